This design comes from an exercise in tuning for small area on the open sky130 flow, not from production work.
RTL that was checked went through simulation tests only; none was proved equivalent to the original.
The runs stand in the order in which they began. Some may have run side by side, so a run need not build on the results above it, and the first need not be the original design.
Some runs may be left out. An edit can pass the tests and still lose a function that they never use.
Function not checked in run 6: the RTL went through the layout flow alone.
In runs 4 to 12 the design's own scripts or RTL, not TritonCTS, make the clock network.
The clock input has no modelled driver; a real chip could not lean on it and would need a root buffer or a full tree.
Power and IR drop assume default switching activity.

`config.mk`:
```
export PLATFORM = sky130hd
export DESIGN_NAME = top
export DESIGN_NICKNAME = top
export VERILOG_FILES = /design/flow/design.v
export SDC_FILE = /design/flow/constraint.sdc
export NUM_CORES = 4
export LEC_CHECK = 0
export CAP_MARGIN = 20
export CORE_MARGIN = 2
export CORE_UTILIZATION = 40
export SLEW_MARGIN = 20
```
`constraint.sdc`:
```
create_clock -name core_clock -period 10.0 [get_ports {clk}]
set_input_delay 2.0000 -clock core_clock [delete_from_list [all_inputs] [get_ports {clk}]]
set_output_delay 2.0000 -clock core_clock [all_outputs]
set_load 0.01 [all_outputs]
```
`design.v`:
```
module key(
	input		wire			clk,
	input		wire			rst_n,
	input		wire 			key,
	output		reg				po_key_flag			
	);
parameter	CNT_5ms = 249999;
reg 		key_reg;
reg 		cnt_flag;
reg [31:0]  key_cnt;
always @(posedge clk or negedge rst_n) begin
	if (rst_n==1'b0) begin
		key_reg<='d0;
	end
	else begin 
		key_reg<=key;
	end
end
always @(posedge clk or negedge rst_n) begin
	if (rst_n==1'b0) begin
		key_cnt<='d0;
	end
	else if (key == 1'b1 && key_reg == 1'b0) begin
		key_cnt <= 'd0;
	end
	else if (key == 1'b0 && key_reg == 1'b1) begin
		key_cnt <= 'd0;
	end
	else if(cnt_flag == 'd1)begin
		key_cnt<= key_cnt;
	end
	else if(key==0)begin
		key_cnt<= key_cnt+1'b1;
	end
end
always @(posedge clk or negedge rst_n) begin
	if (rst_n==1'b0) begin
		cnt_flag <= 'd0;
	end
	else if (key == 1'b1 && key_reg == 1'b0) begin
		cnt_flag <= 'd0;
	end
	else if (key_cnt >= CNT_5ms) begin
		cnt_flag <= 'd1;
	end
end
always @(posedge clk or negedge rst_n) begin
	if (rst_n==1'b0) begin
		po_key_flag<='d0;
	end
	else if (key_cnt == CNT_5ms && cnt_flag == 'd0) begin
		po_key_flag<='d1;
	end
	else begin
		po_key_flag<='d0;
	end
end
endmodule
module fsm(
	input		wire		clk,
	input		wire		rst_n,
	input		wire        key1,
	input		wire        key2,
	output		reg [1:0]	po_money					
	);
parameter	ZERO =5'b00001;
parameter	ONE  =5'b00010;
parameter	TWO  =5'b00100;
parameter	THREE=5'b01000;
parameter	FOUR =5'b10000;
reg [4:0]state;
reg 	po_thing;
always @(posedge clk or negedge rst_n) begin
	if (rst_n== 1'b0) begin
		state <= ZERO;
	end
	else  case(state)
		ZERO:
		if(key1 == 1'b1 )begin
			state <= ONE;
		end 
		else  if(key2 == 1'b1)begin
			state <= TWO;
		end
		else begin
			state <= ZERO;
		end
		ONE  :if(key1 == 1'b1)begin
			state<=TWO;
		end 
		else  if(key2 == 1'b1)begin
			state<=THREE;
		end
		else begin
			state<=ONE;
		end 
		TWO  :if(key1 == 1'b1)begin
			state<=THREE;
		end 
		else  if(key2 == 1'b1)begin
			state<=FOUR;
		end
		else begin
			state<=TWO;
		end  
		THREE:if(key1 == 1'b1)begin
			state<=FOUR;
		end 
		else  if(key2 == 1'b1)begin
			state<=ZERO;
		end
		else begin
			state<=THREE;
		end  
		FOUR :if(key1 == 1'b1)begin
			state<=ZERO;
		end 
		else  if(key2 == 1'b1)begin
			state<=ZERO;
		end
		else begin
			state<=FOUR;
		end  
		default state<=ZERO;
	endcase
	end
always @(posedge clk or negedge rst_n) begin
	if (rst_n== 1'b0) begin
		po_money<=2'b00;
	end
	else if(state==THREE&&key2 == 1'b1)begin
		  po_money<=2'b01;
	end
	else if (state==FOUR&&key1 == 1'b1) begin
		  po_money<=2'b01;
	end
	else if(state==FOUR&&key2 == 1'b1)begin
		  po_money<=2'b10;
	end
	else po_money<=2'b00;
end
always @(posedge clk or negedge rst_n) begin
	if (rst_n== 1'b0) begin
		po_thing<='d0;
	end
	else if(state==THREE&&key2 == 1'b1)begin
		  po_thing<=1'd1;
	end
	else if (state==FOUR&&key1 == 1'b1) begin
		  po_thing<=1'd1;
	end
	else if(state==FOUR&&key2 == 1'b1)begin
		  po_thing<=1'd1;
	end
	else begin
		  po_thing<=1'd0;
	end
end
endmodule
module led(
input		wire		    clk,
input		wire		    rst_n,
input		wire[1:0]		flag_sd,	
output		reg [3:0]		led	
	);
parameter	cnt_max=119; 
parameter	cnt_max_1=124; 
reg flag_s;
reg flag_d;
reg [25:0]cnt_25;
reg [5:0]cnt_40;
reg flag_state;
always @(posedge clk or negedge rst_n) begin
	if (rst_n==1'b0) begin
		flag_d<='d0;	
	end
	else if (cnt_40==41 && cnt_25==cnt_max) begin
		flag_d <= 'd0;
	end
	else if (flag_sd == 2'b10) begin
		flag_d <= 1'b1;
	end
	else begin
		flag_d <= flag_d;
	end
end
always @(posedge clk or negedge rst_n) begin
	if (rst_n==1'b0) begin
		flag_s<='d0;	
	end
	else if (cnt_40==39 && cnt_25==cnt_max_1) begin
		flag_s <= 'd0;
		end
	else if (flag_sd ==2'b01) begin
		flag_s <= 1'b1;
	end
	else begin
		flag_s <= flag_s;
	end
end
always @(posedge clk or negedge rst_n) begin
	if (rst_n==1'b0) begin
		cnt_40 <='d0;
	end
	else if(flag_s==1'b1)
	begin 
	if (cnt_40==39 && cnt_25==cnt_max_1) begin
		        cnt_40 <='d0;
		end
	else if(cnt_25==cnt_max_1)begin
		        cnt_40 <=cnt_40 +1'b1;
		end
	end
	else if(flag_d==1'b1)
	begin if (cnt_40==41 && cnt_25==cnt_max) begin
		     cnt_40 <='d0;
		end
	else if(cnt_25==cnt_max)begin
		     cnt_40 <=cnt_40 +1'b1;
		end
	end
end
always @(posedge clk or negedge rst_n) begin
	if (rst_n==1'b0) begin
		cnt_25<='d0;
	end
	else if (flag_s==1'b1) begin
		if(cnt_25==cnt_max_1)
			cnt_25<='d0;
		else 
			cnt_25<=cnt_25+1'b1;
	end
	else if (flag_d==1'b1) begin
		if(cnt_25==cnt_max)
			cnt_25<='d0;
		else 
			cnt_25<=cnt_25+1'b1;
	end
end
always @(posedge clk or negedge rst_n) begin
	if (rst_n==1'b0) begin
		led<=4'b0001;
	end
	else if (flag_s==1'b1 && cnt_25==cnt_max_1) begin
		led<={led[2:0],led[3]};
	end
	else if(flag_d==1'b1&& cnt_25==cnt_max )begin
		 if(flag_state =='d1)begin
			led	<= {led[0],led[3:1]};
		end
		else if(flag_state =='d0)
			led	<= {led[2:0],led[3]};
	end
	else begin
	 	led<=led;
	end
end
always @(posedge clk or negedge rst_n) begin
	if (rst_n==1'b0) begin
		flag_state<='d0;
	end
	else if (led==4'b1000) begin
		flag_state<='d1;
	end
	else if (led==4'b0001) begin
		flag_state<='d0;
	end
	else begin
		flag_state <= flag_state;
	end
end
endmodule
module top(
input		wire		clk,
input		wire		rst_n,
input		wire		key1,
input		wire		key2,	
output		wire [3:0]	led	
	);
wire   [1:0]po_money;
wire   po_key_flag1;
wire   po_key_flag2;
key  inst_key (
			.clk         (clk),
			.rst_n       (rst_n),
			.key         (key1),
			.po_key_flag (po_key_flag1)
		);
key inst_key1 (
			.clk         (clk),
			.rst_n       (rst_n),
			.key         (key2),
			.po_key_flag (po_key_flag2)
		);
fsm inst_fsm (
			.clk      (clk),
			.rst_n    (rst_n),
			.key1     (po_key_flag1),
			.key2     (po_key_flag2),
			.po_money (po_money)
		);
led  inst_led (
			.clk     (clk),
			.rst_n   (rst_n),
			.flag_sd (po_money),
			.led     (led)
		);
endmodule
```
`run.sh`:
```
#!/bin/bash
# synth_recipe.tcl (not shown) runs the flow's synth.tcl, then flattens the netlist and writes it again
# the make line also repeats each setting of config.mk as NAME=value (left out here)
make -C /OpenROAD-flow-scripts/flow DESIGN_CONFIG=/design/flow/config.mk WORK_HOME=/design/flow/orfs CLKGATE_MAP_FILE= SYNTH_SCRIPT=/design/flow/synth_recipe.tcl finish
```
==> results of run 1 <==
==> power by group <==
group	internal, mW	switching (mW)
Sequential	0.476	0.00674
Clock	0.350	0.212
Combinational	0.00947	0.0267
Total	0.835	0.245
==> worst register-to-register path, stage by stage, from the launching register on <==
cell	delay [ps]
sky130_fd_sc_hd__dfrtp_1	400
sky130_fd_sc_hd__ha_1	300
sky130_fd_sc_hd__a21oi_1	560
sky130_fd_sc_hd__nand4_1	930
sky130_fd_sc_hd__nor4_1	650
sky130_fd_sc_hd__xnor2_1	170
sky130_fd_sc_hd__nor2_1	50
==> stage by stage <==
stage / total power, mW / setup WS [ps] / cell area (um^2) / util, %
after CTS: 1.10 / 5100 / 6930 / 45.7
after detailed placement: 0.528 / 4670 / 6380 / 42.1
final: 1.08 / 5040 / 6930 / 45.7
after global placement: 0.526 / 4810 / 6380 / 42.1
after floorplan: 0.509 / 6400 / 6160 / -
after global routing: 1.12 / 4660 / 6930 / 45.7
==> worst max-delay path by stage <==
stage / startpoint / end / slack [ps] / cells after the start
final: key2 / inst_key1.key_cnt[29]$_DFFE_PN0P_ / 5040 / 8
after global routing: key2 / inst_key1.key_cnt[23]$_DFFE_PN0P_ / 4660 / 8
after CTS: key2 / inst_key1.key_cnt[29]$_DFFE_PN0P_ / 5100 / 8
after detailed placement: key2 / inst_key1.key_cnt[29]$_DFFE_PN0P_ / 4670 / 8
after global placement: key2 / inst_key1.key_cnt[27]$_DFFE_PN0P_ / 4810 / 8
after floorplan: key1 / inst_key.key_cnt[26]$_DFFE_PN0P_ / 6400 / 8
==> routing by layer <==
| layer | wire (um) | up-vias | track usage [%] |
|---|---|---|---|
| met5 | 0 | - | 0 |
| met4 | 207 | 0 | 6.79 |
| met3 | 409 | 24 | 4.88 |
| met2 | 5970 | 65 | 27.2 |
| met1 | 5920 | 2285 | 21.2 |
| li1 | - | 2320 | - |
==> area by class of cell <==
class | instances | area [um^2]
clock buffer | 21 | 460
tap | 188 | 235
multi-input combinational | 489 | 3060
fill | 1431 | 8220
timing repair buffer | 12 | 105
inverter | 22 | 82.6
sequential | 116 | 2910
clock inverter | 11 | 85.1
==> cells by family (layout without fill, tap and decap cells) <==
kind of cell    count (synthesis)  after routing  share of synthesized area [%]
simple gates                  320            320                           27.9
xor+xnor                       72             72                           10.2
compound gates                 74             74                           7.13
mux                            11             11                           1.95
flops                         116            116                           47.2
buf+inv                        45             66                           3.21
fa+ha+maj                      12             12                           2.44
==> cells in the final DEF (no fill, tap or decap), types with 9 or more instances in the layout <==
cell and count:
sky130_fd_sc_hd__dfrtp_1 114, sky130_fd_sc_hd__nor2_1 84, sky130_fd_sc_hd__nand2_1 50, sky130_fd_sc_hd__nand3_1 42, sky130_fd_sc_hd__xnor2_1 37, sky130_fd_sc_hd__xor2_1 35
sky130_fd_sc_hd__o21ai_0 30, sky130_fd_sc_hd__nor4_1 26, sky130_fd_sc_hd__nand4_1 26, sky130_fd_sc_hd__inv_1 22, sky130_fd_sc_hd__nor3_1 20, sky130_fd_sc_hd__a21oi_1 19
sky130_fd_sc_hd__and3_1 18, sky130_fd_sc_hd__clkbuf_16 17, sky130_fd_sc_hd__ha_1 12, sky130_fd_sc_hd__and4_1 9
==> Yosys cell counts (all sizes together), types with 3 or more instances <==
cell type and count:
a21oi 19, a22o 3, and2 4, and3 18, and4 9, buf 9
clkbuf 14, dfrtp 114, ha 12, inv 22, mux2 8, mux2i 3
nand2 50, nand3 42, nand3b 5, nand4 28, nor2 86, nor3 21
nor3b 5, nor4 31, o211ai 3, o21ai 31, o41ai 3, or2 5
or3 6, or4 4, xnor2 37, xor2 35
==> impl_metrics.py, run 1 <==
metrics = {
    "outcome": {
        "status": "no timing/DRC/antenna violations",
    },
    "critical_path": {
        "end_kind": "flop",
        "critPathRequiredTime_ps": 10300,
        "worst_setup_path_start_kind": "input pin",
        "critical_path.cell_chain": "clkdlybuf4s50_1, inv_1, ha_1, a21oi_1, nand4_1, nor4_1, xnor2_1, nor2_1",
        "reg2reg_setup_slack_ps": 6830,
        "crit-reg2reg-capture": "inst_key1.key_cnt[29]$_DFFE_PN0P_",
        "cp.buffers_inverters": 2,
        "crit_path_top_delay_cell": "sky130_fd_sc_hd__nand4_1",
        "timing_worst_setup_path_type": "in2reg",
        "critical_path.max_stage_delay_ps": 930,
        "arrival_ps": 5260,
        "worst-r2r-cell-count": 6,
        "worstPathMaxFanout": 20,
        "cpLargestDelayFamily": "simple AND/OR/NAND/NOR gates",
        "timing.rr.start": "inst_key1.key_reg$_DFF_PN0_",
    },
    "clocking": {
        "cts_setup_buffers": 0,
        "cts.hold.buffers_added": 0,
        "max-clock-path-buffers": 2,
        "h-tree-depth": 4,
        "cts.root.buffer_cell": "sky130_fd_sc_hd__clkbuf_16",
        "cts_resized": 0,
        "cts.sink_count": 116,
        "insertion_delay_ps": 420,
        "cts_tree": "yes",
        "cts-buffers-inserted": 17,
        "clock_pin_slew_on_the_worst_setup_and_hold_paths_ps": 50,
    },
    "yosys": {
        "synth.avg_cell_area_um2": 9.47,
        "synth_top_cell_area_share_pct": 46.3,
        "synth_area_leader_cell": "sky130_fd_sc_hd__dfrtp_1",
        "yosysUniqueCellTypes": 57,
        "syn_area_mm2": 0.00616,
        "post_synth_inst_count": 650,
        "ys_dominant_reg_cell": "sky130_fd_sc_hd__dfrtp_1",
        "portion_of_the_post_synthesis_area_used_by_sequential_elements_pct": 47.2,
        "ys_ff_latch": 116,
        "synth_area_leaders": "sky130_fd_sc_hd__dfrtp_1 46%, sky130_fd_sc_hd__xnor2_1 5.3%, sky130_fd_sc_hd__nor2_1 5.1%, sky130_fd_sc_hd__xor2_1 5.0%, sky130_fd_sc_hd__nand3_1 3.4%",
        "syn_nets": 666,
        "yosys_warnings": 3,
        "synth_edf_count": 0,
        "async_flop_share_pct": 100,
    },
    "sta": {
        "number_of_failing_setup_endpoints_in_the_final_timing_report": 0,
        "max_freq_mhz": 202,
        "finalHoldWorstSlack_ps": 472,
        "slew_headroom_pct": 35.5,
        "setup_tns_ps": 0,
        "grt_setup_unrepaired": "no",
        "finalCritPeriodShare_pct": 49.6,
        "min_period_ps": 4960,
        "final_max_slew_viol_count": 0,
        "tightest_slew_ps": 964,
        "timing_hold_violations_final": 0,
        "clock_skew_ps": 8.57,
    },
    "power": {
        "power-per-cell-area_mw_per_mm2": 156,
        "irDropWorstVdd_uv": 146,
        "reported_leakage_power_nw": 3.00,
    },
    "route": {
        "route.detailed.wl_per_inst_um": 14.6,
        "drt_first_pass_iters": 4,
        "drc": 0,
        "wl_mm": 12.5,
        "vias_per_cell": 5.46,
        "drt-initial-drc-count": 302,
        "routed-via-count": 4694,
        "route.antenna.remaining_nets": 0,
    },
    "die": {
        "core_mm2": 0.0151,
        "horiz_die_dim_um": 128,
        "initial_utilization_pct": 40.7,
        "design.portCount": 8,
        "rows": 45,
        "die_area_mm2": 0.0164,
        "die_height_um": 128,
    },
    "global_route": {
        "grtUsageTotal_pct": 16.8,
        "grt_max_degree": 65,
        "global_route_wire_length_before_repair_mm": 22.1,
        "first_global_vias": 4701,
        "grt_overflow": 0,
        "antenna_found_initial": 0,
    },
    "placed_design": {
        "gp_routability_congestion": 0.810,
        "place_inst": 827,
        "place.port_buffers": 7,
        "dp.final_hpwl_mm": 8.25,
    },
    "min_path": {
        "worstHoldEndpoint": "inst_led.cnt_25[25]$_DFFE_PN0P_",
        "cell_count_of_the_worst_hold_path": 1,
        "hold_start": "inst_led.cnt_25[25]$_DFFE_PN0P_",
        "hold_class": "reg2reg",
    },
    "final_layout": {
        "biggestRegsByFlops": "inst_key.key_cnt: 32 flops, inst_key1.key_cnt: 32 flops, inst_led.cnt_25: 26 flops",
        "stdcell_count": 859,
        "nNetsFinal": 674,
        "synthToLayoutAreaGrowth_pct": 12.5,
        "count_of_inserted_antenna_diode_cells": 0,
        "drive_gt1_share_pct": 9.39,
    },
    "flow_run": {
        "cap_viol_max_count": 0,
    },
}
==> inputs of run 2 (changes only) <==
==> design.v (replaced) <==
module top(
	input  wire       clk,
	input  wire       rst_n,
	input  wire       key1,
	input  wire       key2,
	output wire [3:0] led
);
reg r;
always @(posedge clk or negedge rst_n)
	if (!rst_n) r <= 1'b1;
	else        r <= 1'b0;
localparam [17:0] KPOL  = 18'h2AAAA;
localparam [17:0] KHIGH = 18'h2AAAA;
localparam [17:0] KS1   = 18'h2AAAB;
localparam [17:0] KTHR  = 18'h15E74;
localparam [17:0] KMSK  = 18'h3F7FF;
reg  [17:0] q1, q2;           
wire [17:0] l1 = q1 ^ KPOL;
wire [17:0] l2 = q2 ^ KPOL;
wire        m1 = ((l1 ^ KTHR) & KMSK) == 18'd0;
wire        m2 = ((l2 ^ KTHR) & KMSK) == 18'd0;
wire        k1 = m1 & !r;     
wire        k2 = m2 & !r;
always @(posedge clk) begin
	q1 <= (key1 ? KHIGH : r ? KS1 : m1 ? 18'd0 : {l1[16:0], l1[17] ^ l1[6]}) ^ KPOL;
	q2 <= (key2 ? KHIGH : r ? KS1 : m2 ? 18'd0 : {l2[16:0], l2[17] ^ l2[6]}) ^ KPOL;
end
reg  [2:0] c;                 
wire vend_s = ((c == 3'd3) & k2) | ((c == 3'd4) & k1);
wire vend_d = (c == 3'd4) & k2 & !k1;
always @(posedge clk) begin
	if (r)       c <= 3'd0;
	else if (k1) c <= (c == 3'd4) ? 3'd0 : c + 3'd1;
	else if (k2) c <= (c >= 3'd3) ? 3'd0 : c + 3'd2;
end
reg        rs, rd;            
reg  [6:0] tm;                
reg  [5:0] ns;                
reg  [2:0] j;                 
wire idle   = !rs & !rd;
wire tick_s = rs & (tm == 7'h50);        
wire tick_d = rd & (tm[5:0] == 6'h2a);   
wire tick   = tick_s | tick_d;
wire end_s  = tick_s & ({ns[5:4], ns[2:0]} == 5'b10101);  
wire end_d  = tick_d & (ns[3:0] == 4'b0100);              
always @(posedge clk) begin
	if (idle)      tm <= 7'h20;
	else if (tick) tm <= 7'h00;
	else           tm <= {tm[5:0], ~(tm[6] ^ tm[5])};
	if (idle | tick) ns <= {ns[4:0], ~idle & ~(ns[5] ^ ns[4])};
end
always @(posedge clk or negedge rst_n) begin
	if (!rst_n) begin
		rs <= 1'b0;
		rd <= 1'b0;
		j  <= 3'b000;
	end else begin
		rs <= (rs & !end_s) | vend_s;
		rd <= (rd & !end_d) | vend_d;
		if (tick_s)
			case (j)
				3'b000: j <= 3'b001;
				3'b001: j <= 3'b011;
				3'b011: j <= 3'b111;
				3'b111: j <= 3'b000;
				3'b100: j <= 3'b110;
				default: j <= 3'b111;
			endcase
		else if (tick_d)
			j <= {j[1:0], !j[2]};
	end
end
assign led = {j[2] & j[0], j[1] & !(j[2] & j[0]), !j[1] & (j[0] | j[2]), !j[2] & !j[0]};
endmodule
--- a/config.mk
+++ b/config.mk
@@ -5,6 +5,7 @@
 export SDC_FILE = /design/flow/constraint.sdc
 export NUM_CORES = 4
 export LEC_CHECK = 0
+export ABC_AREA = 1
 export CAP_MARGIN = 20
 export CORE_MARGIN = 2
 export CORE_UTILIZATION = 40
==> run 2 against run 1 <==
  * Die area shrank 63%
  * Final cell count shrank 58%
  * Via count shrank 65%
  * Count of clock-buffer cells in the layout shrank 10
  * Non-clock buffer count shrank 5
  * Synthesized cell count shrank 59%
  * Flip-flop and latch count shrank 58
  * Synthesized area shrank 64%
  * Critical endpoint is now led[2]
  * Largest cell class is now registers
  * Largest power group is now registers
==> impl_metrics.py, run 2 <==
metrics = {
    "final_layout": {
        "biggestRegsByFlops": "q1: 18 flops, q2: 18 flops, tm: 7 flops",
        "nNetsFinal": 291,
        "layout_commonest_cell": "sky130_fd_sc_hd__nor2_1",
        "stdcell_count": 359,
        "final_core_utilization_pct": 47.8,
        "count_of_inserted_antenna_diode_cells": 0,
        "drive_gt1_share_pct": 10.1,
        "synthToLayoutAreaGrowth_pct": 17.2,
        "final_cell_area_mm2": 0.00258,
        "commonest_cells_after_routing_fill_and_taps_aside": "50 x sky130_fd_sc_hd__nor2_1, 47 x sky130_fd_sc_hd__nand2_1, 46 x sky130_fd_sc_hd__dfxtp_1",
    },
    "route": {
        "route.antenna.remaining_nets": 0,
        "vias_per_cell": 4.52,
        "wl_mm": 3.70,
        "drt-initial-drc-count": 58,
        "drc": 0,
        "routed-via-count": 1624,
        "drt_first_pass_iters": 4,
        "route.detailed.wl_per_inst_um": 10.3,
    },
    "critical_path": {
        "worst_setup_path_start_kind": "flop",
        "crit-reg2reg-capture": "ns[1]$_DFFE_PP_",
        "timing_worst_setup_path_type": "reg2out",
        "arrival_ps": 1570,
        "worst-r2r-cell-count": 4,
        "timing.rr.start": "tm[5]$_SDFF_PP1_",
        "end_kind": "primary output",
        "worstPathMaxFanout": 4,
        "reg2reg_setup_slack_ps": 8440,
        "critPathRequiredTime_ps": 8000,
    },
    "clocking": {
        "max-clock-path-buffers": 2,
        "cts.root.buffer_cell": "sky130_fd_sc_hd__clkbuf_8",
        "insertion_delay_ps": 330,
        "cts_tree": "yes",
        "cts_setup_buffers": 0,
        "cts_resized": 0,
        "clock_pin_slew_on_the_worst_setup_and_hold_paths_ps": 70,
        "cts-buffers-inserted": 9,
        "cts.hold.buffers_added": 0,
        "h-tree-depth": 3,
        "cts.sink_count": 58,
    },
    "placed_design": {
        "place.port_buffers": 7,
        "placement.setup.worst_slack_ps": 6780,
        "gp_routability_congestion": 0.746,
        "postPlaceCellArea_mm2": 0.00236,
        "place_inst": 343,
        "dp.final_hpwl_mm": 2.59,
    },
    "sta": {
        "max_freq_mhz": 280,
        "clock_skew_ps": 7.51,
        "finalCritPeriodShare_pct": 35.7,
        "tightest_slew_ps": 503,
        "finalHoldWorstSlack_ps": 386,
        "grt_setup_unrepaired": "no",
        "timing.final.ws_setup_ps": 6430,
        "number_of_failing_setup_endpoints_in_the_final_timing_report": 0,
        "min_period_ps": 3570,
        "timing_hold_violations_final": 0,
        "setup_tns_ps": 0,
        "slew_headroom_pct": 66.4,
        "final_max_slew_viol_count": 0,
    },
    "die": {
        "die_area_mm2": 0.00612,
        "design.portCount": 8,
        "die_height_um": 78.2,
        "rows": 27,
        "horiz_die_dim_um": 78.2,
        "core_mm2": 0.00541,
        "initial_utilization_pct": 40.8,
    },
    "yosys": {
        "ys_ff_latch": 58,
        "portion_of_the_post_synthesis_area_used_by_sequential_elements_pct": 56.8,
        "async_flop_share_pct": 10.3,
        "syn_area_mm2": 0.00220,
        "synth_top_cells_by_count": "50 x sky130_fd_sc_hd__nor2_1, 47 x sky130_fd_sc_hd__nand2_1, 46 x sky130_fd_sc_hd__dfxtp_1, 38 x sky130_fd_sc_hd__inv_1, 17 x sky130_fd_sc_hd__a21oi_1",
        "syn_nets": 273,
        "synth.avg_cell_area_um2": 8.35,
        "post_synth_inst_count": 264,
        "synth_area_leader_cell": "sky130_fd_sc_hd__dfxtp_1",
        "synth_edf_count": 6,
        "yosys_warnings": 1,
        "synth_area_leaders": "sky130_fd_sc_hd__dfxtp_1 42%, sky130_fd_sc_hd__nor2_1 8.5%, sky130_fd_sc_hd__edfxtp_1 8.2%, sky130_fd_sc_hd__nand2_1 8.0%, sky130_fd_sc_hd__inv_1 6.5%",
        "post-synth-top-count-cell": "sky130_fd_sc_hd__nor2_1",
        "yosysUniqueCellTypes": 25,
        "ys_dominant_reg_cell": "sky130_fd_sc_hd__dfxtp_1",
        "synth_top_cell_area_share_pct": 41.8,
    },
    "global_route": {
        "first_global_vias": 1586,
        "antenna_found_initial": 0,
        "grt_overflow": 0,
        "global_route_wire_length_before_repair_mm": 6.76,
        "grtUsageTotal_pct": 14.7,
        "grt_max_degree": 13,
    },
    "min_path": {
        "cell_count_of_the_worst_hold_path": 1,
        "hold_start": "q2[11]$_DFF_P_",
        "hold_class": "reg2reg",
        "worstHoldEndpoint": "q2[12]$_SDFF_PP0_",
    },
    "power": {
        "p_sw_mw": 0.0999,
        "power_frac_comb_pct": 2.4,
        "reported_leakage_power_nw": 1.17,
        "seq_power_share_pct": 50.3,
        "internal-power_mw": 0.395,
        "power.share.switching_pct": 20.2,
        "irDropWorstVdd_uv": 95.1,
        "power.share.clock_pct": 47.3,
        "fin_total_pwr_mw": 0.494,
        "power-per-cell-area_mw_per_mm2": 191,
    },
    "flow_run": {
        "cap_viol_max_count": 0,
    },
    "outcome": {
        "status": "no timing/DRC/antenna violations",
    },
}
[run 2: changes by cell type after synthesis, moves of 16 or more]
cell and change:
sky130_fd_sc_hd__nand3_1 -30, sky130_fd_sc_hd__and3_1 -18, sky130_fd_sc_hd__xnor2_1 -37, sky130_fd_sc_hd__dfxtp_1 +46
sky130_fd_sc_hd__o21ai_0 -22, sky130_fd_sc_hd__inv_1 +16, sky130_fd_sc_hd__nand4_1 -19, sky130_fd_sc_hd__nor3_1 -19
sky130_fd_sc_hd__dfrtp_1 -109, sky130_fd_sc_hd__nor4_1 -26, sky130_fd_sc_hd__nor2_1 -34, sky130_fd_sc_hd__xor2_1 -35
[run 2: power groups by stage]
| stage | Sequential [mW] | Combinational, mW | Clock, mW |
|---|---|---|---|
| after floorplan | 0.252 | 0.00839 | 0 |
| after detailed placement | 0.253 | 0.0122 | 0 |
| after global routing | 0.249 | 0.0142 | 0.256 |
| final | 0.249 | 0.0120 | 0.234 |
| after global placement | 0.254 | 0.0120 | 0 |
| after CTS | 0.248 | 0.0123 | 0.243 |
[run 2: kinds of logic after synthesis]
kind of cell	count (synthesis)	share of synthesized area, %
compound gates	30	7.38
flops	58	56.8
simple gates	129	25.8
fa+ha+maj	5	2.84
other cells	1	0.170
buf+inv	41	6.98
[run 2: layout make-up]
cell class / count / area [um^2]
clock buffers: 11 / 141
clock inverters: 5 / 77.6
fillers: 540 / 2820
inverters: 41 / 154
multi-input cells: 165 / 798
flip-flops and latches: 58 / 1250
well taps: 72 / 90.1
repair buffers: 7 / 70.1
[run 2: worst max path at each step]
stage,from,endpoint,slack (ps)
3_5_place_dp,j[0]$_DFFE_PN0P_,led[2],6780
3_3_place_gp,j[0]$_DFFE_PN0P_,led[2],6820
5_1_grt,j[0]$_DFFE_PN0P_,led[2],6320
2_1_floorplan,j[0]$_DFFE_PN0P_,led[2],7250
4_1_cts,j[0]$_DFFE_PN0P_,led[2],6400
6_report,j[0]$_DFFE_PN0P_,led[2],6430
[run 2: layer usage]
metal | global-route usage, % | routed length (um)
met4 | 6.84 | 58
met5 | 0 | 0
met2 | 22.8 | 1700
met3 | 8.05 | 168
met1 | 16.5 | 1780
[run 2: worst max-delay path: stages, from the launching register on]
cell and delay [ps]:
sky130_fd_sc_hd__dfrtp_1 400, sky130_fd_sc_hd__nand2_1 120, sky130_fd_sc_hd__inv_1 60, sky130_fd_sc_hd__nor2_1 120
sky130_fd_sc_hd__clkdlybuf4s50_1 550
==> inputs of run 3 (changes only) <==
--- a/design.v
+++ b/design.v
@@ -28,11 +28,18 @@
 reg  [2:0] c;                 
 wire vend_s = ((c == 3'd3) & k2) | ((c == 3'd4) & k1);
 wire vend_d = (c == 3'd4) & k2 & !k1;
-always @(posedge clk) begin
-	if (r)       c <= 3'd0;
-	else if (k1) c <= (c == 3'd4) ? 3'd0 : c + 3'd1;
-	else if (k2) c <= (c >= 3'd3) ? 3'd0 : c + 3'd2;
+reg [2:0] cn;
+always @* begin
+	case (c)
+		3'd0:    cn = k1 ? 3'd1 : k2 ? 3'd2 : 3'd0;
+		3'd1:    cn = k1 ? 3'd2 : k2 ? 3'd3 : 3'd1;
+		3'd2:    cn = k1 ? 3'd3 : k2 ? 3'd4 : 3'd2;
+		3'd3:    cn = k1 ? 3'd4 : k2 ? 3'd0 : 3'd3;
+		default: cn = (k1 | k2) ? 3'd0 : 3'd4;
+	endcase
+	if (r) cn = 3'd0;
 end
+always @(posedge clk) c <= cn;
 reg        rs, rd;            
 reg  [6:0] tm;                
 reg  [5:0] ns;                
--- a/config.mk
+++ b/config.mk
@@ -5,8 +5,8 @@
 export SDC_FILE = /design/flow/constraint.sdc
 export NUM_CORES = 4
 export LEC_CHECK = 0
-export ABC_AREA = 1
 export CAP_MARGIN = 20
 export CORE_MARGIN = 2
-export CORE_UTILIZATION = 40
+export CORE_UTILIZATION = 60
+export CTS_BUF_LIST = sky130_fd_sc_hd__clkbuf_8
 export SLEW_MARGIN = 20
==> run 3 against run 2 <==
  * Via count decreased by 18%
  * Total power decreased by 13%
  * Critical path type unchanged
  * Fmax increased by 1.3%
  * Still clean
  * Sequential share of layout area increased by 7.7 points
  * Core utilization increased by 25 points
==> impl_metrics.py, run 3 <==
metrics = {
    "outcome": {
        "status": "no timing/DRC/antenna violations",
    },
    "placed_design": {
        "gp_routability_congestion": 0.811,
        "place.port_buffers": 7,
        "dp.final_hpwl_mm": 2.29,
    },
    "die": {
        "rows": 20,
        "initial_utilization_pct": 63.9,
        "core_mm2": 0.00308,
        "die_area_mm2": 0.00375,
        "design.portCount": 8,
        "horiz_die_dim_um": 61.3,
        "die_height_um": 61.3,
    },
    "yosys": {
        "post_synth_inst_count": 185,
        "ys_ff_latch": 58,
        "yosysUniqueCellTypes": 41,
        "ys_dominant_reg_cell": "sky130_fd_sc_hd__dfxtp_1",
        "post-synth-top-count-cell": "sky130_fd_sc_hd__dfxtp_1",
        "syn_area_mm2": 0.00197,
        "synth_top_cell_area_share_pct": 46.8,
        "syn_nets": 189,
        "async_flop_share_pct": 10.3,
        "synth_edf_count": 6,
        "portion_of_the_post_synthesis_area_used_by_sequential_elements_pct": 63.7,
        "synth_top_cells_by_count": "46 x sky130_fd_sc_hd__dfxtp_1, 33 x sky130_fd_sc_hd__nor2_1, 18 x sky130_fd_sc_hd__a21oi_1, 8 x sky130_fd_sc_hd__nand2_1",
        "synth.avg_cell_area_um2": 10.6,
        "yosys_warnings": 1,
        "synth_area_leader_cell": "sky130_fd_sc_hd__dfxtp_1",
        "synth_area_leaders": "sky130_fd_sc_hd__dfxtp_1 47%, sky130_fd_sc_hd__edfxtp_1 9.2%, sky130_fd_sc_hd__dfrtp_1 6.4%, sky130_fd_sc_hd__nor2_1 6.3%, sky130_fd_sc_hd__a21oi_1 4.6%",
    },
    "sta": {
        "slew_headroom_pct": 62.7,
        "timing_hold_violations_final": 0,
        "max_freq_mhz": 284,
        "grt_setup_unrepaired": "no",
        "clock_skew_ps": 6.20,
        "final_max_slew_viol_count": 0,
        "tightest_slew_ps": 554,
        "finalCritPeriodShare_pct": 35.3,
        "setup_tns_ps": 0,
        "number_of_failing_setup_endpoints_in_the_final_timing_report": 0,
        "min_period_ps": 3530,
    },
    "clocking": {
        "cts.root.buffer_cell": "sky130_fd_sc_hd__clkbuf_8",
        "insertion_delay_ps": 320,
        "h-tree-depth": 3,
        "cts.hold.buffers_added": 0,
        "clock_pin_slew_on_the_worst_setup_and_hold_paths_ps": 60,
        "cts_resized": 0,
        "cts.sink_count": 58,
        "cts_setup_buffers": 0,
        "cts-buffers-inserted": 9,
        "cts_tree": "yes",
        "max-clock-path-buffers": 2,
    },
    "power": {
        "power-per-cell-area_mw_per_mm2": 194,
        "irDropWorstVdd_uv": 128,
        "reported_leakage_power_nw": 0.912,
        "fin_total_pwr_mw": 0.431,
    },
    "final_layout": {
        "layout_commonest_cell": "sky130_fd_sc_hd__dfxtp_1",
        "synthToLayoutAreaGrowth_pct": 13.3,
        "count_of_inserted_antenna_diode_cells": 0,
        "nNetsFinal": 203,
        "biggestRegsByFlops": "q1: 18 flops, q2: 18 flops, tm: 7 flops",
        "commonest_cells_after_routing_fill_and_taps_aside": "46 x sky130_fd_sc_hd__dfxtp_1, 33 x sky130_fd_sc_hd__nor2_1, 18 x sky130_fd_sc_hd__a21oi_1",
        "drive_gt1_share_pct": 9.45,
    },
    "critical_path": {
        "arrival_ps": 1530,
        "worstPathMaxFanout": 5,
        "critPathRequiredTime_ps": 8000,
        "crit-reg2reg-capture": "q2[2]$_SDFF_PP0_",
        "timing.critical_path.from": "j[2]$_DFFE_PN0P_",
        "timing_worst_setup_path_type": "reg2out",
        "worstSetupEndpoint": "led[2]",
        "worst_setup_path_start_kind": "flop",
        "worst-r2r-cell-count": 5,
        "reg2reg_setup_slack_ps": 8170,
        "timing.rr.start": "q2[13]$_DFF_P_",
        "end_kind": "primary output",
    },
    "min_path": {
        "hold_class": "reg2reg",
    },
    "route": {
        "route.antenna.remaining_nets": 0,
        "route.layer.met1.wl_mm": 1.48,
        "drt-initial-drc-count": 81,
        "routed-via-count": 1331,
        "route.detailed.wl_per_inst_um": 13.3,
        "vias_per_cell": 5.43,
        "routed.top_layer": "met4",
        "drc": 0,
        "wl_met3_um": 159,
        "wl_met2_mm": 1.56,
        "wl_mm": 3.26,
        "drt_first_pass_iters": 4,
    },
    "global_route": {
        "global_route_wire_length_before_repair_mm": 5.53,
        "antenna_found_initial": 0,
        "grt_max_degree": 14,
        "grtUsageTotal_pct": 21.6,
        "grt_overflow": 0,
        "first_global_vias": 1234,
    },
    "flow_run": {
        "cap_viol_max_count": 0,
    },
}
-- run 3: changes by cell type in the layout (fill, tap and decap cells not counted), moves of 4 or more --
cell                      change
sky130_fd_sc_hd__nand2_1     -39
sky130_fd_sc_hd__inv_1       -32
sky130_fd_sc_hd__nor2_1      -17
sky130_fd_sc_hd__and2_1       +6
sky130_fd_sc_hd__o21ai_0      -6
sky130_fd_sc_hd__ha_1         -5
sky130_fd_sc_hd__nand3_1      -5
sky130_fd_sc_hd__nand2_2      -4
sky130_fd_sc_hd__nand4_1      -4
-- run 3: layout make-up --
type	instances	area [um^2]
clock buffers	11	151
clock inverters	2	7.51
fillers	225	850
inverters	4	15.0
multi-input cells	119	677
flip-flops and latches	58	1250
well taps	44	55.1
repair buffers	7	70.1
-- run 3: report_power, final --
group	switching, mW	internal (mW)
combinational	0.00514	0.00475
sequential	0.00526	0.244
clock	0.0750	0.0972
total	0.0854	0.346
-- run 3: worst max-delay path: stages (launching register included) --
cell and delay (ps):
sky130_fd_sc_hd__dfrtp_1 420, sky130_fd_sc_hd__nand2_1 100, sky130_fd_sc_hd__inv_1 50, sky130_fd_sc_hd__nor2_1 80, sky130_fd_sc_hd__clkdlybuf4s50_1 540
-- run 3: logic make-up (layout without fill, tap and decap cells) --
group | Yosys count | count (layout) | share of synthesized area, %
muxes | 3 | 3 | 1.59
DFF | 58 | 58 | 63.7
xor gates and xnor gates | 4 | 4 | 1.78
AOI/OAI and AO/OA | 28 | 28 | 8.46
buffers and inverters | 8 | 24 | 1.91
other | 1 | 1 | 0.191
and+or+nand+nor | 83 | 83 | 22.4
-- run 3: per-stage QoR --
stage / cell area [um^2] / hold slack (ps) / util (%) / worst slack (ps) / instances
floorplan: 1970 / 368 / - / 7280 / 185
global placement: 2070 / 372 / 67.2 / 6740 / 232
detailed placement: 2070 / 380 / 67.2 / 6720 / 232
CTS: 2230 / 387 / 72.4 / 6450 / 245
global route: 2230 / 389 / 72.4 / 6390 / 245
finish: 2230 / 384 / 72.4 / 6470 / 245
-- run 3: layer usage --
metal | track usage [%] | vias to the layer above
met4 | 12.1 | 0
met2 | 31.8 | 34
met5 | 0 | -
met1 | 26.1 | 625
li1 | - | 667
met3 | 10.1 | 5
-- run 3: worst min-delay path by stage --
stage                   endpoint  slack [ps]           start  depth (start not counted)
5_1_grt        q1[12]$_SDFF_PP0_         390  q1[11]$_DFF_P_                          1
6_report       q1[12]$_SDFF_PP0_         380  q1[11]$_DFF_P_                          1
2_1_floorplan  q1[12]$_SDFF_PP0_         370  q1[11]$_DFF_P_                          1
3_3_place_gp   q1[12]$_SDFF_PP0_         370  q1[11]$_DFF_P_                          1
4_1_cts        q1[12]$_SDFF_PP0_         390  q1[11]$_DFF_P_                          1
3_5_place_dp   q1[12]$_SDFF_PP0_         380  q1[11]$_DFF_P_                          1
==> inputs of run 4 (changes only) <==
==> flow/run.sh (new file) <==
#!/bin/bash
# Own layout flow: the standard flow, except that
#  - ports get the smallest buffer (buf_1) instead of clkdlybuf4s50_1, and
#  - the clock tree is two clkbuf_16, each driving one placement cluster of
#    registers (flow/clock.tcl), instead of TritonCTS's H-tree with dummy loads.
# Each tool's output goes to a log file in the work folder.
set -euo pipefail
here=$(pwd)
res=$here/orfs/results/$FLOW_PLATFORM/top/base
bash standard.sh BUFFER_PORTS_ARGS="-buffer_cell sky130_fd_sc_hd__buf_1" synth floorplan place > $here/flow_place.log 2>&1
RES=$res CLKBUF=sky130_fd_sc_hd__clkbuf_16 NBUF=2 OUTDIR=$res \
  openroad -no_init -exit $here/flow/clock.tcl > $here/flow_clock.log 2>&1
cp $res/4_1_cts.odb $res/4_cts.odb
bash standard.sh BUFFER_PORTS_ARGS="-buffer_cell sky130_fd_sc_hd__buf_1" finish > $here/flow_finish.log 2>&1
==> flow/clock.tcl (new file) <==
# Replace CTS: the clock port drives NBUF clock buffers, each feeding the
# registers of one placement cluster (k-means on register locations).
set res $::env(RES)
set platform /OpenROAD-flow-scripts/flow/platforms/sky130hd
read_liberty $platform/lib/sky130_fd_sc_hd__tt_025C_1v80.lib
read_db $res/3_place.odb
read_sdc $res/3_place.sdc
source $platform/setRC.tcl
set block [ord::get_db_block]
set clknet [$block findNet clk]
set master [[ord::get_db] findMaster $::env(CLKBUF)]
set k $::env(NBUF)
set pins {}
foreach it [$clknet getITerms] {
  set bb [[$it getInst] getBBox]
  lappend pins [list $it [expr {([$bb xMin] + [$bb xMax]) / 2.0}] [expr {([$bb yMin] + [$bb yMax]) / 2.0}]]
}
set pins [lsort -real -index 1 $pins]
set n [llength $pins]
# initial centres: spread along x
set cx {}; set cy {}
for {set i 0} {$i < $k} {incr i} {
  set p [lindex $pins [expr {int(($i + 0.5) * $n / $k)}]]
  lappend cx [lindex $p 1]; lappend cy [lindex $p 2]
}
for {set iter 0} {$iter < 50} {incr iter} {
  set sx [lrepeat $k 0.0]; set sy [lrepeat $k 0.0]; set cnt [lrepeat $k 0]
  set asg {}
  foreach p $pins {
    set best 0; set bd 1e30
    for {set i 0} {$i < $k} {incr i} {
      set d [expr {abs([lindex $p 1] - [lindex $cx $i]) + abs([lindex $p 2] - [lindex $cy $i])}]
      if {$d < $bd} { set bd $d; set best $i }
    }
    lappend asg $best
    lset sx $best [expr {[lindex $sx $best] + [lindex $p 1]}]
    lset sy $best [expr {[lindex $sy $best] + [lindex $p 2]}]
    lset cnt $best [expr {[lindex $cnt $best] + 1}]
  }
  for {set i 0} {$i < $k} {incr i} {
    if {[lindex $cnt $i] > 0} {
      lset cx $i [expr {[lindex $sx $i] / [lindex $cnt $i]}]
      lset cy $i [expr {[lindex $sy $i] / [lindex $cnt $i]}]
    }
  }
}
for {set i 0} {$i < $k} {incr i} {
  set buf [odb::dbInst_create $block $master clkbuf_$i]
  set out [odb::dbNet_create $block clknet_$i]
  $out setSigType CLOCK
  [$buf findITerm A] connect $clknet
  [$buf findITerm X] connect $out
  $buf setLocation [expr {int([lindex $cx $i])}] [expr {int([lindex $cy $i])}]
  $buf setPlacementStatus PLACED
  lappend outs $out
}
foreach p $pins a $asg {
  set it [lindex $p 0]
  $it disconnect
  $it connect [lindex $outs $a]
}
puts "clock buffers: $k, sinks per buffer: $cnt"
detailed_placement
check_placement -verbose
set_propagated_clock [all_clocks]
estimate_parasitics -placement
report_clock_skew
foreach out $outs {
  set worst 0
  foreach it [$out getITerms] {
    if {[$it isInputSignal]} {
      set pin [get_pins [[$it getInst] getName]/[[$it getMTerm] getName]]
      set s [get_property $pin slew_max]
    }
  }
}
report_check_types -max_slew -max_capacitance -violators
report_worst_slack -min
report_worst_slack -max
foreach it [get_pins -hierarchical */CLK] { foreach e {rise fall} { lappend sl [sta::time_sta_ui [get_property $it slew_max_$e]] } }
puts "max clk pin slew: [lindex [lsort -real $sl] end]"
if {[info exists ::env(OUTDIR)]} {
  write_db $::env(OUTDIR)/4_1_cts.odb
  write_sdc -no_timestamp $::env(OUTDIR)/4_cts.sdc
}
==> standard.sh (new file) <==
#!/bin/bash
# synth_recipe.tcl (not shown) runs the flow's synth.tcl, then flattens the netlist and writes it again
# the make line also repeats each setting of config.mk as NAME=value (left out here)
make -C /OpenROAD-flow-scripts/flow DESIGN_CONFIG=/design/flow/config.mk WORK_HOME=/design/flow/orfs CLKGATE_MAP_FILE= SYNTH_SCRIPT=/design/flow/synth_recipe.tcl "${@:-finish}"
--- a/config.mk
+++ b/config.mk
@@ -8,5 +8,4 @@
 export CAP_MARGIN = 20
 export CORE_MARGIN = 2
 export CORE_UTILIZATION = 60
-export CTS_BUF_LIST = sky130_fd_sc_hd__clkbuf_8
 export SLEW_MARGIN = 20
removed: run.sh
==> run 4 against run 3 <==
  * Still clean
  * Setup slack improved by 570 ps
  * Core utilization fell by 5.0 points
  * Register-to-register slack got worse by 40 ps
  * Synthesized cell count did not move
  * Clock power fell by 48%
  * Fmax rose by 19%
  * Synthesized area did not move
  * Final cell count fell by 4.5%
  * Sequential share of layout area rose by 4.1 points
  * Routed wire length fell by 6.7%
  * Via count fell by 3.5%
  * Combinational power fell by 7.6%
  * Critical path type unchanged
  * Highest routed layer unchanged
==> impl_metrics.py, run 4 <==
metrics = {
    "outcome": {
        "status": "no timing/DRC/antenna violations",
    },
    "route": {
        "route.antenna.remaining_nets": 0,
        "route.detailed.wl_per_inst_um": 13.0,
        "drt_first_pass_iters": 6,
        "drt-initial-drc-count": 75,
        "wl_mm": 3.04,
        "vias_per_cell": 5.49,
        "drc": 0,
        "routed-via-count": 1285,
    },
    "sta": {
        "timing_hold_violations_final": 0,
        "min_period_ps": 2960,
        "max_freq_mhz": 338,
        "grt_setup_unrepaired": "no",
        "finalHoldWorstSlack_ps": 397,
        "clock_skew_ps": 16.0,
        "timing.final.ws_setup_ps": 7040,
        "final_max_slew_viol_count": 0,
        "finalCritPeriodShare_pct": 29.6,
        "number_of_failing_setup_endpoints_in_the_final_timing_report": 0,
        "slew_headroom_pct": 57.1,
        "setup_tns_ps": 0,
        "tightest_slew_ps": 638,
    },
    "die": {
        "die_height_um": 61.3,
        "initial_utilization_pct": 63.9,
        "die_area_mm2": 0.00375,
        "design.portCount": 8,
        "horiz_die_dim_um": 61.3,
        "rows": 20,
        "core_mm2": 0.00308,
    },
    "yosys": {
        "syn_area_mm2": 0.00197,
        "ys_dominant_reg_cell": "sky130_fd_sc_hd__dfxtp_1",
        "synth-simple-area-share_pct": 22.4,
        "synth_edf_count": 6,
        "synth_area_leader_cell": "sky130_fd_sc_hd__dfxtp_1",
        "post_synth_inst_count": 185,
        "dominant_combinational_cell_family_by_area_after_synthesis": "simple AND/OR/NAND/NOR gates",
        "synth_area_leaders": "sky130_fd_sc_hd__dfxtp_1 47%, sky130_fd_sc_hd__edfxtp_1 9.2%, sky130_fd_sc_hd__dfrtp_1 6.4%, sky130_fd_sc_hd__nor2_1 6.3%, sky130_fd_sc_hd__a21oi_1 4.6%",
        "yosys_warnings": 1,
        "ys_ff_latch": 58,
        "proportion_of_synthesized_area_in_mux_cells_pct": 1.59,
        "syn_nets": 189,
        "post-synth-top-count-cell": "sky130_fd_sc_hd__dfxtp_1",
        "yosysUniqueCellTypes": 41,
        "synth_compound_gate_area_share_pct": 8.46,
        "post_synth_fa_ha_maj_area_fraction_pct": 0,
        "synth.avg_cell_area_um2": 10.6,
        "portion_of_the_post_synthesis_area_used_by_sequential_elements_pct": 63.7,
        "synth_top_cell_area_share_pct": 46.8,
        "synth_top_cells_by_count": "46 x sky130_fd_sc_hd__dfxtp_1, 33 x sky130_fd_sc_hd__nor2_1, 18 x sky130_fd_sc_hd__a21oi_1, 8 x sky130_fd_sc_hd__nand2_1",
        "xor_xnor_cell_area_share_of_the_yosys_netlist_pct": 1.78,
        "async_flop_share_pct": 10.3,
    },
    "final_layout": {
        "final_core_utilization_pct": 67.4,
        "biggestRegsByFlops": "q1: 18 flops, q2: 18 flops, tm: 7 flops",
        "commonest_cells_after_routing_fill_and_taps_aside": "46 x sky130_fd_sc_hd__dfxtp_1, 33 x sky130_fd_sc_hd__nor2_1, 18 x sky130_fd_sc_hd__a21oi_1",
        "nNetsFinal": 196,
        "layout_commonest_cell": "sky130_fd_sc_hd__dfxtp_1",
        "count_of_inserted_antenna_diode_cells": 0,
        "fillCellCount": 237,
        "drive_gt1_share_pct": 5.26,
        "final_cell_area_mm2": 0.00208,
        "synthToLayoutAreaGrowth_pct": 5.53,
        "stdcell_count": 234,
    },
    "min_path": {
        "cell_count_of_the_worst_hold_path": 1,
        "worstHoldEndpoint": "q1[12]$_SDFF_PP0_",
        "hold_class": "reg2reg",
        "hold_start": "q1[11]$_DFF_P_",
    },
    "critical_path": {
        "critPathRequiredTime_ps": 8000,
        "worst-r2r-cell-count": 5,
        "worstPathMaxFanout": 5,
        "critical_path.cell_chain": "nand2_1, inv_1, nor2_1, buf_1",
        "arrival_ps": 960,
        "reg2reg_setup_slack_ps": 8130,
        "worst_setup_path_start_kind": "flop",
        "timing_worst_setup_path_type": "reg2out",
        "critical_path.max_stage_delay_ps": 430,
        "crit_path_top_delay_cell": "sky130_fd_sc_hd__dfrtp_1",
        "timing.rr.start": "q2[16]$_SDFF_PP0_",
        "end_kind": "primary output",
        "crit-reg2reg-capture": "q2[16]$_SDFF_PP0_",
    },
    "power": {
        "irDropWorstVdd_uv": 174,
        "power.share.switching_pct": 18.1,
        "power-per-cell-area_mw_per_mm2": 167,
        "seq_power_share_pct": 71.7,
        "reported_leakage_power_nw": 0.829,
        "p_sw_mw": 0.0626,
        "power_frac_comb_pct": 2.6,
        "internal-power_mw": 0.284,
        "fin_total_pwr_mw": 0.347,
        "power.share.clock_pct": 25.7,
    },
    "global_route": {
        "antenna_found_initial": 0,
        "grtUsageTotal_pct": 17.0,
        "global_route_wire_length_before_repair_mm": 4.97,
        "grt_overflow": 0,
        "first_global_vias": 1134,
        "grt_max_degree": 34,
    },
    "placed_design": {
        "dp.final_hpwl_mm": 2.20,
        "place.port_buffers": 7,
        "postPlaceCellArea_mm2": 0.00203,
        "placement.setup.worst_slack_ps": 7040,
        "place_inst": 232,
        "gp_routability_congestion": 0.826,
    },
    "flow_run": {
        "cap_viol_max_count": 0,
    },
    "clocking": {
        "insertion_delay_ps": 170,
        "clock_pin_slew_on_the_worst_setup_and_hold_paths_ps": 110,
    },
}
## run 4: changes by cell type in the layout (fill, tap and decap cells not counted)
cell                              previous run  this run
sky130_fd_sc_hd__clkdlybuf4s50_1             7         0
sky130_fd_sc_hd__clkbuf_8                   11         0
sky130_fd_sc_hd__clkbuf_16                   0         2
sky130_fd_sc_hd__buf_1                       0         7
sky130_fd_sc_hd__inv_1                       6         4
## run 4: area by class of cell
type                       instances  area [um^2]  area share [%]
sequential                        58         1250            60.3
multi-input combinational        119          677            32.6
tap                               44         55.1            2.65
buffer                             2         50.0            2.41
timing repair buffer               7         26.3            1.27
inverter                           4         15.0           0.723
## run 4: worst max-delay path by stage
stage	startpoint	to	slack [ps]	depth (start not counted)
finish	j[2]$_DFFE_PN0P_	led[2]	7040	4
floorplan	j[0]$_DFFE_PN0P_	led[1]	7280	2
detailed placement	key1	q1[12]$_SDFF_PP0_	7040	4
global route	j[2]$_DFFE_PN0P_	led[2]	6960	4
global placement	key1	q1[2]$_SDFF_PP0_	7060	4
## run 4: worst max-delay path, delay by kind of cell (launching register included)
kind                   cells  cell delay [ps]
AND/OR/NAND/NOR            2              180
flip-flops                 1              430
buffers and inverters      2              200
## run 4: power groups by stage
stage / Combinational [mW] / Sequential [mW] / Clock (mW)
after floorplan: 0.00711 / 0.252 / 0
after global placement: 0.00886 / 0.254 / 0
after detailed placement: 0.00938 / 0.254 / 0
after global routing: 0.0107 / 0.250 / 0.0991
final: 0.00914 / 0.249 / 0.0892
## run 4: cell families after synthesis
group / after synthesis
other: 1
DFF: 58
AOI/OAI and AO/OA: 28
buffers and inverters: 8
xor gates and xnor gates: 4
and+or+nand+nor: 83
muxes: 3
## run 4: metal layers
metal | track usage [%] | share of wire (%) | vias to the layer above
met3 | 1.26 | 2.6 | 2
met1 | 22.2 | 48 | 613
met5 | 0 | 0 | -
li1 | - | - | 653
met2 | 32.4 | 49 | 17
met4 | 0.932 | 0.69 | 0
==> inputs of run 5 (changes only) <==
==> flow/run.sh (replaced) <==
#!/bin/bash
# Own layout flow: the standard flow, except that
#  - after the standard synthesis, Yosys/ABC re-maps the combinational logic
#    for area (flow/reopt.ys, flow/reopt.abc); registers are left untouched,
#  - ports get the smallest buffer (buf_1) instead of clkdlybuf4s50_1, and
#  - the clock tree is two clkbuf_16, each driving one placement cluster of
#    registers (flow/clock.tcl), instead of TritonCTS's H-tree with dummy loads.
# Each tool's output goes to a log file in the work folder.
set -euo pipefail
here=$(pwd)
res=$here/orfs/results/$FLOW_PLATFORM/top/base
lib=$FLOW_HOME/platforms/$FLOW_PLATFORM/lib/sky130_fd_sc_hd__tt_025C_1v80.lib
yosys=$(command -v yosys || echo $FLOW_HOME/../tools/install/yosys/bin/yosys)
ports="BUFFER_PORTS_ARGS=-buffer_cell sky130_fd_sc_hd__buf_1"

bash standard.sh "$ports" synth > $here/flow_synth.log 2>&1

cp $res/1_2_yosys.v $here/synth_standard.v
dontuse=$(sed -n '/DONT_USE_CELLS/,/^$/p' $FLOW_HOME/platforms/$FLOW_PLATFORM/config.mk | grep -o 'sky130_fd_sc_hd__[A-Za-z0-9_]*' | sed 's/^/-dont_use /' | tr '\n' ' ')
sed -e "s#@LIB@#$lib#g" -e "s#@IN@#$here/synth_standard.v#" -e "s#@OUT@#$here/synth_reopt.v#g" \
    -e "s#@SCRIPT@#$here/flow/reopt.abc#" -e "s#@DONTUSE@#$dontuse#" $here/flow/reopt.ys > $here/reopt.ys
$yosys -s $here/reopt.ys > $here/flow_reopt.log 2>&1
cp $here/synth_reopt.v $res/1_2_yosys.v

bash standard.sh "$ports" floorplan place > $here/flow_place.log 2>&1
RES=$res CLKBUF=sky130_fd_sc_hd__clkbuf_16 NBUF=2 OUTDIR=$res \
  openroad -no_init -exit $here/flow/clock.tcl > $here/flow_clock.log 2>&1
cp $res/4_1_cts.odb $res/4_cts.odb
bash standard.sh "$ports" finish > $here/flow_finish.log 2>&1
==> flow/reopt.abc (new file) <==
strash
&get -n
&st
&deepsyn -T 30
&put
dch -f
amap
==> flow/reopt.ys (new file) <==
# Re-map the combinational logic of the standard synthesis for area. The
# registers stay as they are (same instances, names and cells).
read_liberty -ignore_miss_func @LIB@
read_verilog @IN@
hierarchy -top top
setattr -mod -set keep_hierarchy 1 sky130_fd_sc_hd__df* sky130_fd_sc_hd__edf* sky130_fd_sc_hd__conb*
flatten
blackbox =sky130_fd_sc_hd__df* =sky130_fd_sc_hd__edf* =sky130_fd_sc_hd__conb*
select -module top
opt_clean top
cd top
abc -liberty @LIB@ @DONTUSE@ -script @SCRIPT@
opt_clean -purge
splitnets
opt_clean -purge
hilomap -singleton -hicell sky130_fd_sc_hd__conb_1 HI -locell sky130_fd_sc_hd__conb_1 LO
insbuf -buf sky130_fd_sc_hd__buf_1 A X
cd
tee -o @OUT@.stat stat -liberty @LIB@
write_verilog -noattr -noexpr -nohex -nodec -selected @OUT@
==> run 5 against run 4 <==
  * Clock power increased by 0.7%
  * Flip-flop and latch count unchanged
  * Die area decreased by 5.2%
  * Synthesized cell count up 0.54%
  * Final cell count decreased by 2.1%
  * Global-route usage up 0.21 points
  * Register-to-register slack got worse by 480 ps
  * Critical path depth is the same
  * Routed wire length fell by 5.0%
  * Core utilization down 1.4 points
  * Sequential share of layout area up 2.9 points
  * Largest power group unchanged
==> impl_metrics.py, run 5 <==
metrics = {
    "outcome": {
        "status": "no timing/DRC/antenna violations",
    },
    "global_route": {
        "grt_util_met2_pct": 30.6,
        "grt_max_degree": 34,
        "grt_overflow": 0,
        "globalRoute.busiestLayer": "met2",
        "first_global_vias": 1167,
        "global_route_wire_length_before_repair_mm": 4.84,
        "met1_layer_usage_reported_by_global_route_pct": 23.5,
        "antenna_found_initial": 0,
        "grtUsageTotal_pct": 17.3,
        "global_route.usage.met3_pct": 1.53,
    },
    "final_layout": {
        "synthToLayoutAreaGrowth_pct": 6.74,
        "drive_gt1_share_pct": 2.04,
        "nNetsFinal": 202,
        "sequential_cell_area_mm2": 0.00125,
        "final_cell_area_mm2": 0.00198,
        "count_of_inserted_antenna_diode_cells": 0,
        "final_core_utilization_pct": 66.0,
        "multi_input_comb_area_um2": 548,
        "biggestRegsByFlops": "q1: 18 flops, q2: 18 flops, tm: 7 flops",
        "fillCellCount": 232,
        "commonest_cells_after_routing_fill_and_taps_aside": "48 x sky130_fd_sc_hd__nor2_1, 46 x sky130_fd_sc_hd__dfxtp_1, 18 x sky130_fd_sc_hd__a21oi_1",
        "layout_commonest_cell": "sky130_fd_sc_hd__nor2_1",
    },
    "sta": {
        "timing_hold_violations_final": 0,
        "max_freq_mhz": 332,
        "tightest_slew_ps": 670,
        "min_period_ps": 3010,
        "final_max_slew_viol_count": 0,
        "finalCritPeriodShare_pct": 30.1,
        "finalHoldWorstSlack_ps": 392,
        "slew_headroom_pct": 54.9,
        "setup_tns_ps": 0,
        "clock_skew_ps": 13.6,
        "number_of_failing_setup_endpoints_in_the_final_timing_report": 0,
        "grt_setup_unrepaired": "no",
    },
    "route": {
        "wl_mm": 2.89,
        "drt_first_pass_iters": 4,
        "route.antenna.remaining_nets": 0,
        "route.detailed.wl_per_inst_um": 12.6,
        "drt-initial-drc-count": 48,
        "vias_per_cell": 5.46,
        "drc": 0,
        "routed-via-count": 1250,
    },
    "critical_path": {
        "critical_path.cell_chain": "nand2_1, clkinv_1, nor2b_1, buf_1",
        "critical_path.max_stage_delay_ps": 430,
        "arrival_ps": 1010,
        "timing_worst_setup_path_type": "reg2out",
        "crit_path_top_delay_cell": "sky130_fd_sc_hd__dfrtp_1",
        "end_kind": "primary output",
        "worst_setup_path_start_kind": "flop",
        "cp.buffers_inverters": 2,
        "cpLargestDelayFamily": "flip-flops",
        "worstPathMaxFanout": 5,
        "critPathRequiredTime_ps": 8000,
    },
    "yosys": {
        "post_synth_inst_count": 186,
        "syn_nets": 190,
        "syn_area_mm2": 0.00186,
        "synth.avg_cell_area_um2": 9.98,
        "yosys_warnings": 1,
    },
    "die": {
        "horiz_die_dim_um": 59.6,
        "design.portCount": 8,
        "core_mm2": 0.00300,
        "die_height_um": 59.6,
        "die_area_mm2": 0.00356,
        "rows": 20,
        "initial_utilization_pct": 61.8,
    },
    "flow_run": {
        "cap_viol_max_count": 0,
    },
    "placed_design": {
        "gp_routability_congestion": 0.764,
        "place.port_buffers": 7,
        "dp.final_hpwl_mm": 2.17,
        "postPlaceCellArea_mm2": 0.00193,
    },
    "min_path": {
        "hold_class": "reg2reg",
    },
    "power": {
        "reported_leakage_power_nw": 0.771,
        "irDropWorstVdd_uv": 175,
        "power-per-cell-area_mw_per_mm2": 175,
    },
    "clocking": {
        "clock_pin_slew_on_the_worst_setup_and_hold_paths_ps": 110,
        "insertion_delay_ps": 170,
    },
}
## run 5: routing by layer
metal / part of all wire [%] / routed length [um] / up-vias
li1: - / - / 648
met1: 48 / 1380 / 587
met2: 49 / 1420 / 13
met3: 2.5 / 73 / 2
met4: 0.69 / 20 / 0
met5: 0 / 0 / -
## run 5: stage by stage
| step | instances | total power [mW] | worst slack, ps |
|---|---|---|---|
| 2_1_floorplan | 186 | 0.258 | 7190 |
| 3_3_place_gp | 227 | 0.262 | 7190 |
| 3_5_place_dp | 227 | 0.262 | 7120 |
| 5_1_grt | 229 | 0.361 | 6870 |
| 6_report | 229 | 0.347 | 6990 |
## run 5: worst register-to-register path, delay by kind of cell (launching register included)
| family | cells | cell delay, ps |
|---|---|---|
| buffers and inverters | 1 | 390 |
| and+or+nand+nor | 5 | 1120 |
| DFF | 1 | 320 |
| AOI/OAI and AO/OA | 2 | 400 |
## run 5: power breakdown
group | switching (mW) | internal, mW | total (mW)
sequential | 0.00464 | 0.243 | 0.248
clock | 0.0529 | 0.0369 | 0.0898
combinational | 0.00551 | 0.00342 | 0.00892
total | 0.0630 | 0.284 | 0.347
## run 5: final timing paths
path | startpoint | to | slack (ps) | cells past startpoint
max | j[0]$_DFFE_PN0P_ | led[2] | 6990 | 4
min reg2reg | q1[11]$_DFF_P_ | q1[12]$_SDFF_PP0_ | 390 | 1
max reg2reg | q2[8]$_SDFF_PP0_ | c[0]$_SDFF_PP0_ | 7650 | 8
min | q1[11]$_DFF_P_ | q1[12]$_SDFF_PP0_ | 390 | 1
min in group asynchronous | rst_n | rs$_DFF_PN0_ | 1710 | 1
max in group asynchronous | rst_n | r$_DFF_PN1_ | 7990 | 1
## run 5: layout make-up
cell class,instances,area share [%]
multi-input combinational,113,27.7
sequential,58,63.2
timing repair buffer,8,1.70
buffer,2,2.53
inverter,15,2.84
tap,33,2.08
==> inputs of run 6 (changes only) <==
--- a/design.v
+++ b/design.v
@@ -5,10 +5,11 @@
 	input  wire       key2,
 	output wire [3:0] led
 );
-reg r;
+reg  rn;
+wire r = !rn;
 always @(posedge clk or negedge rst_n)
-	if (!rst_n) r <= 1'b1;
-	else        r <= 1'b0;
+	if (!rst_n) rn <= 1'b0;
+	else        rn <= rst_n;
 localparam [17:0] KPOL  = 18'h2AAAA;
 localparam [17:0] KHIGH = 18'h2AAAA;
 localparam [17:0] KS1   = 18'h2AAAB;
==> flow/run.sh (replaced) <==
#!/bin/bash
# Own layout flow: the standard flow, except that
#  - after the standard synthesis, Yosys/ABC re-maps the combinational logic
#    for area (flow/reopt.ys; several ABC seeds, the smallest result is kept);
#    the registers are left untouched,
#  - ports get the smallest buffer (buf_1) instead of clkdlybuf4s50_1, and
set -euo pipefail
here=$(pwd)
res=$here/orfs/results/$FLOW_PLATFORM/top/base
lib=$FLOW_HOME/platforms/$FLOW_PLATFORM/lib/sky130_fd_sc_hd__tt_025C_1v80.lib
yosys=$(command -v yosys || echo $FLOW_HOME/../tools/install/yosys/bin/yosys)
ports="BUFFER_PORTS_ARGS=-buffer_cell sky130_fd_sc_hd__buf_1"

bash standard.sh "$ports" synth > $here/flow_synth.log 2>&1

# ---- re-map the combinational logic
cp $res/1_2_yosys.v $here/synth_standard.v
dontuse=$(sed -n '/DONT_USE_CELLS/,/^$/p' $FLOW_HOME/platforms/$FLOW_PLATFORM/config.mk | grep -o 'sky130_fd_sc_hd__[A-Za-z0-9_]*' | sed 's/^/-dont_use /' | tr '\n' ' ')
mkdir -p $here/reopt
for s in 1 2 3 4 5 6 7 8; do
  printf 'strash\n&get -n\n&st\n&deepsyn -T 15 -S %s\n&put\ndch -f\namap\n' $s > $here/reopt/s$s.abc
  sed -e "s#@LIB@#$lib#g" -e "s#@IN@#$here/synth_standard.v#" -e "s#@OUT@#$here/reopt/s$s.v#g" \
      -e "s#@SCRIPT@#$here/reopt/s$s.abc#" -e "s#@DONTUSE@#$dontuse#" $here/flow/reopt.ys > $here/reopt/s$s.ys
done
for s in 1 2 3 4 5 6 7 8; do echo $s; done | xargs -P 4 -I{} sh -c "$yosys -s $here/reopt/s{}.ys > $here/flow_reopt_s{}.log 2>&1"
best=""; bestarea=1e30
for s in 1 2 3 4 5 6 7 8; do
  a=$(awk '/Chip area for module/ {print $NF}' $here/reopt/s$s.v.stat | tail -1)
  echo "seed $s: area $a" >> $here/flow_reopt_pick.log
  if [[ -n "$a" ]] && awk -v a=$a -v b=$bestarea 'BEGIN{exit !(a<b)}'; then best=$s; bestarea=$a; fi
done
echo "picked seed $best: area $bestarea" >> $here/flow_reopt_pick.log
cp $here/reopt/s$best.v $res/1_2_yosys.v

# ---- floorplan and placement
bash standard.sh "$ports" floorplan place > $here/flow_place.log 2>&1

# ---- clock buffers
pick=""
for cfg in "buf_12 2" "clkbuf_16 2" "buf_12 3" "clkbuf_16 3" "clkbuf_16 4"; do
  set -- $cfg
  s=$(RES=$res CLKBUF=sky130_fd_sc_hd__$1 NBUF=$2 openroad -no_init -exit $here/flow/clock.tcl 2>&1 \
      | tee -a $here/flow_clock_try.log | awk '/max clk pin slew:/ {print $NF}')
  echo "$cfg: $s" >> $here/flow_clock_pick.log
  if [[ -n "$s" ]] && awk -v s=$s 'BEGIN{exit !(s < 112)}'; then pick=$cfg; break; fi
done
[[ -n "$pick" ]] || pick="clkbuf_16 4"
set -- $pick
echo "picked $pick" >> $here/flow_clock_pick.log
RES=$res CLKBUF=sky130_fd_sc_hd__$1 NBUF=$2 OUTDIR=$res \
  openroad -no_init -exit $here/flow/clock.tcl > $here/flow_clock.log 2>&1
cp $res/4_1_cts.odb $res/4_cts.odb

# ---- routing and final layout
bash standard.sh "$ports" finish > $here/flow_finish.log 2>&1
--- a/flow/clock.tcl
+++ b/flow/clock.tcl
@@ -78,7 +78,7 @@
 report_worst_slack -min
 report_worst_slack -max
 foreach it [get_pins -hierarchical */CLK] { foreach e {rise fall} { lappend sl [sta::time_sta_ui [get_property $it slew_max_$e]] } }
-puts "max clk pin slew: [lindex [lsort -real $sl] end]"
+puts "max clk pin slew: [format %.2f [expr {[lindex [lsort -real $sl] end] / 1e6}]]"
 if {[info exists ::env(OUTDIR)]} {
   write_db $::env(OUTDIR)/4_1_cts.odb
   write_sdc -no_timestamp $::env(OUTDIR)/4_cts.sdc
==> config.mk (replaced) <==
export PLATFORM = sky130hd
export DESIGN_NAME = top
export DESIGN_NICKNAME = top
export VERILOG_FILES = /design/flow/design.v
export SDC_FILE = /design/flow/constraint.sdc
export NUM_CORES = 4
export LEC_CHECK = 0
export CAP_MARGIN = 0
export CORE_MARGIN = 2
export CORE_UTILIZATION = 70
export SLEW_MARGIN = 0
removed: flow/reopt.abc
==> run 6 against run 5 <==
  * Clock power shrank 2%
  * Combinational power rose by 2.9%
  * Sequential power hardly changed
  * Die area is 13% lower
==> impl_metrics.py, run 6 <==
metrics = {
    "sta": {
        "clock_skew_ps": 25.2,
        "min_period_ps": 2960,
        "slew_headroom_pct": 41.0,
        "tightest_slew_ps": 876,
        "max_freq_mhz": 338,
        "final_max_slew_viol_count": 0,
        "finalCritPeriodShare_pct": 29.6,
        "setup_tns_ps": 0,
        "grt_setup_unrepaired": "no",
        "timing_hold_violations_final": 0,
        "number_of_failing_setup_endpoints_in_the_final_timing_report": 0,
    },
    "yosys": {
        "yosys_warnings": 1,
        "post_synth_inst_count": 185,
        "syn_area_mm2": 0.00186,
        "synth.avg_cell_area_um2": 10.1,
        "syn_nets": 189,
    },
    "die": {
        "initial_utilization_pct": 74.4,
        "core_mm2": 0.00250,
        "rows": 18,
        "horiz_die_dim_um": 55.5,
        "die_area_mm2": 0.00308,
        "design.portCount": 8,
        "die_height_um": 55.5,
    },
    "global_route": {
        "global_route_wire_length_before_repair_mm": 5.31,
        "first_global_vias": 1231,
        "grtUsageTotal_pct": 20.6,
        "grt_max_degree": 36,
        "antenna_found_initial": 0,
        "grt_overflow": 0,
    },
    "final_layout": {
        "sequential_cell_area_mm2": 0.00125,
        "multi_input_comb_area_um2": 544,
        "stdcell_count": 225,
        "count_of_inserted_antenna_diode_cells": 0,
        "final_core_utilization_pct": 79.2,
        "fillCellCount": 166,
        "layout_commonest_cell": "sky130_fd_sc_hd__nor2_1",
        "drive_gt1_share_pct": 1.54,
        "nNetsFinal": 201,
        "biggestRegsByFlops": "q1: 18 flops, q2: 18 flops, tm: 7 flops",
        "commonest_cells_after_routing_fill_and_taps_aside": "52 x sky130_fd_sc_hd__nor2_1, 46 x sky130_fd_sc_hd__dfxtp_1, 18 x sky130_fd_sc_hd__a21oi_1",
        "synthToLayoutAreaGrowth_pct": 6.53,
    },
    "outcome": {
        "status": "no timing/DRC/antenna violations",
    },
    "route": {
        "route.antenna.remaining_nets": 0,
        "drc": 0,
        "routed-via-count": 1273,
        "vias_per_cell": 5.66,
        "drt_first_pass_iters": 4,
        "drt-initial-drc-count": 63,
        "wl_mm": 3.10,
        "route.detailed.wl_per_inst_um": 13.8,
    },
    "critical_path": {
        "critPathRequiredTime_ps": 8000,
        "arrival_ps": 960,
        "worstPathMaxFanout": 3,
        "end_kind": "primary output",
        "crit_path_top_delay_cell": "sky130_fd_sc_hd__dfrtp_1",
        "path_common_cell": "sky130_fd_sc_hd__nor2_1",
        "timing_worst_setup_path_type": "reg2out",
        "worst_setup_path_start_kind": "flop",
        "critical_path.cell_chain": "nor2_1, nor2_1, buf_1",
        "critical_path.max_stage_delay_ps": 410,
    },
    "min_path": {
        "hold_class": "reg2reg",
    },
    "placed_design": {
        "gp_routability_congestion": 0.901,
        "dp.final_hpwl_mm": 2.32,
        "place.port_buffers": 7,
        "place_inst": 223,
    },
    "clocking": {
        "clock_pin_slew_on_the_worst_setup_and_hold_paths_ps": 110,
        "insertion_delay_ps": 170,
    },
    "power": {
        "irDropWorstVdd_uv": 212,
        "power-per-cell-area_mw_per_mm2": 175,
        "fin_total_pwr_mw": 0.346,
        "reported_leakage_power_nw": 0.771,
    },
    "flow_run": {
        "cap_viol_max_count": 0,
    },
}
## run 6: per-stage QoR
| stage | worst slack [ps] | area [um^2] | hold slack (ps) |
|---|---|---|---|
| global route | 6980 | 1980 | 400 |
| detailed placement | 7110 | 1930 | 373 |
| finish | 7040 | 1980 | 391 |
| floorplan | 7240 | 1860 | 368 |
| global placement | 7210 | 1930 | 369 |
## run 6: final timing paths
path / slack (ps) / depth (start not counted) / from / endpoint
max in group asynchronous: 8070 / 1 / rst_n / rn$_DFF_PN0_
hold / removal: 390 / 1 / q1[11]$_DFF_P_ / q1[12]$_SDFF_PP0_
min in group asynchronous: 1700 / 1 / rst_n / j[0]$_DFFE_PN0P_
setup reg to reg: 7450 / 8 / q2[8]$_SDFF_PP0_ / c[0]$_SDFF_PN0_
hold reg to reg: 390 / 1 / q1[11]$_DFF_P_ / q1[12]$_SDFF_PP0_
setup / recovery: 7040 / 3 / j[2]$_DFFE_PN0P_ / led[1]
## run 6: worst max-delay path: cells and delay by family (launching register included)
| kind | cells | cell delay [ps] |
|---|---|---|
| flops | 1 | 410 |
| simple gates | 2 | 270 |
| buf+inv | 1 | 130 |
## run 6: layout make-up
| cell class | count | area share, % |
|---|---|---|
| Buffer | 2 | 2.53 |
| Inverter | 17 | 3.22 |
| Timing Repair Buffer | 8 | 1.71 |
| Sequential cell | 58 | 63.2 |
| Tap cell | 30 | 1.90 |
| Multi-Input combinational cell | 110 | 27.5 |
## run 6: power breakdown
part | internal [mW] | leakage (nW) | switching [mW]
Sequential | 0.243 | 0.535 | 0.00499
Combinational | 0.00346 | 0.211 | 0.00572
Clock | 0.0369 | 0.0246 | 0.0515
Total | 0.284 | 0.771 | 0.0622
## run 6: per-layer routing
metal  global-route usage, %  vias to the layer above  wire [um]
met2                    36.6                       23       1540
met5                       0                        -          0
li1                        -                      650          -
met3                    1.64                        5         87
met1                    27.7                      595       1430
met4                    4.18                        0         41
==> inputs of run 7 (changes only) <==
--- a/design.v
+++ b/design.v
@@ -43,19 +43,19 @@
 always @(posedge clk) c <= cn;
 reg        rs, rd;            
 reg  [6:0] tm;                
-reg  [5:0] ns;                
+reg  [6:0] nc;                
 reg  [2:0] j;                 
 wire idle   = !rs & !rd;
 wire tick_s = rs & (tm == 7'h50);        
 wire tick_d = rd & (tm[5:0] == 6'h2a);   
 wire tick   = tick_s | tick_d;
-wire end_s  = tick_s & ({ns[5:4], ns[2:0]} == 5'b10101);  
-wire end_d  = tick_d & (ns[3:0] == 4'b0100);              
+wire end_s  = tick_s & ({nc[5:3], nc[0]} == 4'b1000);     
+wire end_d  = tick_d & ({nc[6], nc[4], nc[1:0]} == 4'b1011);  
 always @(posedge clk) begin
 	if (idle)      tm <= 7'h20;
 	else if (tick) tm <= 7'h00;
 	else           tm <= {tm[5:0], ~(tm[6] ^ tm[5])};
-	if (idle | tick) ns <= {ns[4:0], ~idle & ~(ns[5] ^ ns[4])};
+	nc <= {nc[5:0], ~idle & ~(nc[6] ^ nc[0])};
 end
 always @(posedge clk or negedge rst_n) begin
 	if (!rst_n) begin
==> flow/run.sh (replaced) <==
#!/bin/bash
# Own layout flow: the standard flow, except that
#  - after the standard synthesis, Yosys/ABC re-maps the combinational logic
#    for area (flow/reopt.ys; two ABC scripts with eight seeds each, the
#    smallest result is kept);
#    the registers are left untouched,
#  - ports get the smallest buffer (buf_1) instead of clkdlybuf4s50_1, and
set -euo pipefail
here=$(pwd)
res=$here/orfs/results/$FLOW_PLATFORM/top/base
lib=$FLOW_HOME/platforms/$FLOW_PLATFORM/lib/sky130_fd_sc_hd__tt_025C_1v80.lib
yosys=$(command -v yosys || echo $FLOW_HOME/../tools/install/yosys/bin/yosys)
ports="BUFFER_PORTS_ARGS=-buffer_cell sky130_fd_sc_hd__buf_1"

bash standard.sh "$ports" synth > $here/flow_synth.log 2>&1

# ---- re-map the combinational logic
cp $res/1_2_yosys.v $here/synth_standard.v
dontuse=$(sed -n '/DONT_USE_CELLS/,/^$/p' $FLOW_HOME/platforms/$FLOW_PLATFORM/config.mk | grep -o 'sky130_fd_sc_hd__[A-Za-z0-9_]*' | sed 's/^/-dont_use /' | tr '\n' ' ')
mkdir -p $here/reopt
runs=""
for s in 1 2 3 4 5 6 7 8; do
  printf 'strash\n&get -n\n&st\n&deepsyn -T 15 -S %s\n&put\ndch -f\namap\n' $s > $here/reopt/a$s.abc
  printf 'strash\n&get -n\n&st\n&deepsyn -T 15 -S %s\n&dch -f\n&nf -R 1000\n&put\n' $s > $here/reopt/n$s.abc
  runs="$runs a$s n$s"
done
for v in $runs; do
  sed -e "s#@LIB@#$lib#g" -e "s#@IN@#$here/synth_standard.v#" -e "s#@OUT@#$here/reopt/$v.v#g" \
      -e "s#@SCRIPT@#$here/reopt/$v.abc#" -e "s#@DONTUSE@#$dontuse#" $here/flow/reopt.ys > $here/reopt/$v.ys
done
for v in $runs; do echo $v; done | xargs -P 4 -I{} sh -c "$yosys -s $here/reopt/{}.ys > $here/flow_reopt_{}.log 2>&1"
best=""; bestarea=1e30
for v in $runs; do
  a=$(awk '/Chip area for module/ {print $NF}' $here/reopt/$v.v.stat 2>/dev/null | tail -1)
  echo "run $v: area $a" >> $here/flow_reopt_pick.log
  if [[ -n "$a" ]] && awk -v a=$a -v b=$bestarea 'BEGIN{exit !(a<b)}'; then best=$v; bestarea=$a; fi
done
echo "picked $best: area $bestarea" >> $here/flow_reopt_pick.log
cp $here/reopt/$best.v $res/1_2_yosys.v

# ---- floorplan and placement
bash standard.sh "$ports" floorplan place > $here/flow_place.log 2>&1

# ---- clock buffers
pick=""
for cfg in "buf_12 2 x" "buf_12 2 y" "clkbuf_8 3 x" "buf_8 3 x" "clkbuf_16 2 x" "clkbuf_16 2 y" "clkbuf_16 3 x" "clkbuf_16 4 x"; do
  set -- $cfg
  s=$(RES=$res CLKBUF=sky130_fd_sc_hd__$1 NBUF=$2 SPLIT=$3 openroad -no_init -exit $here/flow/clock.tcl 2>&1 \
      | tee -a $here/flow_clock_try.log | awk '/max clk pin slew:/ {print $NF}')
  echo "$cfg: $s" >> $here/flow_clock_pick.log
  if [[ -n "$s" ]] && awk -v s=$s 'BEGIN{exit !(s < 112)}'; then pick=$cfg; break; fi
done
[[ -n "$pick" ]] || pick="clkbuf_16 4 x"
set -- $pick
echo "picked $pick" >> $here/flow_clock_pick.log
RES=$res CLKBUF=sky130_fd_sc_hd__$1 NBUF=$2 SPLIT=$3 OUTDIR=$res \
  openroad -no_init -exit $here/flow/clock.tcl > $here/flow_clock.log 2>&1
cp $res/4_1_cts.odb $res/4_cts.odb

# ---- routing and final layout
bash standard.sh "$ports" finish > $here/flow_finish.log 2>&1
--- a/flow/clock.tcl
+++ b/flow/clock.tcl
@@ -17,31 +17,52 @@
 }
 set pins [lsort -real -index 1 $pins]
 set n [llength $pins]
-# initial centres: spread along x
-set cx {}; set cy {}
-for {set i 0} {$i < $k} {incr i} {
-  set p [lindex $pins [expr {int(($i + 0.5) * $n / $k)}]]
-  lappend cx [lindex $p 1]; lappend cy [lindex $p 2]
-}
-for {set iter 0} {$iter < 50} {incr iter} {
+set split [expr {[info exists ::env(SPLIT)] ? $::env(SPLIT) : "kmeans"}]
+if {$split eq "kmeans"} {
+  # initial centres: spread along x
+  set cx {}; set cy {}
+  for {set i 0} {$i < $k} {incr i} {
+    set p [lindex $pins [expr {int(($i + 0.5) * $n / $k)}]]
+    lappend cx [lindex $p 1]; lappend cy [lindex $p 2]
+  }
+  for {set iter 0} {$iter < 50} {incr iter} {
+    set sx [lrepeat $k 0.0]; set sy [lrepeat $k 0.0]; set cnt [lrepeat $k 0]
+    set asg {}
+    foreach p $pins {
+      set best 0; set bd 1e30
+      for {set i 0} {$i < $k} {incr i} {
+        set d [expr {abs([lindex $p 1] - [lindex $cx $i]) + abs([lindex $p 2] - [lindex $cy $i])}]
+        if {$d < $bd} { set bd $d; set best $i }
+      }
+      lappend asg $best
+      lset sx $best [expr {[lindex $sx $best] + [lindex $p 1]}]
+      lset sy $best [expr {[lindex $sy $best] + [lindex $p 2]}]
+      lset cnt $best [expr {[lindex $cnt $best] + 1}]
+    }
+    for {set i 0} {$i < $k} {incr i} {
+      if {[lindex $cnt $i] > 0} {
+        lset cx $i [expr {[lindex $sx $i] / [lindex $cnt $i]}]
+        lset cy $i [expr {[lindex $sy $i] / [lindex $cnt $i]}]
+      }
+    }
+  }
+} else {
+  # equal-size strips along x or y
+  set idx [expr {$split eq "x" ? 1 : 2}]
+  set pins [lsort -real -index $idx $pins]
   set sx [lrepeat $k 0.0]; set sy [lrepeat $k 0.0]; set cnt [lrepeat $k 0]
-  set asg {}
+  set asg {}; set j 0
   foreach p $pins {
-    set best 0; set bd 1e30
-    for {set i 0} {$i < $k} {incr i} {
-      set d [expr {abs([lindex $p 1] - [lindex $cx $i]) + abs([lindex $p 2] - [lindex $cy $i])}]
-      if {$d < $bd} { set bd $d; set best $i }
-    }
-    lappend asg $best
-    lset sx $best [expr {[lindex $sx $best] + [lindex $p 1]}]
-    lset sy $best [expr {[lindex $sy $best] + [lindex $p 2]}]
-    lset cnt $best [expr {[lindex $cnt $best] + 1}]
+    set b [expr {$j * $k / $n}]; incr j
+    lappend asg $b
+    lset sx $b [expr {[lindex $sx $b] + [lindex $p 1]}]
+    lset sy $b [expr {[lindex $sy $b] + [lindex $p 2]}]
+    lset cnt $b [expr {[lindex $cnt $b] + 1}]
   }
+  set cx {}; set cy {}
   for {set i 0} {$i < $k} {incr i} {
-    if {[lindex $cnt $i] > 0} {
-      lset cx $i [expr {[lindex $sx $i] / [lindex $cnt $i]}]
-      lset cy $i [expr {[lindex $sy $i] / [lindex $cnt $i]}]
-    }
+    lappend cx [expr {[lindex $sx $i] / [lindex $cnt $i]}]
+    lappend cy [expr {[lindex $sy $i] / [lindex $cnt $i]}]
   }
 }
 for {set i 0} {$i < $k} {incr i} {
--- a/config.mk
+++ b/config.mk
@@ -8,4 +8,5 @@
 export CAP_MARGIN = 0
 export CORE_MARGIN = 2
 export CORE_UTILIZATION = 70
+export GPL_TIMING_DRIVEN = 0
 export SLEW_MARGIN = 0
==> run 7 against run 6 <==
  * Synthesized area fell by 2.2%
  * Via count fell by 5.3%
  * Global-route usage fell by 1.5 points
  * Final area fell by 2.9%
  * Synthesized cell count fell by 3.2%
  * Critical path depth did not move
  * Routed wire length fell by 8.6%
  * Worst hold slack got worse by 45 ps
  * Flip-flop and latch count rose by 1
  * Total power fell by 0.64%
  * Still clean on timing, DRC and antenna
  * Setup slack improved by 18 ps
  * Register-to-register slack improved by 380 ps
==> impl_metrics.py, run 7 <==
metrics = {
    "power": {
        "power-per-cell-area_mw_per_mm2": 179,
        "irDropWorstVdd_uv": 180,
        "reported_leakage_power_nw": 0.771,
    },
    "final_layout": {
        "final_cell_area_mm2": 0.00192,
        "count_of_inserted_antenna_diode_cells": 0,
        "layout_commonest_cell": "sky130_fd_sc_hd__dfxtp_1",
        "sequential_cell_area_mm2": 0.00121,
        "fillCellCount": 161,
        "multi_input_comb_area_um2": 593,
        "commonest_cells_after_routing_fill_and_taps_aside": "53 x sky130_fd_sc_hd__dfxtp_1, 36 x sky130_fd_sc_hd__nor2_1, 20 x sky130_fd_sc_hd__a21oi_1",
        "final_core_utilization_pct": 77.6,
        "nNetsFinal": 194,
        "biggestRegsByFlops": "q1: 18 flops, q2: 18 flops",
        "synthToLayoutAreaGrowth_pct": 5.71,
        "drive_gt1_share_pct": 1.06,
    },
    "critical_path": {
        "crit-reg2reg-capture": "c[0]$_SDFF_PN0_",
        "worst-r2r-cell-count": 7,
        "crit_path_top_delay_cell": "sky130_fd_sc_hd__dfrtp_1",
        "worstPathMaxFanout": 5,
        "critPathRequiredTime_ps": 8000,
        "timing_worst_setup_path_type": "reg2out",
        "critical_path.cell_chain": "nand2_1, and2_0, buf_1",
        "end_kind": "primary output",
        "worst_setup_path_start_kind": "flop",
        "timing.rr.start": "q1[9]$_DFF_P_",
        "arrival_ps": 940,
        "critical_path.max_stage_delay_ps": 420,
        "reg2reg_setup_slack_ps": 7830,
    },
    "min_path": {
        "worstHoldEndpoint": "nc[3]$_DFF_P_",
        "hold_start": "nc[2]$_DFF_P_",
        "hold_class": "reg2reg",
        "cell_count_of_the_worst_hold_path": 0,
    },
    "sta": {
        "clock_skew_ps": 4.54,
        "tightest_slew_ps": 536,
        "number_of_failing_setup_endpoints_in_the_final_timing_report": 0,
        "min_period_ps": 2940,
        "max_freq_mhz": 340,
        "slew_headroom_pct": 64.2,
        "timing.final.ws_setup_ps": 7060,
        "timing_hold_violations_final": 0,
        "grt_setup_unrepaired": "no",
        "finalCritPeriodShare_pct": 29.4,
        "setup_tns_ps": 0,
        "final_max_slew_viol_count": 0,
    },
    "die": {
        "design.portCount": 8,
        "horiz_die_dim_um": 55.0,
        "initial_utilization_pct": 73.4,
        "die_area_mm2": 0.00302,
        "die_height_um": 55.0,
        "core_mm2": 0.00248,
        "rows": 18,
    },
    "global_route": {
        "grt_max_degree": 31,
        "first_global_vias": 1032,
        "grtUsageTotal_pct": 19.1,
        "global_route_wire_length_before_repair_mm": 4.27,
        "antenna_found_initial": 0,
        "grt_overflow": 0,
    },
    "clocking": {
        "clock_pin_slew_on_the_worst_setup_and_hold_paths_ps": 100,
        "insertion_delay_ps": 140,
    },
    "route": {
        "route.detailed.wl_per_inst_um": 13.0,
        "drt-initial-drc-count": 19,
        "drc": 0,
        "vias_per_cell": 5.53,
        "routed-via-count": 1205,
        "wl_mm": 2.83,
        "route.antenna.remaining_nets": 0,
        "drt_first_pass_iters": 4,
    },
    "yosys": {
        "syn_area_mm2": 0.00182,
        "post_synth_inst_count": 179,
        "syn_nets": 183,
        "yosys_warnings": 1,
        "synth.avg_cell_area_um2": 10.2,
    },
    "placed_design": {
        "place.port_buffers": 7,
        "dp.final_hpwl_mm": 2.11,
        "placement.setup.worst_slack_ps": 7030,
        "postPlaceCellArea_mm2": 0.00188,
        "gp_routability_congestion": 0.750,
    },
    "outcome": {
        "status": "no timing/DRC/antenna violations",
    },
    "flow_run": {
        "cap_viol_max_count": 0,
    },
}
[run 7: cell types whose count changed in the layout (fill, tap and decap cells not counted), sizes merged, moves of 3 or more]
cell and change:
nor2 -16, clkinv -13, nand2 +5, and2 +6
dfxtp +7, nand2b +6, a211oi -3, edfxtp -6
[run 7: worst max-delay path by stage]
| stage | from | end | slack (ps) | cells past startpoint |
|---|---|---|---|---|
| floorplan | j[2]$_DFFE_PN0P_ | led[1] | 7250 | 2 |
| global placement | key1 | q1[4]$_SDFF_PP0_ | 7060 | 4 |
| detailed placement | key1 | q1[8]$_SDFF_PP0_ | 7030 | 4 |
| global route | j[0]$_DFFE_PN0P_ | led[2] | 6970 | 3 |
| finish | j[0]$_DFFE_PN0P_ | led[2] | 7060 | 3 |
[run 7: cell type report]
| type | instances | share of cell area (%) |
|---|---|---|
| flip-flops and latches | 59 | 63.0 |
| multi-input cells | 116 | 30.8 |
| plain buffers | 2 | 2.08 |
| well taps | 30 | 1.95 |
| repair buffers | 7 | 1.37 |
| inverters | 4 | 0.781 |
[run 7: through the flow]
| stage | hold WS [ps] | power, mW | cells |
|---|---|---|---|
| detailed placement | 323 | 0.264 | 216 |
| finish | 346 | 0.344 | 218 |
| floorplan | 310 | 0.259 | 179 |
| global route | 362 | 0.355 | 218 |
| global placement | 315 | 0.263 | 216 |
[run 7: power by group]
| part | switching (mW) | internal, mW |
|---|---|---|
| combinational | 0.00557 | 0.00396 |
| sequential | 0.00480 | 0.244 |
| clock | 0.0527 | 0.0327 |
| total | 0.0631 | 0.280 |
[run 7: worst max-delay path, delay by kind of cell (launching register included)]
kind                   cells  cell delay (ps)
buffers and inverters      1              140
AND/OR/NAND/NOR            2              250
flip-flops                 1              420
[run 7: layer usage]
metal	track usage (%)	up-vias	wire, um
li1	-	631	-
met1	24.4	560	1360
met2	36.1	10	1390
met3	1.34	4	51
met4	2.44	0	29
met5	0	-	0
==> inputs of run 8 (changes only) <==
--- a/config.mk
+++ b/config.mk
@@ -6,7 +6,7 @@
 export NUM_CORES = 4
 export LEC_CHECK = 0
 export CAP_MARGIN = 0
-export CORE_MARGIN = 2
-export CORE_UTILIZATION = 70
+export CORE_AREA = 2 2 57.63 57.63
+export DIE_AREA = 0 0 59.63 59.63
 export GPL_TIMING_DRIVEN = 0
 export SLEW_MARGIN = 0
==> run 8 against run 7 <==
  * Core utilization is 13 points lower
  * Clock power is 2% higher
  * Die area is 18% higher
  * Via count is 2.1% lower
  * Fmax is 2.2% lower
  * Total power is 0.43% higher
  * Highest routed layer unchanged
  * Synthesized cell count is 3.4% lower
  * Largest power group unchanged
  * Final cell count is 1.4% lower
  * Combinational power is 4.5% lower
  * Setup slack worse by 65 ps
  * Critical endpoint unchanged
  * Flip-flop and latch count stayed put
  * Critical path depth stayed put
==> impl_metrics.py, run 8 <==
metrics = {
    "placed_design": {
        "place_inst": 213,
        "gp_routability_congestion": 0.807,
        "postPlaceCellArea_mm2": 0.00189,
        "place.port_buffers": 7,
        "placement.setup.worst_slack_ps": 7040,
        "dp.final_hpwl_mm": 2.05,
    },
    "sta": {
        "grt_setup_unrepaired": "no",
        "final_max_slew_viol_count": 0,
        "number_of_failing_setup_endpoints_in_the_final_timing_report": 0,
        "slew_headroom_pct": 64.2,
        "setup_tns_ps": 0,
        "clock_skew_ps": 3.93,
        "finalHoldWorstSlack_ps": 359,
        "tightest_slew_ps": 536,
        "max_freq_mhz": 332,
        "timing_hold_violations_final": 0,
        "finalCritPeriodShare_pct": 30.1,
        "min_period_ps": 3010,
        "timing.final.ws_setup_ps": 6990,
    },
    "critical_path": {
        "worst-r2r-cell-count": 6,
        "worst_setup_path_start_kind": "flop",
        "end_kind": "primary output",
        "worstPathMaxFanout": 3,
        "critical_path.max_stage_delay_ps": 410,
        "cp.buffers_inverters": 1,
        "timing_worst_setup_path_type": "reg2out",
        "crit-reg2reg-capture": "c[0]$_SDFF_PN0_",
        "arrival_ps": 1010,
        "worst-path-stages": 3,
        "reg2reg_setup_slack_ps": 8180,
        "critPathRequiredTime_ps": 8000,
        "timing.rr.start": "q1[0]$_SDFF_PP0_",
        "crit_path_top_delay_cell": "sky130_fd_sc_hd__dfrtp_1",
        "critical_path.cell_chain": "and2_0, nor2b_1, buf_1",
        "cpLargestDelayFamily": "flip-flops",
    },
    "route": {
        "vias_per_cell": 5.49,
        "drt_first_pass_iters": 4,
        "route.detailed.wl_per_inst_um": 12.9,
        "drt-initial-drc-count": 44,
        "wl_met2_mm": 1.34,
        "routed.top_layer": "met4",
        "routed-via-count": 1180,
        "wl_met3_um": 68,
        "route.layer.met1.wl_mm": 1.34,
        "drc": 0,
        "wl_mm": 2.78,
        "route.antenna.remaining_nets": 0,
    },
    "final_layout": {
        "final_cell_area_mm2": 0.00193,
        "stdcell_count": 215,
        "biggestRegsByFlops": "q1: 18 flops, q2: 18 flops",
        "commonest_cells_after_routing_fill_and_taps_aside": "53 x sky130_fd_sc_hd__dfxtp_1, 32 x sky130_fd_sc_hd__nor2_1, 18 x sky130_fd_sc_hd__a21oi_1",
        "synthToLayoutAreaGrowth_pct": 5.89,
        "layout_commonest_cell": "sky130_fd_sc_hd__dfxtp_1",
        "count_of_inserted_antenna_diode_cells": 0,
        "fillCellCount": 254,
        "drive_gt1_share_pct": 1.10,
        "nNetsFinal": 188,
    },
    "die": {
        "core_mm2": 0.00300,
        "initial_utilization_pct": 60.8,
        "die_height_um": 59.6,
        "die_area_mm2": 0.00356,
        "rows": 20,
        "horiz_die_dim_um": 59.6,
        "design.portCount": 8,
    },
    "min_path": {
        "hold_class": "reg2reg",
        "cell_count_of_the_worst_hold_path": 0,
        "worstHoldEndpoint": "nc[6]$_DFF_P_",
        "hold_start": "nc[5]$_DFF_P_",
    },
    "power": {
        "irDropWorstVdd_uv": 159,
        "reported_leakage_power_nw": 0.793,
        "power-per-cell-area_mw_per_mm2": 178,
    },
    "clocking": {
        "clock_pin_slew_on_the_worst_setup_and_hold_paths_ps": 100,
        "insertion_delay_ps": 140,
    },
    "yosys": {
        "yosys_warnings": 1,
        "synth.avg_cell_area_um2": 10.6,
        "syn_nets": 177,
        "post_synth_inst_count": 173,
        "syn_area_mm2": 0.00183,
    },
    "global_route": {
        "grt_overflow": 0,
        "antenna_found_initial": 0,
        "global_route_wire_length_before_repair_mm": 4.71,
        "grt_max_degree": 31,
        "first_global_vias": 1092,
        "grtUsageTotal_pct": 16.7,
    },
    "outcome": {
        "status": "no timing/DRC/antenna violations",
    },
    "flow_run": {
        "cap_viol_max_count": 0,
    },
}
## run 8: worst reg2reg max path, cell delays in order, from the launching register on
cell	delay [ps]
sky130_fd_sc_hd__dfxtp_1	330
sky130_fd_sc_hd__and4b_1	240
sky130_fd_sc_hd__nand4_1	440
sky130_fd_sc_hd__nand2_1	260
sky130_fd_sc_hd__o21a_1	190
sky130_fd_sc_hd__a21boi_0	110
sky130_fd_sc_hd__nor2b_1	140
## run 8: layout make-up
cell class                 count  area (um^2)  share of cell area (%)
timing repair buffer           7         26.3                    1.36
buffer                         2         40.0                    2.07
tap                           33         41.3                    2.14
multi-input combinational    110          599                    31.0
inverter                       4         15.0                   0.777
sequential                    59         1210                    62.7
## run 8: per-layer routing
metal / vias to the layer above / GRT usage (%)
li1: 611 / -
met1: 551 / 22.3
met2: 15 / 30.8
met3: 3 / 1.09
met4: 0 / 1.59
met5: - / 0
## run 8: stage by stage
step / util, % / power [mW]
floorplan: - / 0.259
global placement: 63.0 / 0.262
detailed placement: 63.0 / 0.263
global route: 64.4 / 0.356
finish: 64.4 / 0.345
## run 8: how the worst max path moves through the flow
stage | endpoint | startpoint | slack [ps]
6_report | led[2] | j[0]$_DFFE_PN0P_ | 6990
5_1_grt | led[2] | j[0]$_DFFE_PN0P_ | 6920
3_5_place_dp | q1[12]$_SDFF_PP0_ | key1 | 7040
3_3_place_gp | q1[6]$_SDFF_PP0_ | key1 | 7090
2_1_floorplan | led[2] | j[0]$_DFFE_PN0P_ | 7200
## run 8: power breakdown
part	total, mW	switching (mW)	internal [mW]
registers	0.249	0.00475	0.244
logic	0.00910	0.00506	0.00404
clock network	0.0874	0.0547	0.0327
==> inputs of run 9 (changes only) <==
==> flow/run.sh (replaced) <==
#!/bin/bash
# Own layout flow: the standard flow, except that
#  - ports get the smallest buffer (buf_1) instead of clkdlybuf4s50_1, and
set -euo pipefail
here=$(pwd)
res=$here/orfs/results/$FLOW_PLATFORM/top/base
lib=$FLOW_HOME/platforms/$FLOW_PLATFORM/lib/sky130_fd_sc_hd__tt_025C_1v80.lib
yosys=$(command -v yosys || echo $FLOW_HOME/../tools/install/yosys/bin/yosys)
ports="BUFFER_PORTS_ARGS=-buffer_cell sky130_fd_sc_hd__buf_1"

bash standard.sh "$ports" synth > $here/flow_synth.log 2>&1

# ---- re-map the combinational logic
cp $res/1_2_yosys.v $here/synth_standard.v
dontuse=$(sed -n '/DONT_USE_CELLS/,/^$/p' $FLOW_HOME/platforms/$FLOW_PLATFORM/config.mk | grep -o 'sky130_fd_sc_hd__[A-Za-z0-9_]*' | sed 's/^/-dont_use /' | tr '\n' ' ')
mkdir -p $here/reopt
# reopt PASS IN RUNS: ABC runs named by RUNS (a<seed>: deepsyn then amap,
# n<seed>: deepsyn then &nf) on netlist IN; sets best/bestarea over all runs
best=$here/synth_standard.v; bestarea=1e30
reopt() {
  local pass=$1 in=$2 runs=$3 v s
  for v in $runs; do
    s=${v:1}
    if [[ ${v:0:1} == a ]]; then
      printf 'strash\n&get -n\n&st\n&deepsyn -T 30 -S %s\n&put\ndch -f\namap\n' $s > $here/reopt/p$pass$v.abc
    else
      printf 'strash\n&get -n\n&st\n&deepsyn -T 30 -S %s\n&dch -f\n&nf -R 1000\n&put\n' $s > $here/reopt/p$pass$v.abc
    fi
    sed -e "s#@LIB@#$lib#g" -e "s#@IN@#$in#" -e "s#@OUT@#$here/reopt/p$pass$v.v#g" \
        -e "s#@SCRIPT@#$here/reopt/p$pass$v.abc#" -e "s#@DONTUSE@#$dontuse#" $here/flow/reopt.ys > $here/reopt/p$pass$v.ys
  done
  for v in $runs; do echo p$pass$v; done | xargs -P 4 -I{} sh -c "$yosys -s $here/reopt/{}.ys > $here/flow_reopt_{}.log 2>&1"
  for v in $runs; do
    a=$(awk '/Chip area for module/ {print $NF}' $here/reopt/p$pass$v.v.stat 2>/dev/null | tail -1)
    echo "pass $pass run $v: area $a" >> $here/flow_reopt_pick.log
    if [[ -n "$a" ]] && awk -v a=$a -v b=$bestarea 'BEGIN{exit !(a<b)}'; then best=$here/reopt/p$pass$v.v; bestarea=$a; fi
  done
}
reopt 1 $here/synth_standard.v "a1 n1 a2 n2 a3 n3 a4 n4 a5 n5 a6 n6 a7 n7 a8 n8"
reopt 2 $best "a11 n11 a12 n12 a13 n13 a14 n14"
echo "picked $best: area $bestarea" >> $here/flow_reopt_pick.log
cp $best $res/1_2_yosys.v

# ---- floorplan and placement
bash standard.sh "$ports" floorplan place > $here/flow_place.log 2>&1

# ---- clock buffers
pick=""
for cfg in "buf_12 2 x" "buf_12 2 y" "clkbuf_8 3 x" "buf_8 3 x" "clkbuf_16 2 x" "clkbuf_16 2 y" "clkbuf_16 3 x" "clkbuf_16 4 x"; do
  set -- $cfg
  s=$(RES=$res CLKBUF=sky130_fd_sc_hd__$1 NBUF=$2 SPLIT=$3 openroad -no_init -exit $here/flow/clock.tcl 2>&1 \
      | tee -a $here/flow_clock_try.log | awk '/max clk pin slew:/ {print $NF}')
  echo "$cfg: $s" >> $here/flow_clock_pick.log
  if [[ -n "$s" ]] && awk -v s=$s 'BEGIN{exit !(s < 112)}'; then pick=$cfg; break; fi
done
[[ -n "$pick" ]] || pick="clkbuf_16 4 x"
set -- $pick
echo "picked $pick" >> $here/flow_clock_pick.log
RES=$res CLKBUF=sky130_fd_sc_hd__$1 NBUF=$2 SPLIT=$3 OUTDIR=$res \
  openroad -no_init -exit $here/flow/clock.tcl > $here/flow_clock.log 2>&1
cp $res/4_1_cts.odb $res/4_cts.odb

# ---- routing and final layout
bash standard.sh "$ports" finish > $here/flow_finish.log 2>&1
==> run 9 against run 8 <==
  * Largest cell class unchanged
  * Via count is 1.9% higher
  * Flip-flop and latch count stayed put
  * Sequential share of layout area is 0.66 points higher
  * Highest routed layer unchanged
==> impl_metrics.py, run 9 <==
metrics = {
    "global_route": {
        "antenna_found_initial": 0,
        "grt_overflow": 0,
        "grtUsageTotal_pct": 16.7,
        "global_route_wire_length_before_repair_mm": 4.68,
        "grt_max_degree": 31,
        "first_global_vias": 1124,
    },
    "final_layout": {
        "biggestRegsByFlops": "q1: 18 flops, q2: 18 flops",
        "count_of_inserted_antenna_diode_cells": 0,
        "drive_gt1_share_pct": 1.08,
        "final_cell_area_mm2": 0.00191,
        "final_core_utilization_pct": 63.7,
        "synthToLayoutAreaGrowth_pct": 5.96,
        "commonest_cells_after_routing_fill_and_taps_aside": "53 x sky130_fd_sc_hd__dfxtp_1, 35 x sky130_fd_sc_hd__nor2_1, 20 x sky130_fd_sc_hd__a21oi_1",
        "fillCellCount": 261,
        "layout_commonest_cell": "sky130_fd_sc_hd__dfxtp_1",
        "nNetsFinal": 191,
    },
    "die": {
        "die_area_mm2": 0.00356,
        "horiz_die_dim_um": 59.6,
        "die_height_um": 59.6,
        "core_mm2": 0.00300,
        "initial_utilization_pct": 60.1,
        "rows": 20,
        "design.portCount": 8,
    },
    "sta": {
        "final_max_slew_viol_count": 0,
        "timing_hold_violations_final": 0,
        "number_of_failing_setup_endpoints_in_the_final_timing_report": 0,
        "setup_tns_ps": 0,
        "slew_headroom_pct": 61.3,
        "finalCritPeriodShare_pct": 30.0,
        "max_freq_mhz": 333,
        "timing.final.ws_setup_ps": 7000,
        "clock_skew_ps": 5.54,
        "grt_setup_unrepaired": "no",
        "min_period_ps": 3000,
        "tightest_slew_ps": 579,
    },
    "placed_design": {
        "postPlaceCellArea_mm2": 0.00187,
        "placement.setup.worst_slack_ps": 7110,
        "place.port_buffers": 7,
        "dp.final_hpwl_mm": 2.12,
        "gp_routability_congestion": 0.754,
    },
    "power": {
        "internal-power_mw": 0.280,
        "fin_total_pwr_mw": 0.344,
        "seq_power_share_pct": 72.3,
        "power.share.clock_pct": 25.1,
        "p_sw_mw": 0.0637,
        "power-per-cell-area_mw_per_mm2": 180,
        "reported_leakage_power_nw": 0.761,
        "power_frac_comb_pct": 2.6,
        "power.share.switching_pct": 18.5,
        "irDropWorstVdd_uv": 162,
    },
    "route": {
        "wl_mm": 2.76,
        "drt_first_pass_iters": 4,
        "drt-initial-drc-count": 40,
        "route.antenna.remaining_nets": 0,
        "routed-via-count": 1203,
        "drc": 0,
        "route.detailed.wl_per_inst_um": 12.7,
        "vias_per_cell": 5.52,
    },
    "min_path": {
        "cell_count_of_the_worst_hold_path": 0,
        "hold_start": "nc[2]$_DFF_P_",
        "worstHoldEndpoint": "nc[3]$_DFF_P_",
        "hold_class": "reg2reg",
    },
    "flow_run": {
        "cap_viol_max_count": 0,
    },
    "critical_path": {
        "worst-r2r-cell-count": 7,
        "reg2reg_setup_slack_ps": 7790,
        "timing_worst_setup_path_type": "reg2out",
        "end_kind": "primary output",
        "critPathRequiredTime_ps": 8000,
        "worstPathMaxFanout": 3,
        "worst_setup_path_start_kind": "flop",
        "arrival_ps": 1000,
        "timing.rr.start": "q1[9]$_DFF_P_",
        "timing.critical_path.from": "j[0]$_DFFE_PN0P_",
        "crit-reg2reg-capture": "c[1]$_SDFF_PN0_",
    },
    "yosys": {
        "synth.avg_cell_area_um2": 10.3,
        "syn_area_mm2": 0.00181,
        "post_synth_inst_count": 176,
        "syn_nets": 180,
        "yosys_warnings": 1,
    },
    "outcome": {
        "status": "no timing/DRC/antenna violations",
    },
    "clocking": {
        "clock_pin_slew_on_the_worst_setup_and_hold_paths_ps": 100,
        "insertion_delay_ps": 140,
    },
}
-- run 9: routing by layer --
metal	GRT usage [%]	vias to the layer above	share of wire [%]
met1	21.9	569	48
li1	-	622	-
met2	31.1	10	49
met4	1.27	0	0.51
met3	1.31	2	2.2
met5	0	-	0
-- run 9: worst max-delay path: stages (launching register included) --
cell and delay [ps]:
sky130_fd_sc_hd__dfrtp_1 410, sky130_fd_sc_hd__and2_0 200, sky130_fd_sc_hd__nor2b_1 110, sky130_fd_sc_hd__buf_1 150
-- run 9: worst max-delay path by stage --
stage / slack [ps] / end / depth (start not counted)
6_report: 7000 / led[2] / 3
5_1_grt: 6930 / led[1] / 3
3_5_place_dp: 7110 / q1[12]$_SDFF_PP0_ / 4
3_3_place_gp: 7100 / q1[12]$_SDFF_PP0_ / 4
2_1_floorplan: 7190 / led[2] / 2
-- run 9: stage by stage --
stage                     hold slack (ps)  std cells
after global placement                318        216
final                                 357        218
after floorplan                       310        176
after detailed placement              330        216
after global routing                  373        218
-- run 9: cell type report --
cell class,instances,area (um^2),share of cell area (%)
flip-flops and latches,59,1210,63.3
repair buffers,7,26.3,1.37
plain buffers,2,40.0,2.09
inverters,4,15.0,0.785
multi-input cells,113,579,30.3
well taps,33,41.3,2.16
-- run 9: power by group through the flow --
stage / Sequential [mW] / Combinational (mW) / Clock, mW
after floorplan: 0.253 / 0.00657 / 0
after global placement: 0.254 / 0.00850 / 0
after detailed placement: 0.254 / 0.00906 / 0
after global routing: 0.250 / 0.0107 / 0.0965
final: 0.249 / 0.00894 / 0.0863
==> inputs of run 10 (changes only) <==
==> design.v (replaced) <==
module top(
	input  wire       clk,
	input  wire       rst_n,
	input  wire       key1,
	input  wire       key2,
	output wire [3:0] led
);
reg  rn;
wire r = !rn;
always @(posedge clk or negedge rst_n)
	if (!rst_n) rn <= 1'b0;
	else        rn <= rst_n;
localparam [17:0] KPOL  = 18'h2AAAA;
localparam [17:0] KHIGH = 18'h2AAAA;
localparam [17:0] KS1   = 18'h2AAAB;
localparam [17:0] KTHR  = 18'h15E74;
localparam [17:0] KMSK  = 18'h3F7FF;
reg  [17:0] q1, q2;           
wire [17:0] l1 = q1 ^ KPOL;
wire [17:0] l2 = q2 ^ KPOL;
wire        m1 = ((l1 ^ KTHR) & KMSK) == 18'd0;
wire        m2 = ((l2 ^ KTHR) & KMSK) == 18'd0;
wire        k1 = m1 & !r;     
wire        k2 = m2 & !r;
always @(posedge clk) begin
	q1 <= (key1 ? KHIGH : r ? KS1 : m1 ? 18'd0 : {l1[16:0], l1[17] ^ l1[6]}) ^ KPOL;
	q2 <= (key2 ? KHIGH : r ? KS1 : m2 ? 18'd0 : {l2[16:0], l2[17] ^ l2[6]}) ^ KPOL;
end
reg  [2:0] c;                 
wire vend_s = (c[1] & c[0] & k2) | (c[2] & k1);
wire vend_d = c[2] & k2 & !k1;
reg [2:0] cn;
always @* begin
	if (r)       cn = 3'd0;
	else if (k1) cn = {c[1] & c[0], c[1] ^ c[0], !c[0] & !c[2]};    
	else if (k2) cn = {c[1] & !c[0], !c[1] & !c[2], c[0] & !c[1]};  
	else         cn = c;
end
always @(posedge clk) c <= cn;
reg        rs, rd;            
reg  [6:0] tm;                
reg  [6:0] nc;                
reg  [2:0] j;                 
wire idle   = !rs & !rd;
wire tick_s = rs & (tm[5:0] == 6'h00);                  
wire tick_d = rd & ({tm[6], tm[5:2], tm[0]} == 6'h00);  
wire tick   = tick_s | tick_d;
wire end_s  = tick_s & ({nc[4:2], nc[0]} == 4'b1100);     
wire end_d  = tick_d & ({nc[6], nc[4:2]} == 4'b0110);     
always @(posedge clk) begin
	if (idle)      tm <= 7'h01;
	else if (tick) tm <= 7'h07;
	else           tm <= {tm[5:0], tm[6] ^ tm[0]};
	nc <= {nc[5:0], ~idle & ~(nc[6] ^ nc[2])};
end
always @(posedge clk or negedge rst_n) begin
	if (!rst_n) begin
		rs <= 1'b0;
		rd <= 1'b0;
		j  <= 3'b000;
	end else begin
		rs <= (rs & !end_s) | vend_s;
		rd <= (rd & !end_d) | vend_d;
		if (tick_s)     
			j <= {(j[1] | j[2]) & !(j[0] & j[2]), j[0] ^ j[2], !(j[2] & (j[0] | !j[1]))};
		else if (tick_d)
			j <= {j[1:0], !j[2]};
	end
end
assign led = {j[2] & j[0], j[1] & !(j[2] & j[0]), !j[1] & (j[0] | j[2]), !j[2] & !j[0]};
endmodule
==> run 10 against run 9 <==
  * Global-route usage hardly changed
  * Synthesized cell count down 5.1%
  * Sequential share of layout area rose by 0.71 points
  * Clock power fell by 1%
  * Final cell count decreased by 4.1%
  * Total power grew 0.57%
  * Setup slack got worse by 14 ps
  * Still clean
  * Fmax down 0.48%
  * Final area decreased by 1.1%
  * Register-to-register slack improved by 50 ps
  * Synthesized area is 1.2% lower
  * Flip-flop and latch count is the same
==> impl_metrics.py, run 10 <==
metrics = {
    "global_route": {
        "grt_max_degree": 31,
        "global_route_wire_length_before_repair_mm": 4.78,
        "antenna_found_initial": 0,
        "grt_overflow": 0,
        "grtUsageTotal_pct": 16.7,
        "first_global_vias": 1097,
    },
    "sta": {
        "tightest_slew_ps": 760,
        "max_freq_mhz": 331,
        "clock_skew_ps": 5.60,
        "slew_headroom_pct": 48.8,
        "timing.final.ws_setup_ps": 6980,
        "setup_tns_ps": 0,
        "final_max_slew_viol_count": 0,
        "min_period_ps": 3020,
        "number_of_failing_setup_endpoints_in_the_final_timing_report": 0,
        "grt_setup_unrepaired": "no",
        "timing_hold_violations_final": 0,
        "finalCritPeriodShare_pct": 30.2,
    },
    "yosys": {
        "syn_area_mm2": 0.00178,
        "yosys_warnings": 1,
        "syn_nets": 171,
        "synth.avg_cell_area_um2": 10.7,
        "post_synth_inst_count": 167,
    },
    "final_layout": {
        "biggestRegsByFlops": "q1: 18 flops, q2: 18 flops",
        "layout_commonest_cell": "sky130_fd_sc_hd__dfxtp_1",
        "nNetsFinal": 182,
        "count_of_inserted_antenna_diode_cells": 0,
        "sequential_cell_area_mm2": 0.00121,
        "multi_input_comb_area_um2": 558,
        "drive_gt1_share_pct": 1.14,
        "fillCellCount": 276,
        "synthToLayoutAreaGrowth_pct": 6.03,
        "commonest_cells_after_routing_fill_and_taps_aside": "53 x sky130_fd_sc_hd__dfxtp_1, 25 x sky130_fd_sc_hd__nor2_1, 20 x sky130_fd_sc_hd__a21oi_1",
    },
    "critical_path": {
        "end_kind": "primary output",
        "critPathRequiredTime_ps": 8000,
        "timing.rr.start": "q2[3]$_DFF_P_",
        "timing.critical_path.from": "j[0]$_DFFE_PN0P_",
        "reg2reg_setup_slack_ps": 7840,
        "worst-r2r-cell-count": 7,
        "timing_worst_setup_path_type": "reg2out",
        "worstSetupEndpoint": "led[2]",
        "arrival_ps": 1020,
        "worst_setup_path_start_kind": "flop",
        "crit_path_top_delay_cell": "sky130_fd_sc_hd__dfrtp_1",
        "critical_path.max_stage_delay_ps": 450,
        "worstPathMaxFanout": 6,
        "crit-reg2reg-capture": "c[1]$_SDFFE_PN0P_",
        "critical_path.cell_chain": "and2_0, nor2b_1, buf_1",
    },
    "route": {
        "vias_per_cell": 5.69,
        "drc": 0,
        "drt_first_pass_iters": 5,
        "route.detailed.wl_per_inst_um": 12.8,
        "wl_mm": 2.68,
        "drt-initial-drc-count": 62,
        "routed-via-count": 1190,
        "route.antenna.remaining_nets": 0,
    },
    "power": {
        "power.share.switching_pct": 18.6,
        "irDropWorstVdd_uv": 142,
        "power-per-cell-area_mw_per_mm2": 183,
        "seq_power_share_pct": 72.4,
        "power_frac_comb_pct": 2.9,
        "reported_leakage_power_nw": 0.786,
        "internal-power_mw": 0.282,
        "p_sw_mw": 0.0643,
        "power.share.clock_pct": 24.7,
    },
    "die": {
        "design.portCount": 8,
        "core_mm2": 0.00300,
        "rows": 20,
        "initial_utilization_pct": 59.4,
        "die_area_mm2": 0.00356,
        "die_height_um": 59.6,
        "horiz_die_dim_um": 59.6,
    },
    "clocking": {
        "clock_pin_slew_on_the_worst_setup_and_hold_paths_ps": 100,
        "insertion_delay_ps": 140,
    },
    "placed_design": {
        "placement.setup.worst_slack_ps": 7050,
        "place.port_buffers": 7,
        "dp.final_hpwl_mm": 1.98,
        "gp_routability_congestion": 0.743,
    },
    "min_path": {
        "hold_class": "reg2reg",
    },
    "flow_run": {
        "cap_viol_max_count": 0,
    },
    "outcome": {
        "status": "no timing/DRC/antenna violations",
    },
}
run 10: cell count changes in the layout (fill, tap and decap cells not counted), moves of 2 or more:
cell / before / now
sky130_fd_sc_hd__a21o_1: 0 / 2
sky130_fd_sc_hd__and2_0: 4 / 1
sky130_fd_sc_hd__nand2_1: 13 / 9
sky130_fd_sc_hd__nor2_1: 35 / 25
sky130_fd_sc_hd__nor2b_1: 4 / 9
sky130_fd_sc_hd__nor4_1: 4 / 2
sky130_fd_sc_hd__o31ai_1: 0 / 2
run 10: layout make-up:
type                    count  area share [%]
repair buffers              7            1.39
plain buffers               2            2.12
inverters                   4           0.794
well taps                  33            2.18
multi-input cells         104            29.5
flip-flops and latches     59            64.0
run 10: metal layers:
layer	vias up	track usage [%]	part of all wire, %
met5	-	0	0
met4	0	1.27	0.93
met3	3	1.09	3.2
met2	15	30.1	50
met1	578	23.0	46
li1	594	-	-
run 10: critical path: cells and delay by family, from the launching register on:
kind | cells | cell delay (ps)
buffers and inverters | 1 | 150
AND/OR/NAND/NOR | 2 | 290
flip-flops | 1 | 450
run 10: power groups by stage:
stage                     clock [mW]  combinational [mW]  sequential, mW
after global placement             0             0.00952           0.255
after floorplan                    0             0.00752           0.254
after global routing          0.0981              0.0121           0.252
final                         0.0854              0.0101           0.250
after detailed placement           0              0.0102           0.256
run 10: how the worst min path moves through the flow:
| stage | cells past startpoint | from | slack, ps | to |
|---|---|---|---|---|
| after global routing | 0 | nc[1]$_DFF_P_ | 350 | nc[2]$_DFF_P_ |
| after detailed placement | 0 | nc[1]$_DFF_P_ | 320 | nc[2]$_DFF_P_ |
| final | 0 | nc[1]$_DFF_P_ | 340 | nc[2]$_DFF_P_ |
| after global placement | 0 | nc[5]$_DFF_P_ | 320 | nc[6]$_DFF_P_ |
| after floorplan | 0 | nc[1]$_DFF_P_ | 310 | nc[2]$_DFF_P_ |
run 10: per-stage QoR:
step           power, mW  hold slack [ps]  cell area, um^2  utilization [%]  std cells
2_1_floorplan      0.262              310             1780                -        167
5_1_grt            0.362              349             1890             63.0        209
3_5_place_dp       0.266              320             1850             61.7        207
3_3_place_gp       0.265              316             1850             61.7        207
6_report           0.346              338             1890             63.0        209
==> inputs of run 11 (changes only) <==
--- a/design.v
+++ b/design.v
@@ -38,9 +38,10 @@
 end
 always @(posedge clk) c <= cn;
 reg        rs, rd;            
-reg  [6:0] tm;                
+reg  [6:0] tq;                
 reg  [6:0] nc;                
 reg  [2:0] j;                 
+wire [6:0] tm     = tq ^ 7'h2A;
 wire idle   = !rs & !rd;
 wire tick_s = rs & (tm[5:0] == 6'h00);                  
 wire tick_d = rd & ({tm[6], tm[5:2], tm[0]} == 6'h00);  
@@ -48,9 +49,9 @@
 wire end_s  = tick_s & ({nc[4:2], nc[0]} == 4'b1100);     
 wire end_d  = tick_d & ({nc[6], nc[4:2]} == 4'b0110);     
 always @(posedge clk) begin
-	if (idle)      tm <= 7'h01;
-	else if (tick) tm <= 7'h07;
-	else           tm <= {tm[5:0], tm[6] ^ tm[0]};
+	if (idle)      tq <= 7'h01 ^ 7'h2A;
+	else if (tick) tq <= 7'h07 ^ 7'h2A;
+	else           tq <= {tm[5:0], tm[6] ^ tm[0]} ^ 7'h2A;
 	nc <= {nc[5:0], ~idle & ~(nc[6] ^ nc[2])};
 end
 always @(posedge clk or negedge rst_n) begin
==> run 11 against run 10 <==
  * Total power is 0.94% lower
  * Core utilization shrank 0.33 points
  * Synthesized area decreased by 0.56%
  * Register-to-register slack improved by 50 ps
  * Worst hold slack worse by 0.84 ps
  * Still clean on timing, DRC and antenna
  * Combinational power shrank 14%
  * Highest routed layer unchanged
  * Final area fell by 0.53%
  * Largest power group unchanged
  * Synthesized cell count did not move
  * Flip-flop and latch count unchanged
  * Die area is the same
  * Global-route usage increased by 1.2 points
  * Critical endpoint unchanged
  * Critical path depth unchanged
  * Critical path type unchanged
==> impl_metrics.py, run 11 <==
metrics = {
    "global_route": {
        "global_route_wire_length_before_repair_mm": 5.05,
        "grt_max_degree": 31,
        "first_global_vias": 1141,
        "grt_overflow": 0,
        "grtUsageTotal_pct": 17.8,
        "antenna_found_initial": 0,
    },
    "sta": {
        "clock_skew_ps": 5.06,
        "setup_tns_ps": 0,
        "number_of_failing_setup_endpoints_in_the_final_timing_report": 0,
        "finalCritPeriodShare_pct": 30.1,
        "max_freq_mhz": 332,
        "min_period_ps": 3010,
        "grt_setup_unrepaired": "no",
        "final_max_slew_viol_count": 0,
        "tightest_slew_ps": 624,
        "timing.final.ws_setup_ps": 6990,
        "timing_hold_violations_final": 0,
        "slew_headroom_pct": 58.3,
    },
    "yosys": {
        "synth.avg_cell_area_um2": 10.6,
        "syn_nets": 171,
        "syn_area_mm2": 0.00177,
        "yosys_warnings": 1,
        "post_synth_inst_count": 167,
    },
    "placed_design": {
        "place_inst": 207,
        "placement.setup.worst_slack_ps": 7050,
        "dp.final_hpwl_mm": 2.07,
        "gp_routability_congestion": 0.745,
        "place.port_buffers": 7,
    },
    "die": {
        "core_mm2": 0.00300,
        "initial_utilization_pct": 59.1,
        "rows": 20,
        "design.portCount": 8,
        "die_height_um": 59.6,
        "horiz_die_dim_um": 59.6,
        "die_area_mm2": 0.00356,
    },
    "final_layout": {
        "multi_input_comb_area_um2": 548,
        "nNetsFinal": 182,
        "commonest_cells_after_routing_fill_and_taps_aside": "53 x sky130_fd_sc_hd__dfxtp_1, 29 x sky130_fd_sc_hd__nor2_1, 20 x sky130_fd_sc_hd__a21oi_1",
        "fillCellCount": 243,
        "drive_gt1_share_pct": 1.14,
        "biggestRegsByFlops": "q1: 18 flops, q2: 18 flops",
        "stdcell_count": 209,
        "layout_commonest_cell": "sky130_fd_sc_hd__dfxtp_1",
        "synthToLayoutAreaGrowth_pct": 6.06,
        "count_of_inserted_antenna_diode_cells": 0,
        "sequential_cell_area_mm2": 0.00121,
    },
    "critical_path": {
        "worst_setup_path_start_kind": "flop",
        "worstPathMaxFanout": 5,
        "worst-r2r-cell-count": 6,
        "timing_worst_setup_path_type": "reg2out",
        "critPathRequiredTime_ps": 8000,
        "end_kind": "primary output",
        "arrival_ps": 1010,
    },
    "route": {
        "drt-initial-drc-count": 114,
        "wl_mm": 2.78,
        "routed-via-count": 1183,
        "vias_per_cell": 5.66,
        "route.antenna.remaining_nets": 0,
        "drt_first_pass_iters": 4,
        "route.detailed.wl_per_inst_um": 13.3,
        "drc": 0,
    },
    "min_path": {
        "hold_class": "reg2reg",
        "cell_count_of_the_worst_hold_path": 0,
    },
    "clocking": {
        "insertion_delay_ps": 140,
        "clock_pin_slew_on_the_worst_setup_and_hold_paths_ps": 100,
    },
    "power": {
        "irDropWorstVdd_uv": 132,
        "power-per-cell-area_mw_per_mm2": 182,
        "reported_leakage_power_nw": 0.765,
    },
    "flow_run": {
        "cap_viol_max_count": 0,
    },
    "outcome": {
        "status": "no timing/DRC/antenna violations",
    },
}
## run 11: path summary, 6_finish.rpt
check	startpoint	slack (ps)	to
min in group asynchronous	rst_n	1720	j[1]$_DFFE_PN0P_
max in group asynchronous	rst_n	8030	rd$_DFF_PN0_
worst min register to register	nc[1]$_DFF_P_	340	nc[2]$_DFF_P_
worst min-delay path	nc[1]$_DFF_P_	340	nc[2]$_DFF_P_
worst max-delay path	j[0]$_DFFE_PN0P_	6990	led[2]
worst max register to register	q1[9]$_DFF_P_	7890	c[1]$_SDFFE_PN0P_
## run 11: metrics by stage
stage / utilization [%] / hold WS (ps) / instance area [um^2] / power [mW]
after floorplan: - / 310 / 1770 / 0.259
after global routing: 62.7 / 355 / 1880 / 0.357
final: 62.7 / 337 / 1880 / 0.343
after global placement: 61.3 / 315 / 1840 / 0.262
after detailed placement: 61.3 / 315 / 1840 / 0.263
## run 11: final cells by class
cell class / count / area share (%)
repair buffers: 7 / 1.40
inverters: 4 / 0.798
multi-input cells: 104 / 29.1
flip-flops and latches: 59 / 64.4
well taps: 33 / 2.19
plain buffers: 2 / 2.13
## run 11: critical path: stages (launching register included)
cell	delay, ps
sky130_fd_sc_hd__dfrtp_1	430
sky130_fd_sc_hd__and2_0	180
sky130_fd_sc_hd__nor2_1	100
sky130_fd_sc_hd__buf_1	160
## run 11: layer usage
layer / vias to the layer above / track usage [%] / share of wire [%]
met5: - / 0 / 0
met1: 571 / 24.0 / 45
li1: 596 / - / -
met4: 0 / 1.59 / 0.83
met3: 2 / 1.09 / 2.5
met2: 14 / 32.8 / 52
## run 11: where the power goes
group          switching (mW)  leakage [nW]  internal, mW  total [mW]
Combinational         0.00500         0.229       0.00372     0.00872
Sequential            0.00497         0.517         0.244       0.249
Clock                  0.0524        0.0188        0.0327      0.0851
==> inputs of run 12 (changes only) <==
--- a/design.v
+++ b/design.v
@@ -43,11 +43,10 @@
 reg  [2:0] j;                 
 wire [6:0] tm     = tq ^ 7'h2A;
 wire idle   = !rs & !rd;
-wire tick_s = rs & (tm[5:0] == 6'h00);                  
-wire tick_d = rd & ({tm[6], tm[5:2], tm[0]} == 6'h00);  
-wire tick   = tick_s | tick_d;
-wire end_s  = tick_s & ({nc[4:2], nc[0]} == 4'b1100);     
-wire end_d  = tick_d & ({nc[6], nc[4:2]} == 4'b0110);     
+wire tick   = rd ? ({tm[6], tm[5:2], tm[0]} == 6'h00)      
+                 : rs & (tm[5:0] == 6'h00);                
+wire last   = (nc[4:2] == 3'b110) & (rd ? !nc[6] : !nc[0]);  
+wire done   = tick & last;
 always @(posedge clk) begin
 	if (idle)      tq <= 7'h01 ^ 7'h2A;
 	else if (tick) tq <= 7'h07 ^ 7'h2A;
@@ -60,12 +59,12 @@
 		rd <= 1'b0;
 		j  <= 3'b000;
 	end else begin
-		rs <= (rs & !end_s) | vend_s;
-		rd <= (rd & !end_d) | vend_d;
-		if (tick_s)     
+		rs <= (rs & !done) | vend_s;
+		rd <= (rd & !done) | vend_d;
+		if (tick & rd)   
+			j <= {j[1:0], !j[2]};
+		else if (tick)   
 			j <= {(j[1] | j[2]) & !(j[0] & j[2]), j[0] ^ j[2], !(j[2] & (j[0] | !j[1]))};
-		else if (tick_d)
-			j <= {j[1:0], !j[2]};
 	end
 end
 assign led = {j[2] & j[0], j[1] & !(j[2] & j[0]), !j[1] & (j[0] | j[2]), !j[2] & !j[0]};
==> run 12 against run 11 <==
  * Still clean on timing, DRC and antenna
  * Sequential power hardly changed
  * Die area did not move
  * Sequential share of layout area rose by 0.13 points
  * Synthesized area shrank 0.21%
  * Clock power down 2.6%
  * First-iteration DRC count shrank 61%
  * Final cell count up 0.96%
  * Total power is 0.73% lower
  * Synthesized cell count is 1.2% higher
  * Clock skew increased by 3.2 ps
  * Critical path type unchanged
  * Largest cell class unchanged
  * Highest routed layer is now met3
==> impl_metrics.py, run 12 <==
metrics = {
    "sta": {
        "min_period_ps": 3020,
        "finalHoldWorstSlack_ps": 347,
        "timing.final.ws_setup_ps": 6980,
        "max_freq_mhz": 331,
        "number_of_failing_setup_endpoints_in_the_final_timing_report": 0,
        "grt_setup_unrepaired": "no",
        "slew_headroom_pct": 63.6,
        "finalCritPeriodShare_pct": 30.2,
        "timing_hold_violations_final": 0,
        "final_max_slew_viol_count": 0,
        "setup_tns_ps": 0,
        "clock_skew_ps": 8.30,
        "tightest_slew_ps": 545,
    },
    "global_route": {
        "grt_max_degree": 31,
        "grtUsageTotal_pct": 15.3,
        "global_route_wire_length_before_repair_mm": 4.43,
        "antenna_found_initial": 0,
        "grt_overflow": 0,
        "first_global_vias": 1064,
    },
    "critical_path": {
        "arrival_ps": 1020,
        "critical_path.cell_chain": "and2_0, nor2b_1, buf_1",
        "worst_setup_path_start_kind": "flop",
        "crit_path_top_delay_cell": "sky130_fd_sc_hd__dfrtp_1",
        "end_kind": "primary output",
        "worstPathMaxFanout": 6,
        "critPathRequiredTime_ps": 8000,
        "cp.buffers_inverters": 1,
        "timing_worst_setup_path_type": "reg2out",
        "cpLargestDelayFamily": "flip-flops",
        "critical_path.max_stage_delay_ps": 440,
    },
    "final_layout": {
        "nNetsFinal": 184,
        "count_of_inserted_antenna_diode_cells": 0,
        "commonest_cells_after_routing_fill_and_taps_aside": "53 x sky130_fd_sc_hd__dfxtp_1, 35 x sky130_fd_sc_hd__nor2_1, 20 x sky130_fd_sc_hd__a21oi_1",
        "layout_commonest_cell": "sky130_fd_sc_hd__dfxtp_1",
        "final_cell_area_mm2": 0.00188,
        "stdcell_count": 211,
        "synthToLayoutAreaGrowth_pct": 6.08,
        "final_core_utilization_pct": 62.5,
        "biggestRegsByFlops": "q1: 18 flops, q2: 18 flops",
        "drive_gt1_share_pct": 1.12,
    },
    "die": {
        "die_area_mm2": 0.00356,
        "core_mm2": 0.00300,
        "die_height_um": 59.6,
        "horiz_die_dim_um": 59.6,
        "design.portCount": 8,
        "rows": 20,
        "initial_utilization_pct": 59.0,
    },
    "placed_design": {
        "dp.final_hpwl_mm": 1.86,
        "place.port_buffers": 7,
        "place_inst": 209,
        "placement.setup.worst_slack_ps": 7080,
        "postPlaceCellArea_mm2": 0.00184,
        "gp_routability_congestion": 0.787,
    },
    "outcome": {
        "status": "no timing/DRC/antenna violations",
    },
    "route": {
        "vias_per_cell": 5.48,
        "route.antenna.remaining_nets": 0,
        "wl_mm": 2.52,
        "drt-initial-drc-count": 45,
        "drt_first_pass_iters": 4,
        "routed-via-count": 1156,
        "drc": 0,
        "route.detailed.wl_per_inst_um": 11.9,
    },
    "power": {
        "irDropWorstVdd_uv": 164,
        "power-per-cell-area_mw_per_mm2": 181,
        "reported_leakage_power_nw": 0.756,
        "fin_total_pwr_mw": 0.340,
    },
    "min_path": {
        "hold_class": "reg2reg",
    },
    "yosys": {
        "yosys_warnings": 1,
        "post_synth_inst_count": 169,
        "syn_area_mm2": 0.00177,
        "syn_nets": 173,
        "synth.avg_cell_area_um2": 10.5,
    },
    "clocking": {
        "clock_pin_slew_on_the_worst_setup_and_hold_paths_ps": 100,
        "insertion_delay_ps": 140,
    },
    "flow_run": {
        "cap_viol_max_count": 0,
    },
}
-- run 12: changes by cell type in the layout (fill, tap and decap cells not counted), moves of 2 or more --
cell                       change
sky130_fd_sc_hd__nand2_1       -3
sky130_fd_sc_hd__o21ai_0       -2
sky130_fd_sc_hd__nor2b_1       +2
sky130_fd_sc_hd__nand4b_1      -2
sky130_fd_sc_hd__nand3_1       +4
sky130_fd_sc_hd__clkinv_1      -3
sky130_fd_sc_hd__o22ai_1       +2
sky130_fd_sc_hd__o41ai_1       -2
sky130_fd_sc_hd__nor2_1        +6
-- run 12: final cells by class --
cell class / count / area, um^2
timing repair buffer: 7 / 26.3
buffer: 2 / 40.0
sequential: 59 / 1210
multi-input combinational: 109 / 556
tap: 33 / 41.3
inverter: 1 / 3.75
fill: 267 / 1120
-- run 12: layer usage --
metal / track usage (%) / routed length (um) / vias up
met3: 1.31 / 84 / 0
met1: 20.6 / 1230 / 542
met2: 27.9 / 1210 / 15
met4: 0.952 / 0 / 0
li1: - / - / 599
met5: 0 / 0 / -
-- run 12: worst paths after layout --
kind                                  start                 to  slack (ps)  cells past startpoint
min                           nc[5]$_DFF_P_      nc[6]$_DFF_P_         350                      0
max in group asynchronous             rst_n   j[1]$_DFFE_PN0P_        8030                      1
max reg2reg                  q2[15]$_DFF_P_  c[1]$_SDFFE_PN0P_        7900                      8
min reg2reg                   nc[5]$_DFF_P_      nc[6]$_DFF_P_         350                      0
min in group asynchronous             rst_n       rs$_DFF_PN0_        1730                      1
max                        j[0]$_DFFE_PN0P_             led[2]        6980                      3
-- run 12: worst reg2reg max path, stage by stage (launching register included) --
cell                      delay [ps]
sky130_fd_sc_hd__dfxtp_1         340
sky130_fd_sc_hd__nand4_1         100
sky130_fd_sc_hd__nor4_1          270
sky130_fd_sc_hd__nand4_1         120
sky130_fd_sc_hd__or4_1           630
sky130_fd_sc_hd__nor2b_1         260
sky130_fd_sc_hd__nand3_1         120
sky130_fd_sc_hd__nand3_1         110
sky130_fd_sc_hd__nor2_1           40
-- run 12: report_power, final --
part	switching, mW	internal (mW)	total [mW]
clock network	0.0502	0.0326	0.0829
logic	0.00472	0.00351	0.00823
registers	0.00514	0.244	0.249

-- port drivers added, routing unchanged --
In the flow no input, the clock included, has a driving cell. The finished layouts below were timed again as built, in two steps. Step 1 (the two cells are an assumption about what drives the block):
set clk [get_ports {clk}]
set_driving_cell -lib_cell sky130_fd_sc_hd__clkbuf_16 $clk
set_driving_cell -lib_cell sky130_fd_sc_hd__buf_2 [delete_from_list [all_inputs] $clk]
Step 2, shift: input delay + t, output delay - t, t = (earliest + latest rising clock arrival at the registers) / 2. This alone moves slack from input paths to output paths. Slacks: ideal ports / drivers / drivers and shift; pairs: ideal ports / drivers.
run	t, ns	setup slack, ns	hold WS [ns]	latest minus earliest clock arrival (ns)	slew at the worst register clock pin (ns)
run 1	0.458	5.040 / 5.060 / 4.603	0.472 / 0.472 / 0.472	0.009 / 0.009	0.05 / 0.05
run 2	0.352	6.428 / 6.402 / 6.755	0.386 / 0.386 / 0.386	0.007 / 0.007	0.07 / 0.07
run 3	0.345	6.474 / 6.446 / 6.721	0.384 / 0.384 / 0.384	0.007 / 0.006	0.06 / 0.06
run 4	0.203	7.040 / 6.996 / 7.053	0.397 / 0.397 / 0.397	0.017 / 0.017	0.11 / 0.11
run 5	0.202	6.992 / 6.949 / 7.123	0.392 / 0.392 / 0.392	0.016 / 0.016	0.11 / 0.11
run 6	0.202	7.038 / 6.994 / 7.111	0.391 / 0.391 / 0.391	0.027 / 0.027	0.11 / 0.11
run 7	0.179	7.055 / 7.010 / 7.022	0.346 / 0.346 / 0.346	0.006 / 0.006	0.10 / 0.10
run 8	0.186	6.990 / 6.940 / 7.050	0.359 / 0.359 / 0.359	0.005 / 0.005	0.11 / 0.11
run 9	0.182	6.996 / 6.948 / 7.092	0.357 / 0.357 / 0.357	0.006 / 0.005	0.10 / 0.10
run 10	0.182	6.981 / 6.933 / 7.049	0.338 / 0.338 / 0.338	0.005 / 0.006	0.10 / 0.10
run 11	0.181	6.987 / 6.939 / 7.060	0.337 / 0.337 / 0.337	0.005 / 0.005	0.10 / 0.10
run 12	0.177	6.979 / 6.934 / 7.068	0.347 / 0.347 / 0.347	0.010 / 0.010	0.10 / 0.10
After both steps every run listed still meets setup and hold. The setup slack of run 1, which loses most, moves by +0.020 ns with the drivers and by -0.437 ns with both steps.
